Background: an optimization exercise with open tools, aiming at small area. Do not read the settings as production practice. The RTL was checked by simulation tests, not by an equivalence proof against the original design. Runs are listed by start time; runs that overlapped did not see each other's results, and the first one shown may already differ from the original design. Not every run is shown, and edits may drop behaviour that the tests do not exercise. No activity file was given, so power comes from the tool's default toggle rates.

--- flow/run.sh ---
#!/bin/bash
# synth_recipe.tcl (not shown) runs the flow's synth.tcl, then flattens the netlist and writes it again
# the make line also repeats each setting of config.mk as NAME=value (left out here)
make -C /OpenROAD-flow-scripts/flow DESIGN_CONFIG=/design/flow/config.mk WORK_HOME=/design/flow/orfs CLKGATE_MAP_FILE= SYNTH_SCRIPT=/design/flow/synth_recipe.tcl finish
--- flow/config.mk ---
export PLATFORM = sky130hd
export DESIGN_NAME = fifo
export DESIGN_NICKNAME = fifo
export VERILOG_FILES = /design/flow/design.v
export SDC_FILE = /design/flow/constraint.sdc
export NUM_CORES = 4
export LEC_CHECK = 0
export CAP_MARGIN = 20
export CORE_MARGIN = 2
export CORE_UTILIZATION = 40
export SLEW_MARGIN = 20
--- flow/constraint.sdc ---
create_clock -name core_clock -period 4.0 [get_ports {clk}]
set_input_delay 0.8000 -clock core_clock [delete_from_list [all_inputs] [get_ports {clk}]]
set_output_delay 0.8000 -clock core_clock [all_outputs]
set_load 0.01 [all_outputs]
--- flow/design.v ---
module fifo
        #(parameter WIDTH = 16,
        parameter DEPTH = 16)
        (output logic [WIDTH-1:0] fifo_data_out,
        output logic fifo_full, fifo_empty,
        input logic [WIDTH-1:0] fifo_data_in,
        input logic rst_, clk, fifo_write, fifo_read);
        logic [$clog2(DEPTH)-1:0] wr_ptr, rd_ptr;
        logic [DEPTH-1:0][WIDTH-1:0] fifo_memory;
        logic [$clog2(DEPTH):0] cnt;
	always_ff @(posedge clk, negedge rst_) begin 
	if(!rst_) begin
	    for(bit[4:0] i = 0 ;i <= DEPTH - 1 ; i++)begin fifo_memory[i] <= 0 ; end
	    wr_ptr <= 0;
   	    rd_ptr <= 0;
	    cnt <= 0;
        end
        else begin
            if(fifo_write && !fifo_full) begin
                fifo_memory[wr_ptr] <= fifo_data_in;
                wr_ptr <= wr_ptr + 1 ;
                cnt <= cnt + 1 ;
            end
            else if(fifo_read && !fifo_empty)begin
                fifo_data_out <= fifo_memory[rd_ptr];
                rd_ptr <= rd_ptr + 1;
                cnt <= cnt - 1;
            end
        end
    end
    always_comb begin
        if(cnt == 0) begin 
            fifo_empty = 1;
            fifo_full = 0;
        end
        else if(cnt == DEPTH) begin 
            fifo_empty = 0;
            fifo_full = 1;
        end
        else begin 
            fifo_empty = 0;
            fifo_full = 0;
        end
    end
endmodule
==> summary.md, run 1 <==
| Metric | Value |
|---|---|
| Status | no timing/DRC/antenna violations |
| CP startpoint | cnt[0]$_DFFE_PN0P_ |
| Vias per cell | between 6 and 7 |
| IO Pins | 38 |
| Largest area contributor in the netlist | dfrtp_1 |
| Die Area | 33560 sq um |
| CTS-repair resized insts | 0 |
| Initial core utilization | 0.4070 |
| Num rows | 65 |
| Hold_buf cts | 0 |
| Worst Setup Path Type | reg2out |
| Placed Area | 13780 sq um |
| Nets | 911 |
| Worst r2r src | wr_ptr[0]$_DFFE_PN0P_ |
| Max Slew Vio Count | 0 |
| Synth Area per Inst | roughly 15 sq um |
| Worst EP required | 3.20 ns |
| Dpl ws | 0.6662 ns |
| RR Endpoint | fifo_memory[193]$_DFFE_PN0P_ |
| Crit path capture | fifo_full |
| DRT iter0 DRCs | 606 |
| Worst path slowest cell | nor4_4 |
| Antenna cells | 0 |
| Number of synthesized register bits | between 200 and 300 |
| Max FO, Critical Path | 6 |
| Syn_nets | 887 |
| Register area share after synthesis | 0.5615 |
| TNS Setup | 0 ns |
| Worst R2R Path Depth | 8 |
| Synth top area share | 0.5241 |
| Die height | 183.2 microns |
| Initial antenna violation count | 0 |
| Non-Filler Instances | between 1000 and 1500 |
| Critical path launch point type | flip-flop |
| Ys async rst share | 0.9439 |
| Top post-synthesis cells by area | dfrtp_1 (52%), mux4_2 (11%), a32o_1 (11%), mux2_2 (9.7%), edfxtp_1 (3.7%) |
| Clock buffer depth | 3 |
| Synthesis-to-layout area growth | 15.39% |
| First-pass GRT wire length | 52290 microns |
| Hold Slack | ~0.17 ns |
| Core Util, Final | 0.4697 |
| Total GRT Usage | 0.2025 |
| Tmin final | 3.291 ns |
| Fin crit share | 0.8228 |
| Routed vias | 8143 |
| Critical path depth | 4 |
| Cts bufs inserted | 31 |
| Synth warnings | 1 |
| CP delay by family, top | simple AND/OR/NAND/NOR gates |
| Largest stage delay, worst path | 0.60 ns |
| CTS Root Cell | clkbuf_16 |
| CP Cell Sequence | nor4_4 > nand2_1 > inv_1 > clkdlybuf4s50_1 |
| CP endpoint kind | output pin |
| Postcts setup bufs | 0 |
| CTS clk-pin slew, worst paths | 0.06 ns |
| Synth cell types | 51 |
| # setup viols final | 0 |
| RSZ-0062 raised after global routing | false |
| Worst Path Buf+Inv | 2 |
| Netlist Area Pre-Place | 12840 sq um |
| Synth Instances | 859 |
| Placed Cells | 1252 |
| Finished Cell Area | 14820 sq um |
| Filler cells | roughly 2800 |
| Share of layout cells above drive strength 1 | 0.3172 |
| R2R Setup Slk | 0.90 ns |
| Commonest register cell after synthesis | dfrtp_1 |
| Total Power | 12.83 mW |
| Min-Delay Path Class | in2async |
| CORE AREA | 31560 sq um |
| Static leakage | 6.184 nW |
| Routed Antenna Nets | 0 |
| Post-DP HPWL | 20370 microns |
| Port-buffer cells | 37 |
| Vias in the first global route | 8611 |
| Fmax | 303.8 MHz |
| Drt wl/cell | 24.99 microns |
| Routability Congestion | around 0.76 |
| Slew headroom | 0.3996 |
| CP arrival | between 2 and 2.5 ns |
| Drt pass-1 iters | 5 |
| CTS tree | yes |
| Number of synthesized flops with an enable pin | 16 |
| CTS sink cnt | 285 |
| Final hold vios | 0 |
| Die width | around 180 microns |
| Max_cap viols | 0 |
| GRT Residual Overflow | 0 |
| VDD IR max | 0.3733 mV |
| H-tree depth | 1 |
| Residual DRC | 0 |
| Largest net degree at the start of global routing | 127 |
| Worst-Skew Late Latency | 0.57 ns |
| Setup WS post-layout | 0.7087 ns |
| Worst Skew | 0.02611 ns |
| Post-Route WL | 32740 microns |
| Pwr Density | 865.7 nW/um^2 |
| Worst-Margin Slew | 0.8957 ns |
-- layer usage --
| metal | share of wire | global-route usage | vias to the layer above | wire length [microns] |
|---|---|---|---|---|
| li1 | - | - | 3488 | - |
| met1 | 0.46 | 0.2968 | 4392 | 14950 |
| met2 | 0.48 | 0.3250 | 224 | 15670 |
| met3 | 0.049 | 0.02562 | 39 | 1617 |
| met4 | 0.015 | 0.04416 | 0 | 499 |
| met5 | 0 | 0 | - | 0 |
-- where the power goes --
group	internal, mW	switching (mW)
sequential	4.15	0.806
clock	1.73	1.16
combinational	2.51	2.46
total	8.39	4.44
-- worst min path at each step --
stage                            startpoint                            to  slack, ns  depth (start not counted)
6_report                               rst_   fifo_memory[48]$_DFFE_PN0P_       0.17                          1
5_1_grt                                rst_   fifo_memory[48]$_DFFE_PN0P_       0.21                          1
4_1_cts                                rst_   fifo_memory[48]$_DFFE_PN0P_       0.20                          1
3_5_place_dp    fifo_memory[28]$_DFFE_PN0P_   fifo_memory[28]$_DFFE_PN0P_       0.47                          1
3_3_place_gp   fifo_memory[168]$_DFFE_PN0P_  fifo_memory[168]$_DFFE_PN0P_       0.46                          1
2_1_floorplan   fifo_memory[27]$_DFFE_PN0P_   fifo_memory[27]$_DFFE_PN0P_       0.45                          1
-- cell type report --
type	instances	area [sq um]	area share
sequential	285	7217	0.4870
multi-input combinational	480	5295	0.3573
clock buffer	44	884.6	0.05969
timing repair buffer	79	740.7	0.04998
tap	402	503.0	0.03394
clock inverter	14	155.1	0.01047
inverter	6	25.02	0.001688
-- flip-flops by register name, indices dropped and copies added (netlist names) --
signal,flops
rd_ptr,4
cnt,5
fifo_memory,256
fifo_data_out,16
wr_ptr,4
-- cell usage in the layout, fill, tap and decap left out, types with 3 or more instances in the layout --
cell type / count
clkbuf_8: 6
a22oi_1: 32
ha_1: 7
bufinv_16: 3
nor3_2: 3
nand4_1: 5
mux2_2: 111
nand2b_1: 4
mux4_2: 64
buf_4: 38
dfrtp_1: 267
buf_12: 4
clkbuf_16: 31
and2_1: 4
clkbuf_1: 7
xnor2_1: 9
nor2_1: 6
edfxtp_1: 16
a32o_1: 140
o2bb2ai_1: 5
and3_1: 3
nor2b_1: 8
clkdlybuf4s50_1: 36
nand2_1: 40
clkinv_2: 8
inv_1: 5
-- cell usage after synthesis (all sizes together), types with 4 or more instances --
cell	instances
inv	6
ha	7
nor2	7
buf	21
a22oi	32
nor3	4
mux2	114
nor2b	8
xnor2	9
a32o	140
nand4	5
nand2b	4
mux4	64
and2	4
clkbuf	67
nand2	40
dfrtp	269
edfxtp	16
o2bb2ai	5
-- cell families after synthesis --
kind of cell	after synthesis	share of synthesized area
adders and majority gates	8	0.008378
AOI/OAI and AO/OA	194	0.1427
buffers and inverters	94	0.02962
xor gates and xnor gates	11	0.007502
muxes	179	0.2132
DFF	285	0.5615
and+or+nand+nor	88	0.03702
==> inputs of run 2 (changes only) <==
==> flow/design.v (replaced) <==
module fifo
        #(parameter WIDTH = 16,
        parameter DEPTH = 16)
        (output logic [WIDTH-1:0] fifo_data_out,
        output logic fifo_full, fifo_empty,
        input logic [WIDTH-1:0] fifo_data_in,
        input logic rst_, clk, fifo_write, fifo_read);
    logic [DEPTH-1:0][WIDTH-1:0] mem;
    logic [DEPTH-1:0] head;
    logic empty_r;
    logic push, pop;
    assign fifo_empty = empty_r;
    assign fifo_full  = head[DEPTH-1];
    assign push = fifo_write && !fifo_full;
    assign pop  = fifo_read && !fifo_empty && !push;
    always_ff @(posedge clk, negedge rst_) begin
        if (!rst_) begin
            head <= '0;
            empty_r <= 1'b1;
        end else if (push) begin
            head <= {head[DEPTH-2:0], empty_r};
            empty_r <= 1'b0;
        end else if (pop) begin
            head <= {1'b0, head[DEPTH-1:1]};
            empty_r <= head[0];
        end
    end
    logic [WIDTH-1:0] rdata;
    always_comb begin
        rdata = '0;
        for (int i = 0; i < DEPTH; i++)
            rdata = rdata | (mem[i] & {WIDTH{head[i]}});
    end
    always_ff @(posedge clk) begin
        if (push && rst_)
            mem <= {mem[DEPTH-2:0], fifo_data_in};
        if (pop && rst_)
            fifo_data_out <= rdata;
    end
endmodule
==> summary.md, run 2 <==
| Metric | Value |
|---|---|
| Status | no timing/DRC/antenna violations (unchanged) |
| Synthesis-to-layout area growth | 14.29% (was 15.39%) |
| CP arrival | 2.35 ns (was 2.49 ns) |
| Commonest non-fill, non-tap cell in the layout | edfxtp_1 (was dfrtp_1) |
| Commonest register cell after synthesis | edfxtp_1 (was dfrtp_1) |
| Fmax | 317.7 MHz (was 303.8 MHz) |
| H-tree depth | 1 (unchanged) |
| IO Pins | 38 (unchanged) |
| Placed Cells | 880 (was 1252) |
| Hold_buf cts | 0 (unchanged) |
| Slew headroom | 0.2240 (was 0.3996) |
| Worst-Margin Slew | 1.164 ns (was 0.8957 ns) |
| Die height | 165.5 microns (was 183.2 microns) |
| Initial core utilization | 0.4037 (was 0.4070) |
| Top post-synthesis cells by area | edfxtp_1 (78%), a22o_1 (5.5%), a221oi_1 (5.3%), dfrtp_1 (3.8%), buf_6 (1.5%) (was dfrtp_1 (52%), mux4_2 (11%), a32o_1 (11%), mux2_2 (9.7%), edfxtp_1 (3.7%)) |
| VDD IR max | 0.3228 mV (was 0.3733 mV) |
| Synth top cells by count | edfxtp_1 (272), a22o_1 (65), a221oi_1 (63), nand2_1 (29) (was dfrtp_1 (269), a32o_1 (140), mux2_2 (111), clkbuf_1 (67), mux4_2 (64)) |
| R2R Setup Slk | 1.37 ns (was 0.90 ns) |
| Fin crit share | 0.7869 (was 0.8228) |
| Vias per cell | 5.889 (was 6.216) |
| Worst Setup Path Type | reg2out (unchanged) |
| Synth top area share | 0.7831 (was 0.5241) |
| Clock buffer depth | 3 (unchanged) |
| Vias in the first global route | 5602 (was 8611) |
| CTS-repair resized insts | 0 (unchanged) |
| Worst Skew | 0.009185 ns (was 0.02611 ns) |
| Synth Area per Inst | 19.31 sq um (was 14.95 sq um) |
| Number of synthesized flops with an enable pin | 272 (was 16) |
| Worst path slowest cell | dfrtp_1 (was nor4_4) |
| DRT iter0 DRCs | 713 (was 606) |
| Drt pass-1 iters | 5 (unchanged) |
| Residual DRC | 0 (unchanged) |
| Largest area contributor in the netlist | edfxtp_1 (was dfrtp_1) |
| Top reg by flops | mem (was fifo_memory) |
| Routability Congestion | 0.7665 (was 0.7579) |
| Die Area | 27380 sq um (was 33560 sq um) |
| Routed vias | 5489 (was 8143) |
| Drt wl/cell | 24.79 microns (was 24.99 microns) |
| Largest regs | mem x256, fifo_data_out x16, head x16 (was fifo_memory x256, fifo_data_out x16, cnt x5) |
| Total GRT Usage | 0.1695 (was 0.2025) |
| Largest register FFs | 256 (unchanged) |
| Post-DP HPWL | 11860 microns (was 20370 microns) |
| Most frequent cell after synthesis | edfxtp_1 (was dfrtp_1) |
| CTS clk-pin slew, worst paths | 0.06 ns (about the same) |
| Nets | 596 (was 911) |
| Hold Crit Start | mem[97]$_DFFE_PP_ |
| Synth cell types | 24 (was 51) |
| Syn_nets | 560 (was 887) |
| Footprint of the multi-input gates | 1562 sq um (was 5295 sq um) |
| Initial antenna violation count | 0 (unchanged) |
| Static leakage | 3.818 nW (was 6.184 nW) |
| Max Slew Vio Count | 0 (unchanged) |
| Most frequent cells in the layout | edfxtp_1 (272), a22o_1 (65), a221oi_1 (63), clkdlybuf4s50_1 (37) (was dfrtp_1 (267), a32o_1 (140), mux2_2 (111), mux4_2 (64), nand2_1 (40)) |
| Post-Route WL | 23100 microns (was 32740 microns) |
| RSZ-0062 raised after global routing | false (unchanged) |
| Routed Antenna Nets | 0 (unchanged) |
| Register area share after synthesis | 0.8240 (was 0.5615) |
| Die width | 165.5 microns (was 183.2 microns) |
| Pwr Density | 696.1 nW/um^2 (was 865.7 nW/um^2) |
| Largest stage delay, worst path | 1.10 ns (was 0.60 ns) |
| Total Power | 8.297 mW (was 12.83 mW) |
| Critical path launch point type | flip-flop (unchanged) |
| Hold Path End | mem[113]$_DFFE_PP_ |
| Tmin final | 3.148 ns (was 3.291 ns) |
| Worst EP required | 3.20 ns (about the same) |
| Port-buffer cells | 37 (unchanged) |
| RR Endpoint | mem[208]$_DFFE_PP_ (was fifo_memory[193]$_DFFE_PN0P_) |
| Final hold vios | 0 (unchanged) |
| Num rows | 59 (was 65) |
| GRT Residual Overflow | 0 (unchanged) |
| Hold Slack | 0.4446 ns (was 0.1730 ns) |
| Register area | 8596 sq um (was 7217 sq um) |
| CTS tree | yes (unchanged) |
| CTS sink cnt | 289 (was 285) |
| Number of synthesized register bits | 289 (was 285) |
| Min-Delay Path Class | reg2reg (was in2async) |
| CORE AREA | 25840 sq um (was 31560 sq um) |
| CP delay by family, top | flip-flops (was simple AND/OR/NAND/NOR gates) |
| Non-Filler Instances | 932 (was 1310) |
| CP Cell Sequence | clkdlybuf4s50_1 (was nor4_4 > nand2_1 > inv_1 > clkdlybuf4s50_1) |
| Cts bufs inserted | 29 (was 31) |
| # setup viols final | 0 (unchanged) |
| Synth Instances | 540 (was 859) |
| Max_cap viols | 0 (unchanged) |
| Worst-Skew Late Latency | 0.53 ns (was 0.57 ns) |
| Postcts setup bufs | 0 (unchanged) |
| Hold Crit Depth | 0 |
| Share of layout cells above drive strength 1 | 0.08040 (was 0.3172) |
| Worst r2r src | head[15]$_DFFE_PN0P_ (was wr_ptr[0]$_DFFE_PN0P_) |
| Max FO, Critical Path | 21 (was 6) |
| CTS Root Cell | clkbuf_16 (unchanged) |
| Worst Path Buf+Inv | 1 (was 2) |
| Worst R2R Path Depth | 3 (was 8) |
| First-pass GRT wire length | 34070 microns (was 52290 microns) |
| CP endpoint kind | output pin (unchanged) |
| Synth warnings | 1 (unchanged) |
| TNS Setup | 0 ns (unchanged) |
| Largest net degree at the start of global routing | 117 (was 127) |
| Netlist Area Pre-Place | 10430 sq um (was 12840 sq um) |
| Filler cells | 2167 (was 2782) |
| Ys async rst share | 0.05882 (was 0.9439) |
| Antenna cells | 0 (unchanged) |
[run 2: cell types whose count changed after synthesis, sizes merged, moves of 62 or more]
| cell | delta |
|---|---|
| a32o | -140 |
| clkbuf | -62 |
| mux4 | -64 |
| a221oi | +63 |
| a22o | +65 |
| dfrtp | -253 |
| edfxtp | +256 |
| mux2 | -114 |
[run 2: per-stage QoR]
stage	worst slack (ns)	utilization	instance area (sq um)
final	0.8523	0.4614	11920
after global routing	0.7998	0.4614	11920
after CTS	0.8484	0.4613	11920
after detailed placement	1.045	0.4265	11020
after global placement	1.124	0.4265	11020
after floorplan	-1.201	-	10460
[run 2: worst max-delay path by stage]
stage	to	slack, ns	from	depth (start not counted)
after floorplan	mem[0]$_DFFE_PP_	-1.20	fifo_write	3
after global placement	mem[100]$_DFFE_PP_	1.12	rst_	5
after detailed placement	mem[180]$_DFFE_PP_	1.04	rst_	5
after CTS	fifo_full	0.85	head[15]$_DFFE_PN0P_	1
after global routing	fifo_full	0.80	head[15]$_DFFE_PN0P_	1
final	fifo_full	0.85	head[15]$_DFFE_PN0P_	1
[run 2: kinds of logic after synthesis]
family | Yosys count | share of synthesized area
AND/OR/NAND/NOR | 67 | 0.02927
buffers and inverters | 39 | 0.02819
AO/OA/AOI/OAI | 145 | 0.1185
flip-flops | 289 | 0.8240
[run 2: report_power, final]
part	internal, mW	switching, mW
combinational	0.520	0.465
clock	1.51	1.08
sequential	3.76	0.967
total	5.79	2.51
[run 2: layout make-up]
cell class | count | share of cell area
Inverter | 1 | 0.0003149
Multi-Input combinational cell | 212 | 0.1310
Clock buffer | 33 | 0.06214
Tap cell | 335 | 0.03516
Sequential cell | 289 | 0.7211
Timing Repair Buffer | 43 | 0.03695
Clock inverter | 19 | 0.01333
[run 2: routing by layer]
layer	wire length [microns]	track usage	vias to the layer above
met5	0	0	-
met1	10020	0.2451	2854
met3	1671	0.03122	33
met4	438	0.04232	0
met2	10970	0.2678	245
li1	-	-	2357
==> inputs of run 3 (changes only) <==
==> flow/design.v (replaced) <==
module fifo_aoi3
        (output logic y,
        input logic a0, s0, a1, s1, a2, s2);
    assign y = ~((a0 & s0) | (a1 & s1) | (a2 & s2));
endmodule
module fifo
        #(parameter WIDTH = 16,
        parameter DEPTH = 16)
        (output logic [WIDTH-1:0] fifo_data_out,
        output logic fifo_full, fifo_empty,
        input logic [WIDTH-1:0] fifo_data_in,
        input logic rst_, clk, fifo_write, fifo_read);
    logic [DEPTH-1:0][WIDTH-1:0] mem;
    logic [$clog2(DEPTH):0] cnt;
    logic push, pop;
    assign fifo_empty = (cnt == 0);
    assign fifo_full  = (cnt == DEPTH);
    assign push = fifo_write && !fifo_full;
    assign pop  = fifo_read && !fifo_empty && !push;
    always_ff @(posedge clk, negedge rst_) begin
        if (!rst_)
            cnt <= 0;
        else if (push)
            cnt <= cnt + 1;
        else if (pop)
            cnt <= cnt - 1;
    end
    logic [DEPTH-1:0] sel;
    always_comb
        for (int i = 0; i < DEPTH; i++)
            sel[i] = (cnt[$clog2(DEPTH)-1:0] == 4'(i + 1));
    logic [WIDTH-1:0] rdata;
    logic [4:0][WIDTH-1:0] t;
    for (genvar k = 0; k < 5; k++) begin : g_slice
        for (genvar b = 0; b < WIDTH; b++) begin : g_bit
            fifo_aoi3 u_aoi (.y(t[k][b]),
                .a0(mem[3*k][b]), .s0(sel[3*k]),
                .a1(mem[3*k+1][b]), .s1(sel[3*k+1]),
                .a2(mem[3*k+2][b]), .s2(sel[3*k+2]));
        end
    end
    assign rdata = ~(t[0] & t[1] & t[2] & t[3] & t[4]) | (mem[15] & {WIDTH{sel[15]}});
    always_ff @(posedge clk) begin
        if (push && rst_)
            mem <= {mem[DEPTH-2:0], fifo_data_in};
        if (pop && rst_)
            fifo_data_out <= rdata;
    end
endmodule
--- a/flow/config.mk
+++ b/flow/config.mk
@@ -9,3 +9,4 @@
 export CORE_MARGIN = 2
 export CORE_UTILIZATION = 40
 export SLEW_MARGIN = 20
+export SYNTH_HIERARCHICAL = 1
==> summary.md, run 3 <==
| Metric | Value |
|---|---|
| Synth Area per Inst | 20.71 sq um (was 19.31 sq um) |
| # setup viols final | 0 (unchanged) |
| Routed Antenna Nets | 0 (unchanged) |
| Worst-Skew Late Latency | 0.54 ns (was 0.53 ns) |
| CTS-repair resized insts | 0 (unchanged) |
| Die Area | 25760 sq um (was 27380 sq um) |
| Worst Setup Path Type | reg2out (unchanged) |
| Worst-Margin Slew | 1.142 ns (was 1.164 ns) |
| Vias per cell | 5.954 (was 5.889) |
| Footprint of the multi-input gates | 1562 sq um (unchanged) |
| CP endpoint kind | output pin (unchanged) |
| Top post-synthesis cells by area | edfxtp_1 (83%), a222oi_1 (8.2%), dfrtp_1 (1.3%), and3_1 (1.0%), nand4_1 (1.0%) (was edfxtp_1 (78%), a22o_1 (5.5%), a221oi_1 (5.3%), dfrtp_1 (3.8%), buf_6 (1.5%)) |
| VDD IR max | 0.3286 mV (was 0.3228 mV) |
| Number of synthesized register bits | 277 (was 289) |
| Share of layout cells above drive strength 1 | 0.1320 (was 0.08040) |
| Largest area contributor in the netlist | edfxtp_1 (unchanged) |
| Postcts setup bufs | 0 (unchanged) |
| Pwr Density | 679.9 nW/um^2 (was 696.1 nW/um^2) |
| Worst path slowest cell | or4_4 (was dfrtp_1) |
| Max_cap viols | 0 (unchanged) |
| Largest regs | mem x256, fifo_data_out x16, cnt x5 (was mem x256, fifo_data_out x16, head x16) |
| Finished Cell Area | 11700 sq um (was 11920 sq um) |
| Placed Area | 10780 sq um (was 11020 sq um) |
| Critical path depth | 3 (was 1) |
| Initial antenna violation count | 0 (unchanged) |
| Total Power | 7.957 mW (was 8.297 mW) |
| Total GRT Usage | 0.1588 (was 0.1695) |
| Drt wl/cell | 23.51 microns (was 24.79 microns) |
| Routed vias | 5311 (was 5489) |
| Register area | 8293 sq um (was 8596 sq um) |
| Setup WS post-layout | 0.6943 ns (was 0.8523 ns) |
| Fin crit share | 0.8264 (was 0.7869) |
| Port-buffer cells | 37 (unchanged) |
| Synth top cells by count | edfxtp_1 (272), a222oi_1 (80), nand2_1 (21), and3_1 (16), nand4_1 (16) (was edfxtp_1 (272), a22o_1 (65), a221oi_1 (63), nand2_1 (29)) |
| Most frequent cell after synthesis | edfxtp_1 (unchanged) |
| Static leakage | 3.716 nW (was 3.818 nW) |
| Max Slew Vio Count | 0 (unchanged) |
| TNS Setup | 0 ns (unchanged) |
| Slew headroom | 0.2361 (was 0.2240) |
| Drt pass-1 iters | 6 (was 5) |
| Routability Congestion | 0.8176 (was 0.7665) |
| Final hold vios | 0 (unchanged) |
| CTS sink cnt | 277 (was 289) |
| Synth Instances | 473 (was 540) |
| CP Cell Sequence | or4_4 > nor2_1 > clkdlybuf4s50_1 (was clkdlybuf4s50_1) |
| Tmin final | 3.306 ns (was 3.148 ns) |
| Max FO, Critical Path | 11 (was 21) |
| Netlist Area Pre-Place | 9798 sq um (was 10430 sq um) |
| Commonest register cell after synthesis | edfxtp_1 (unchanged) |
| Largest net degree at the start of global routing | 142 (was 117) |
| Synth warnings | 7 (was 1) |
| Worst EP required | 3.20 ns (about the same) |
| Hold Crit Depth | 0 (unchanged) |
| Pint | 5.767 mW (was 5.786 mW) |
| GRT Residual Overflow | 0 (unchanged) |
| Top reg by flops | mem (unchanged) |
| Worst Path Buf+Inv | 1 (unchanged) |
| Part of the power in the clock network | 0.330 (was 0.312) |
| Sw Pwr | 2.190 mW (was 2.511 mW) |
| First-pass GRT wire length | 31380 microns (was 34070 microns) |
| Worst Skew | 0.01115 ns (was 0.009185 ns) |
| IO Pins | 38 (unchanged) |
| Dpl ws | 0.5983 ns (was 1.045 ns) |
| Cts bufs inserted | 28 (was 29) |
| Ys async rst share | 0.01805 (was 0.05882) |
| Most frequent cells in the layout | edfxtp_1 (272), a222oi_1 (80), clkdlybuf4s50_1 (37), clkbuf_16 (29), nand2_1 (21) (was edfxtp_1 (272), a22o_1 (65), a221oi_1 (63), clkdlybuf4s50_1 (37)) |
| Initial core utilization | 0.4053 (was 0.4037) |
| Post-DP HPWL | 11290 microns (was 11860 microns) |
| Largest register FFs | 256 (unchanged) |
| Register area share after synthesis | 0.8464 (was 0.8240) |
| Vias in the first global route | 5208 (was 5602) |
| Critical path launch point type | flip-flop (unchanged) |
| Largest stage delay, worst path | 0.71 ns (was 1.10 ns) |
| Residual DRC | 0 (unchanged) |
| Synthesis-to-layout area growth | 19.45% (was 14.29%) |
| Number of synthesized flops with an enable pin | 272 (unchanged) |
| CTS tree | yes (unchanged) |
| CORE AREA | 24180 sq um (was 25840 sq um) |
| Switching share of power | 0.2753 (was 0.3026) |
| Syn_nets | 497 (was 560) |
| Die width | 160.5 microns (was 165.5 microns) |
| Commonest non-fill, non-tap cell in the layout | edfxtp_1 (unchanged) |
| CP arrival | 2.51 ns (was 2.35 ns) |
| Status | no timing/DRC/antenna violations (unchanged) |
| Num rows | 57 (was 59) |
| Nets | 571 (was 596) |
| CTS clk-pin slew, worst paths | 0.06 ns (about the same) |
| Filler cells | 1965 (was 2167) |
| Synth top area share | 0.8336 (was 0.7831) |
| CTS Root Cell | clkbuf_16 (unchanged) |
| H-tree depth | 1 (unchanged) |
| Reg power frac | 0.480 (was 0.570) |
| CP delay by family, top | simple AND/OR/NAND/NOR gates (was flip-flops) |
| Fmax | 302.5 MHz (was 317.7 MHz) |
| RSZ-0062 raised after global routing | false (unchanged) |
| DRT iter0 DRCs | 936 (was 713) |
| Die height | 160.5 microns (was 165.5 microns) |
| Post-Route WL | 20980 microns (was 23100 microns) |
| Clock buffer depth | 3 (unchanged) |
| Worst R2R Path Depth | 7 (was 3) |
| Hold_buf cts | 0 (unchanged) |
| Comb power frac | 0.190 (was 0.119) |
| Antenna cells | 0 (unchanged) |
| Min-Delay Path Class | reg2reg (unchanged) |
| Synth cell types | 30 (was 24) |
run 3: path summary, 6_finish.rpt:
| check | from | endpoint | slack [ns] |
|---|---|---|---|
| hold / removal | mem[144]$_DFFE_PP_ | mem[160]$_DFFE_PP_ | 0.45 |
| setup / recovery | cnt[0]$_DFFE_PN0P_ | fifo_full | 0.69 |
| min in group asynchronous | rst_ | cnt[4]$_DFFE_PN0P_ | 0.51 |
| setup reg to reg | cnt[0]$_DFFE_PN0P_ | cnt[4]$_DFFE_PN0P_ | 0.83 |
| max in group asynchronous | rst_ | cnt[2]$_DFFE_PN0P_ | 3.27 |
| hold reg to reg | mem[144]$_DFFE_PP_ | mem[160]$_DFFE_PP_ | 0.45 |
run 3: routing by layer:
layer | wire [microns] | global-route usage | part of all wire | up-vias
met5 | 0 | 0 | 0 | -
met4 | 537 | 0.05160 | 0.026 | 0
met3 | 2011 | 0.03254 | 0.096 | 46
met2 | 9792 | 0.2469 | 0.47 | 270
met1 | 8633 | 0.2268 | 0.41 | 2718
li1 | - | - | - | 2277
run 3: area by class of cell:
cell class	instances	area share
clock buffers	33	0.06329
clock inverters	18	0.01604
inverters	4	0.001283
multi-input cells	185	0.1334
repair buffers	51	0.04276
flip-flops and latches	277	0.7086
well taps	324	0.03464
run 3: kinds of logic (layout without fill, tap and decap cells):
logic type | after synthesis | in the layout | share of synthesized area
DFF | 277 | 277 | 0.8464
AOI/OAI and AO/OA | 97 | 97 | 0.09539
and+or+nand+nor | 81 | 81 | 0.04367
buffers and inverters | 11 | 106 | 0.006001
adders and majority gates | 4 | 4 | 0.005875
xor gates and xnor gates | 3 | 3 | 0.002682
run 3: power groups by stage:
stage,registers (mW),logic [mW],clock network [mW]
final,3.82,1.52,2.63
after detailed placement,3.87,1.51,0
after global placement,3.85,1.48,0
after CTS,3.82,1.52,2.69
after global routing,3.85,1.62,2.79
after floorplan,3.78,0.940,0
run 3: through the flow:
step                        util  cells  hold WS (ns)
after floorplan                -    473        0.4260
after global placement    0.4457    841        0.4298
after detailed placement  0.4457    841        0.4348
after CTS                 0.4841    892        0.4483
after global routing      0.4841    892        0.4565
final                     0.4841    892        0.4453
run 3: per-module statistics from Yosys (local to each module, per instance):
module,flip-flops and latches,cells inside,times used,cell area (sq um)
fifo,277,393,1,8997
fifo_aoi3,0,1,80,10.01
==> inputs of run 4 (changes only) <==
--- a/flow/design.v
+++ b/flow/design.v
@@ -11,24 +11,24 @@
         input logic [WIDTH-1:0] fifo_data_in,
         input logic rst_, clk, fifo_write, fifo_read);
     logic [DEPTH-1:0][WIDTH-1:0] mem;
-    logic [$clog2(DEPTH):0] cnt;
+    logic [$clog2(DEPTH):0] last;
     logic push, pop;
-    assign fifo_empty = (cnt == 0);
-    assign fifo_full  = (cnt == DEPTH);
+    assign fifo_empty = last[$clog2(DEPTH)];
+    assign fifo_full  = !last[$clog2(DEPTH)] && (&last[$clog2(DEPTH)-1:0]);
     assign push = fifo_write && !fifo_full;
     assign pop  = fifo_read && !fifo_empty && !push;
     always_ff @(posedge clk, negedge rst_) begin
         if (!rst_)
-            cnt <= 0;
+            last <= '1;
         else if (push)
-            cnt <= cnt + 1;
+            last <= last + 1'b1;
         else if (pop)
-            cnt <= cnt - 1;
+            last <= last - 1'b1;
     end
     logic [DEPTH-1:0] sel;
     always_comb
         for (int i = 0; i < DEPTH; i++)
-            sel[i] = (cnt[$clog2(DEPTH)-1:0] == 4'(i + 1));
+            sel[i] = (last[$clog2(DEPTH)-1:0] == 4'(i));
     logic [WIDTH-1:0] rdata;
     logic [4:0][WIDTH-1:0] t;
     for (genvar k = 0; k < 5; k++) begin : g_slice
==> flow/flow/run.sh (new file) <==
#!/bin/bash
# The standard layout with two changes:
#  - clock tree: clkbuf_8 leaf buffers on clusters of up to 20 registers, and
#    no dummy loads (the clock tree is not balanced with extra buffers);
#  - port buffers: buf_1 instead of the default choice.
# The make output of every step goes to standard.log in the work folder; ORFS
# keeps each tool's own log under orfs/logs/.
set -euo pipefail
export CTS_ARGS="-sink_clustering_enable -repair_clock_nets -dont_use_dummy_load -buf_list sky130_fd_sc_hd__clkbuf_8 -sink_clustering_size 20 -sink_clustering_max_diameter 60"
export BUFFER_PORTS_ARGS="-buffer_cell sky130_fd_sc_hd__buf_1"
bash standard.sh > standard.log 2>&1
==> flow/standard.sh (new file) <==
#!/bin/bash
# synth_recipe.tcl (not shown) runs the flow's synth.tcl, then flattens the netlist and writes it again
# the make line also repeats each setting of config.mk as NAME=value (left out here)
make -C /OpenROAD-flow-scripts/flow DESIGN_CONFIG=/design/flow/config.mk WORK_HOME=/design/flow/orfs CLKGATE_MAP_FILE= SYNTH_SCRIPT=/design/flow/synth_recipe.tcl "${@:-finish}"
--- a/flow/config.mk
+++ b/flow/config.mk
@@ -7,6 +7,6 @@
 export LEC_CHECK = 0
 export CAP_MARGIN = 20
 export CORE_MARGIN = 2
-export CORE_UTILIZATION = 40
+export CORE_UTILIZATION = 65
 export SLEW_MARGIN = 20
 export SYNTH_HIERARCHICAL = 1
removed: flow/run.sh
==> summary.md, run 4 <==
| Metric | Value |
|---|---|
| Adder-cell area share of the yosys netlist | 0.007160 (was 0.005874) |
| Initial antenna violation count | 0 (unchanged) |
| Largest regs | mem x256, fifo_data_out x16, last x5 (was mem x256, fifo_data_out x16, cnt x5) |
| Top post-synthesis cells by area | edfxtp_1 (83%), a222oi_1 (8.2%), dfstp_2 (1.3%), and3_1 (1.1%), nand4_1 (1.0%) (was edfxtp_1 (83%), a222oi_1 (8.2%), dfrtp_1 (1.3%), and3_1 (1.0%), nand4_1 (1.0%)) |
| Worst Skew | 0.06169 ns (was 0.01115 ns) |
| Routed vias | 5133 (was 5311) |
| Placed Area | 10280 sq um (was 10780 sq um) |
| Max FO, Critical Path | 16 (was 11) |
| Synth Instances | 465 (was 473) |
| Static leakage | 3.257 nW (was 3.716 nW) |
| Slew headroom | 0.2605 (was 0.2361) |
| Syn_nets | 490 (was 497) |
| CTS tree | yes (unchanged) |
| Port-buffer cells | 37 (unchanged) |
| CP delay by family, top | simple AND/OR/NAND/NOR gates (unchanged) |
| Total GRT Usage | 0.2447 (was 0.1588) |
| Die width | 126.7 microns (was 160.5 microns) |
| CTS clk-pin slew, worst paths | 0.12 ns (was 0.06 ns) |
| Die height | 126.7 microns (was 160.5 microns) |
| Vias per cell | 7.271 (was 5.954) |
| Die Area | 16050 sq um (was 25760 sq um) |
| CP arrival | 3.10 ns (was 2.51 ns) |
| TNS Setup | 0 ns (unchanged) |
| Fmax | 370.8 MHz (was 302.5 MHz) |
| CP Cell Sequence | or2b_1 > nor2_2 > a222oi_1 > and3_1 > nand4_1 (was or4_4 > nor2_1 > clkdlybuf4s50_1) |
| H-tree depth | 1 (unchanged) |
| CP endpoint kind | flip-flop (was output pin) |
| Max_cap viols | 0 (unchanged) |
| Synth Area per Inst | 21.04 sq um (was 20.71 sq um) |
| Core Util, Final | 0.7191 (was 0.4841) |
| Met1 usage | 0.3528 (was 0.2268) |
| Top reg by flops | mem (unchanged) |
| CORE AREA | 14640 sq um (was 24180 sq um) |
| Critical path launch point type | flip-flop (unchanged) |
| Filler cells | 897 (was 1965) |
| Vias in the first global route | 5076 (was 5208) |
| Mux cell area share after synthesis | 0.001534 (was 0) |
| Nets | 549 (was 571) |
| Netlist Area Pre-Place | 9786 sq um (was 9798 sq um) |
| Synth warnings | 7 (unchanged) |
| VDD IR max | 0.4181 mV (was 0.3286 mV) |
| Max Slew Vio Count | 0 (unchanged) |
| Finished Cell Area | 10530 sq um (was 11700 sq um) |
| CTS sink cnt | 277 (unchanged) |
| Worst EP required | 4.41 ns (was 3.20 ns) |
| Worst Setup Path Type | reg2reg (was reg2out) |
| Switching share of power | 0.2901 (was 0.2753) |
| Synth cell types | 31 (was 30) |
| Sw Pwr | 1.806 mW (was 2.190 mW) |
| Pint | 4.419 mW (was 5.767 mW) |
| Postcts setup bufs | 0 (unchanged) |
| Share of layout cells above drive strength 1 | 0.09770 (was 0.1320) |
| Commonest register cell after synthesis | edfxtp_1 (unchanged) |
| GRT Residual Overflow | 0 (unchanged) |
| Grt met2 use | 0.3914 (was 0.2469) |
| Clock buffer depth | 3 (unchanged) |
| Min-Delay Path Class | in2reg (was reg2reg) |
| Largest net degree at the start of global routing | 105 (was 142) |
| Dpl ws | 1.306 ns (was 0.5983 ns) |
| Number of synthesized flops with an enable pin | 272 (unchanged) |
| Hold_buf cts | 0 (unchanged) |
| Final hold vios | 0 (unchanged) |
| Tmin final | 2.697 ns (was 3.306 ns) |
| Post-DP HPWL | 10750 microns (was 11290 microns) |
| Number of synthesized register bits | 277 (unchanged) |
| Largest area contributor in the netlist | edfxtp_1 (unchanged) |
| First-pass GRT wire length | 29420 microns (was 31380 microns) |
| Part of the power in the clock network | 0.195 (was 0.330) |
| Register area share after synthesis | 0.8481 (was 0.8464) |
| Cts bufs inserted | 18 (was 28) |
| Residual DRC | 0 (unchanged) |
| Initial core utilization | 0.6682 (was 0.4053) |
| Antenna cells | 0 (unchanged) |
| Status | no timing/DRC/antenna violations (unchanged) |
| Comb power frac | 0.205 (was 0.190) |
| Post-Route WL | 19630 microns (was 20980 microns) |
| Routed Antenna Nets | 0 (unchanged) |
| Gr busiest metal | met2 (unchanged) |
| Synth top area share | 0.8347 (was 0.8336) |
| M3 GR Usage | 0.04808 (was 0.03254) |
| Synthesis-to-layout area growth | 7.608% (was 19.45%) |
| CTS-repair resized insts | 0 (unchanged) |
| Synth Area in Simple Gates | 0.04437 (was 0.04367) |
| XOR/XNOR Fraction of Synth Area | 0.002685 (was 0.002682) |
| Worst-Skew Late Latency | 0.54 ns (about the same) |
| Commonest non-fill, non-tap cell in the layout | edfxtp_1 (unchanged) |
| Largest register FFs | 256 (unchanged) |
| Reg power frac | 0.600 (was 0.480) |
| Largest stage delay, worst path | 0.87 ns (was 0.71 ns) |
| Post-synthesis compound-gate area fraction | 0.08925 (was 0.09539) |
| Most frequent cells in the layout | edfxtp_1 (272), a222oi_1 (80), buf_1 (37), nand2_1 (21), clkbuf_8 (18) (was edfxtp_1 (272), a222oi_1 (80), clkdlybuf4s50_1 (37), clkbuf_16 (29), nand2_1 (21)) |
| Synth top cells by count | edfxtp_1 (272), a222oi_1 (80), nand2_1 (21), and3_1 (17), nand4_1 (16) (was edfxtp_1 (272), a222oi_1 (80), nand2_1 (21), and3_1 (16), nand4_1 (16)) |
| DRT iter0 DRCs | 1017 (was 936) |
| Main combinational cell family by area after synthesis | compound AO/OA/AOI/OAI gates (unchanged) |
| Drt pass-1 iters | 9 (was 6) |
| Worst path slowest cell | nor2_2 (was or4_4) |
| Pwr Density | 591.1 nW/um^2 (was 679.9 nW/um^2) |
| Drt wl/cell | 27.81 microns (was 23.51 microns) |
| Worst-Margin Slew | 1.108 ns (was 1.142 ns) |
| IO Pins | 38 (unchanged) |
| Ys async rst share | 0.01805 (unchanged) |
| RSZ-0062 raised after global routing | false (unchanged) |
| Worst Path Buf+Inv | 0 (was 1) |
| Most frequent cell after synthesis | edfxtp_1 (unchanged) |
| CTS Root Cell | clkbuf_8 (was clkbuf_16) |
| Fin crit share | 0.6742 (was 0.8264) |
| Setup WS post-layout | 1.303 ns (was 0.6943 ns) |
| # setup viols final | 0 (unchanged) |
| Num rows | 44 (was 57) |
| Routability Congestion | 0.7754 (was 0.8176) |
run 4: cell count changes in the layout (fill, tap and decap cells not counted), sizes merged, moves of 4 or more:
cell           previous run  this run
buf                      14        44
bufinv                    4         0
clkinv                   12         0
dfstp                     0         5
a211oi                    4         0
clkbuf                   33        18
dfrtp                     5         0
clkdlybuf4s50            37         0
run 4: cell type report:
cell class	instances	area [sq um]	share of cell area
multi-input cells	179	1509	0.1433
well taps	184	230.2	0.02186
clock buffers	18	247.7	0.02353
flip-flops and latches	277	8299	0.7881
repair buffers	44	229.0	0.02174
inverters	4	15.01	0.001426
run 4: power by group through the flow:
stage               Sequential, mW  Clock (mW)  Combinational (mW)
floorplan                     3.69           0               0.893
detailed placement            3.79           0                1.26
finish                        3.74        1.21                1.28
global route                  3.76        1.31                1.38
global placement              3.78           0                1.22
CTS                           3.73        1.25                1.27
run 4: cell families after synthesis:
logic type | Yosys count
adders and majority gates | 5
buffers and inverters | 9
muxes | 1
AOI/OAI and AO/OA | 89
xor gates and xnor gates | 3
and+or+nand+nor | 81
DFF | 277
run 4: layer usage:
metal  up-vias  routed length, microns
li1       2186                       -
met1      2604                    7668
met2       303                    9544
met3        40                    1964
met4         0                     456
met5         -                       0
run 4: worst reg2reg max path, cell delays in order, from the launching register on:
cell      delay [ns]
dfstp_2         0.74
or2b_1          0.37
nor2_2          0.87
a222oi_1        0.30
and3_1          0.26
nand4_1         0.10
run 4: Yosys stat by module, one instance, submodules excluded:
module	cells	times used
fifo	385	1
fifo_aoi3	1	80
run 4: path summary, 6_finish.rpt:
| path | from | end | slack [ns] | cells after the start |
|---|---|---|---|---|
| max in group asynchronous | rst_ | last[2]$_DFFE_PN1P_ | 3.50 | 1 |
| max | last[2]$_DFFE_PN1P_ | fifo_data_out[11]$_DFFE_PP_ | 1.30 | 5 |
| min reg2reg | mem[97]$_DFFE_PP_ | mem[113]$_DFFE_PP_ | 0.44 | 0 |
| max reg2reg | last[2]$_DFFE_PN1P_ | fifo_data_out[11]$_DFFE_PP_ | 1.30 | 5 |
| min in group asynchronous | rst_ | last[1]$_DFFE_PN1P_ | 0.46 | 1 |
| min | fifo_data_in[6] | mem[6]$_DFFE_PP_ | 0.42 | 1 |
run 4: per-stage QoR:
| step | power (mW) | hold WS [ns] | cells |
|---|---|---|---|
| after floorplan | 4.580 | 0.4260 | 465 |
| after global placement | 4.995 | 0.4301 | 688 |
| after detailed placement | 5.059 | 0.4335 | 688 |
| after CTS | 6.252 | 0.4044 | 706 |
| after global routing | 6.457 | 0.4037 | 706 |
| final | 6.224 | 0.4177 | 706 |
==> inputs of run 5 (changes only) <==
--- a/flow/design.v
+++ b/flow/design.v
@@ -11,24 +11,24 @@
         input logic [WIDTH-1:0] fifo_data_in,
         input logic rst_, clk, fifo_write, fifo_read);
     logic [DEPTH-1:0][WIDTH-1:0] mem;
-    logic [$clog2(DEPTH):0] last;
+    logic [$clog2(DEPTH):0] nlast;
     logic push, pop;
-    assign fifo_empty = last[$clog2(DEPTH)];
-    assign fifo_full  = !last[$clog2(DEPTH)] && (&last[$clog2(DEPTH)-1:0]);
+    assign fifo_empty = !nlast[$clog2(DEPTH)];
+    assign fifo_full  = nlast[$clog2(DEPTH)] && !(|nlast[$clog2(DEPTH)-1:0]);
     assign push = fifo_write && !fifo_full;
     assign pop  = fifo_read && !fifo_empty && !push;
     always_ff @(posedge clk, negedge rst_) begin
         if (!rst_)
-            last <= '1;
+            nlast <= '0;
         else if (push)
-            last <= last + 1'b1;
+            nlast <= nlast - 1'b1;
         else if (pop)
-            last <= last - 1'b1;
+            nlast <= nlast + 1'b1;
     end
     logic [DEPTH-1:0] sel;
     always_comb
         for (int i = 0; i < DEPTH; i++)
-            sel[i] = (last[$clog2(DEPTH)-1:0] == 4'(i));
+            sel[i] = (nlast[$clog2(DEPTH)-1:0] == 4'(DEPTH - 1 - i));
     logic [WIDTH-1:0] rdata;
     logic [4:0][WIDTH-1:0] t;
     for (genvar k = 0; k < 5; k++) begin : g_slice
==> flow/flow/run.sh (replaced) <==
#!/bin/bash
# The standard layout with three changes:
#  - clock tree: clkbuf_8 leaf buffers on clusters of up to 20 registers, and
#    no dummy loads (the clock tree is not balanced with extra buffers);
#  - port buffers: buf_1 instead of the default choice;
#  - after global routing, gates off the critical paths are downsized
#    (RECOVER_POWER 100).
# The make output of every step goes to standard.log in the work folder; ORFS
# keeps each tool's own log under orfs/logs/.
set -euo pipefail
export CTS_ARGS="-sink_clustering_enable -repair_clock_nets -dont_use_dummy_load -buf_list sky130_fd_sc_hd__clkbuf_8 -sink_clustering_size 20 -sink_clustering_max_diameter 60"
export BUFFER_PORTS_ARGS="-buffer_cell sky130_fd_sc_hd__buf_1"
export RECOVER_POWER=100
bash standard.sh > standard.log 2>&1
==> summary.md, run 5 <==
| Metric | Value |
|---|---|
| CP delay by family, top | buffers and inverters (was simple AND/OR/NAND/NOR gates) |
| Hold_buf cts | 0 (unchanged) |
| GRT Residual Overflow | 0 (unchanged) |
| Share of layout cells above drive strength 1 | 0.08779 (was 0.09770) |
| CTS clk-pin slew, worst paths | 0.12 ns (about the same) |
| Synth Area per Inst | 21.08 sq um (was 21.04 sq um) |
| Max_cap viols | 3 (was 0) |
| Core Util, Final | 0.7174 (was 0.7191) |
| Ys async rst share | 0.01805 (unchanged) |
| Port-buffer cells | 37 (unchanged) |
| Routability Congestion | 0.8006 (was 0.7754) |
| Static leakage | 3.243 nW (was 3.257 nW) |
| DRT iter0 DRCs | 896 (was 1017) |
| Largest regs | mem x256, fifo_data_out x16, nlast x5 (was mem x256, fifo_data_out x16, last x5) |
| Largest area contributor in the netlist | edfxtp_1 (unchanged) |
| Post-Route WL | 18880 microns (was 19630 microns) |
| Status | complete, but fails checks (was no timing/DRC/antenna violations) |
| Worst Skew | 0.04111 ns (was 0.06169 ns) |
| Worst path slowest cell | clkbuf_1 (was nor2_2) |
| Netlist Area Pre-Place | 9739 sq um (was 9786 sq um) |
| Die width | 126.4 microns (was 126.7 microns) |
| CP endpoint kind | flip-flop (unchanged) |
| Synthesis-to-layout area growth | 7.464% (was 7.608%) |
| Routed Antenna Nets | 0 (unchanged) |
| Synth warnings | 7 (unchanged) |
| Initial core utilization | 0.6676 (was 0.6682) |
| CTS-repair resized insts | 0 (unchanged) |
| Clock buffer depth | 3 (unchanged) |
| Worst-Skew Late Latency | 0.53 ns (was 0.54 ns) |
| Failed Checks | capacitance limit, slew limit |
| CTS tree | yes (unchanged) |
| Fmax | 307.6 MHz (was 370.8 MHz) |
| Initial antenna violation count | 0 (unchanged) |
| Largest stage delay, worst path | 1.00 ns (was 0.87 ns) |
| Largest register FFs | 256 (unchanged) |
| Min-Delay Path Class | in2async (was in2reg) |
| Largest net degree at the start of global routing | 112 (was 105) |
| Max FO, Critical Path | 20 (was 16) |
| Number of synthesized flops with an enable pin | 272 (unchanged) |
| Synth Instances | 462 (was 465) |
| Die Area | 15980 sq um (was 16050 sq um) |
| Critical path launch point type | flip-flop (unchanged) |
| Max Slew Vio Count | 164 (was 0) |
| Synth cell types | 30 (was 31) |
| Pwr Density | 593.2 nW/um^2 (was 591.1 nW/um^2) |
| CTS sink cnt | 277 (unchanged) |
| Tmin final | 3.251 ns (was 2.697 ns) |
| Finished Cell Area | 10470 sq um (was 10530 sq um) |
| Antenna cells | 0 (unchanged) |
| Top post-synthesis cells by area | edfxtp_1 (84%), a222oi_1 (8.2%), dfrtp_1 (1.3%), and3_1 (1.0%), nand4_1 (1.0%) (was edfxtp_1 (83%), a222oi_1 (8.2%), dfstp_2 (1.3%), and3_1 (1.1%), nand4_1 (1.0%)) |
| Critical path depth | 6 (was 5) |
| CTS Root Cell | clkbuf_8 (unchanged) |
| Worst EP required | 4.10 ns (was 4.41 ns) |
| Routed vias | 5023 (was 5133) |
| Placed Area | 10280 sq um (unchanged) |
| Worst R2R Path Depth | 6 (was 5) |
| Total GRT Usage | 0.2389 (was 0.2447) |
| Number of synthesized register bits | 277 (unchanged) |
| Worst Setup Path Type | reg2reg (unchanged) |
| Post-DP HPWL | 10530 microns (was 10750 microns) |
| CP Cell Sequence | nor4_4 > buf_4 > a21o_1 > inv_1 > nor3_2 > clkbuf_1 (was or2b_1 > nor2_2 > a222oi_1 > and3_1 > nand4_1) |
| Most frequent cell after synthesis | edfxtp_1 (unchanged) |
| Vias per cell | 7.095 (was 7.271) |
| Postcts setup bufs | 0 (unchanged) |
| Die height | 126.4 microns (was 126.7 microns) |
| Synth top cells by count | edfxtp_1 (272), a222oi_1 (80), nand2_1 (21), and3_1 (16), nand4_1 (16) (was edfxtp_1 (272), a222oi_1 (80), nand2_1 (21), and3_1 (17), nand4_1 (16)) |
| Top reg by flops | mem (unchanged) |
| Nets | 550 (was 549) |
| IO Pins | 38 (unchanged) |
| Worst-Margin Slew | 1.746 ns (was 1.108 ns) |
| Drt wl/cell | 26.67 microns (was 27.81 microns) |
| RSZ-0062 raised after global routing | false (unchanged) |
| Synth top area share | 0.8386 (was 0.8347) |
| Drt pass-1 iters | 8 (was 9) |
| Commonest non-fill, non-tap cell in the layout | edfxtp_1 (unchanged) |
| Vias in the first global route | 4920 (was 5076) |
| Num rows | 44 (unchanged) |
| Slew headroom | -0.1638 (was 0.2605) |
| Final hold vios | 0 (unchanged) |
| # setup viols final | 0 (unchanged) |
| VDD IR max | 0.3652 mV (was 0.4181 mV) |
| CORE AREA | 14590 sq um (was 14640 sq um) |
| Most frequent cells in the layout | edfxtp_1 (272), a222oi_1 (80), buf_1 (36), nand2_1 (21), clkbuf_8 (18) (was edfxtp_1 (272), a222oi_1 (80), buf_1 (37), nand2_1 (21), clkbuf_8 (18)) |
| Syn_nets | 486 (was 490) |
| Register area share after synthesis | 0.8515 (was 0.8481) |
| CP arrival | 3.35 ns (was 3.10 ns) |
| Cts bufs inserted | 18 (unchanged) |
| H-tree depth | 1 (unchanged) |
| Worst Path Buf+Inv | 3 (was 0) |
| TNS Setup | 0 ns (unchanged) |
| First-pass GRT wire length | 28840 microns (was 29420 microns) |
| Residual DRC | 0 (unchanged) |
| Fin crit share | 0.8126 (was 0.6742) |
| Commonest register cell after synthesis | edfxtp_1 (unchanged) |
[run 5: changes by cell type after synthesis, sizes merged, moves of 2 or more]
cell and delta:
buf -2, inv +3, dfrtp +5, xnor2 +2, dfstp -5, nor2 -2, xor2 -2
[run 5: final cells by class]
class / instances / area (sq um)
Timing Repair Buffer: 47 / 205.2
Fill cell: 887 / 4123
Clock buffer: 18 / 247.7
Multi-Input combinational cell: 175 / 1456
Tap cell: 184 / 230.2
Sequential cell: 277 / 8293
Inverter: 7 / 33.78
[run 5: stage by stage]
stage / worst slack [ns] / hold WS [ns] / instances / power, mW
3_3_place_gp: 1.450 / 0.4309 / 690 / 5.048
3_5_place_dp: 1.325 / 0.4341 / 690 / 5.100
2_1_floorplan: -1.234 / 0.4260 / 462 / 4.593
6_report: 0.7495 / 0.1526 / 708 / 6.209
4_1_cts: 1.134 / 0.1323 / 708 / 6.280
5_1_grt: 0.5252 / 0.1389 / 708 / 6.474
[run 5: worst reg2reg max path: stages (launching register included)]
cell and delay (ns):
dfrtp_1 0.53, nor4_4 0.31, buf_4 0.33, a21o_1 0.32, inv_1 0.16, nor3_2 0.19
clkbuf_1 1.00
[run 5: kinds of logic (layout without fill, tap and decap cells)]
group           count (synthesis)  in the layout  share of synthesized area
compound gates                 88             88                    0.08813
xor+xnor                        3              3                   0.002698
fa+ha+maj                       4              4                   0.005910
buf+inv                        10             72                   0.005138
flops                         277            277                     0.8515
mux                             3              3                   0.004111
simple gates                   77             77                    0.04253
[run 5: per-module statistics from Yosys (local to each module, per instance)]
module,copies in the design,cells
fifo_aoi3,80,1
fifo,1,382
[run 5: report_power, final]
part           leakage [nW]  internal [mW]  switching (mW)
logic                 0.509          0.482           0.816
registers              2.60           3.54           0.176
clock network         0.129          0.410           0.785
[run 5: path summary, 6_finish.rpt]
kind | from | slack (ns) | end
setup / recovery | nlast[0]$_DFFE_PN0P_ | 0.75 | fifo_data_out[13]$_DFFE_PP_
hold / removal | rst_ | 0.15 | nlast[0]$_DFFE_PN0P_
setup reg to reg | nlast[0]$_DFFE_PN0P_ | 0.75 | fifo_data_out[13]$_DFFE_PP_
hold reg to reg | mem[143]$_DFFE_PP_ | 0.42 | mem[159]$_DFFE_PP_
max in group asynchronous | rst_ | 3.55 | nlast[2]$_DFFE_PN0P_
min in group core_clock | mem[143]$_DFFE_PP_ | 0.42 | mem[159]$_DFFE_PP_
[run 5: routing by layer]
layer | up-vias | GRT usage | share of wire
li1 | 2176 | - | -
met1 | 2570 | 0.3531 | 0.39
met2 | 248 | 0.3863 | 0.50
met3 | 29 | 0.04007 | 0.091
met4 | 0 | 0.05495 | 0.016
met5 | - | 0 | 0
==> inputs of run 6 (changes only) <==
==> flow/flow/run.sh (replaced) <==
#!/bin/bash
# The standard layout with two changes:
#  - clock tree: clkbuf_8 leaf buffers on clusters of up to 20 registers, and
#    no dummy loads (the clock tree is not balanced with extra buffers);
#  - port buffers: buf_1 instead of the default choice.
# The make output of every step goes to standard.log in the work folder; ORFS
# keeps each tool's own log under orfs/logs/.
set -euo pipefail
export CTS_ARGS="-sink_clustering_enable -repair_clock_nets -dont_use_dummy_load -buf_list sky130_fd_sc_hd__clkbuf_8 -sink_clustering_size 20 -sink_clustering_max_diameter 60"
export BUFFER_PORTS_ARGS="-buffer_cell sky130_fd_sc_hd__buf_1"
bash standard.sh > standard.log 2>&1
==> summary.md, run 6 <==
| Metric | Value |
|---|---|
| Status | no timing/DRC/antenna violations (was complete, but fails checks) |
| Ys async rst share | 0.01805 (unchanged) |
| Worst Path Buf+Inv | 2 (was 3) |
| Synth cell types | 30 (unchanged) |
| Worst Skew | 0.04166 ns (was 0.04111 ns) |
| CP delay by family, top | flip-flops (was buffers and inverters) |
| Worst Setup Path Type | reg2out (was reg2reg) |
| Slew headroom | 0.2907 (was -0.1638) |
| Vias in the first global route | 4920 (unchanged) |
| Largest register FFs | 256 (unchanged) |
| Initial antenna violation count | 0 (unchanged) |
| Max_cap viols | 0 (was 3) |
| Syn_nets | 486 (unchanged) |
| Largest area contributor in the netlist | edfxtp_1 (unchanged) |
| Number of synthesized register bits | 277 (unchanged) |
| Most frequent cells in the layout | edfxtp_1 (272), a222oi_1 (80), buf_1 (37), nand2_1 (21), clkbuf_8 (18) (was edfxtp_1 (272), a222oi_1 (80), buf_1 (36), nand2_1 (21), clkbuf_8 (18)) |
| Share of layout cells above drive strength 1 | 0.09924 (was 0.08779) |
| CTS sink cnt | 277 (unchanged) |
| Synthesis-to-layout area growth | 8.119% (was 7.464%) |
| Hold_buf cts | 0 (unchanged) |
| Pwr Density | 592.6 nW/um^2 (was 593.2 nW/um^2) |
| Setup WS post-layout | 1.193 ns (was 0.7495 ns) |
| CTS-repair resized insts | 0 (unchanged) |
| Synth top area share | 0.8386 (unchanged) |
| DRT iter0 DRCs | 1009 (was 896) |
| Critical path launch point type | flip-flop (unchanged) |
| Post-DP HPWL | 10530 microns (unchanged) |
| Cts bufs inserted | 18 (unchanged) |
| CTS clk-pin slew, worst paths | 0.12 ns (about the same) |
| Synth Area per Inst | 21.08 sq um (unchanged) |
| Fin crit share | 0.7017 (was 0.8126) |
| Postcts setup bufs | 0 (unchanged) |
| Number of synthesized flops with an enable pin | 272 (unchanged) |
| Clock buffer depth | 3 (unchanged) |
| Total GRT Usage | 0.2389 (unchanged) |
| CP arrival | 2.01 ns (was 3.35 ns) |
| Max Slew Vio Count | 0 (was 164) |
| H-tree depth | 1 (unchanged) |
| Top post-synthesis cells by area | edfxtp_1 (84%), a222oi_1 (8.2%), dfrtp_1 (1.3%), and3_1 (1.0%), nand4_1 (1.0%) (unchanged) |
| CTS tree | yes (unchanged) |
| Antenna cells | 0 (unchanged) |
| Worst EP required | 3.20 ns (was 4.10 ns) |
| Placed Cells | 690 (unchanged) |
| Die Area | 15980 sq um (unchanged) |
| Tmin final | 2.807 ns (was 3.251 ns) |
| Register area share after synthesis | 0.8515 (unchanged) |
| Die height | 126.4 microns (unchanged) |
| Commonest register cell after synthesis | edfxtp_1 (unchanged) |
| Static leakage | 3.267 nW (was 3.243 nW) |
| Min-Delay Path Class | in2async (unchanged) |
| CTS Root Cell | clkbuf_8 (unchanged) |
| VDD IR max | 0.3653 mV (was 0.3652 mV) |
| Most frequent cell after synthesis | edfxtp_1 (unchanged) |
| Post-Route WL | 18970 microns (was 18880 microns) |
| Largest net degree at the start of global routing | 112 (unchanged) |
| CP endpoint kind | output pin (was flip-flop) |
| Routability Congestion | 0.8006 (unchanged) |
| Worst-Skew Late Latency | 0.53 ns (about the same) |
| Non-Filler Instances | 708 (unchanged) |
| Vias per cell | 7.121 (was 7.095) |
| # setup viols final | 0 (unchanged) |
| Synth top cells by count | edfxtp_1 (272), a222oi_1 (80), nand2_1 (21), and3_1 (16), nand4_1 (16) (unchanged) |
| Routed Antenna Nets | 0 (unchanged) |
| Drt pass-1 iters | 8 (unchanged) |
| Max FO, Critical Path | 20 (unchanged) |
| Nets | 550 (unchanged) |
| Netlist Area Pre-Place | 9739 sq um (unchanged) |
| CORE AREA | 14590 sq um (unchanged) |
| Die width | 126.4 microns (unchanged) |
| GRT Residual Overflow | 0 (unchanged) |
| Fmax | 356.3 MHz (was 307.6 MHz) |
| Initial core utilization | 0.6676 (unchanged) |
| CP Cell Sequence | nor4_4 > buf_4 > and2_1 > buf_1 (was nor4_4 > buf_4 > a21o_1 > inv_1 > nor3_2 > clkbuf_1) |
| First-pass GRT wire length | 28840 microns (unchanged) |
| Synth warnings | 7 (unchanged) |
| Final hold vios | 0 (unchanged) |
| Port-buffer cells | 37 (unchanged) |
| Synth Instances | 462 (unchanged) |
| Routed vias | 5042 (was 5023) |
| Largest stage delay, worst path | 0.53 ns (was 1.00 ns) |
| Num rows | 44 (unchanged) |
| Largest regs | mem x256, fifo_data_out x16, nlast x5 (unchanged) |
| RSZ-0062 raised after global routing | false (unchanged) |
| Drt wl/cell | 26.79 microns (was 26.67 microns) |
| Commonest non-fill, non-tap cell in the layout | edfxtp_1 (unchanged) |
| Residual DRC | 0 (unchanged) |
| Worst-Margin Slew | 1.063 ns (was 1.746 ns) |
| IO Pins | 38 (unchanged) |
| Top reg by flops | mem (unchanged) |
| Worst path slowest cell | dfrtp_1 (was clkbuf_1) |
| Hold Slack | 0.1485 ns (was 0.1526 ns) |
| Dpl ws | 1.325 ns (unchanged) |
==> run 6: changes by cell type in the layout (fill, tap and decap cells not counted), sizes merged <==
cell	before	now
buf	42	47
clkbuf	23	18
==> run 6: Yosys stat by module (local to each module, per instance) <==
| module | copies in the design | flip-flops and latches | area [sq um] | cells inside |
|---|---|---|---|---|
| fifo_aoi3 | 80 | 0 | 10.01 | 1 |
| fifo | 1 | 277 | 8939 | 382 |
==> run 6: logic make-up after synthesis <==
kind of cell             share of synthesized area
XOR/XNOR                                  0.002698
AO/OA/AOI/OAI                              0.08813
AND/OR/NAND/NOR                            0.04253
buffers and inverters                     0.005138
multiplexers                              0.004111
adder cells (fa/ha/maj)                   0.005910
flip-flops                                  0.8515
==> run 6: where the power goes <==
group	switching [mW]	leakage, nW	total (mW)	internal, mW
Sequential	0.178	2.60	3.71	3.53
Clock	0.786	0.129	1.20	0.410
Combinational	0.825	0.533	1.34	0.511
Total	1.79	3.27	6.24	4.45
==> run 6: stage by stage <==
step                total power, mW  instance area (sq um)  setup TNS (ns)    util
floorplan                     4.593                   9754         -315.78       -
global placement              5.048                  10280               0  0.7048
detailed placement            5.100                  10280               0  0.7048
CTS                           6.280                  10530               0  0.7218
global route                  6.499                  10530               0  0.7218
finish                        6.240                  10530               0  0.7218
==> run 6: area by class of cell <==
cell class / instances / area, sq um
sequential: 277 / 8293
multi-input combinational: 175 / 1474
fill: 880 / 4059
tap: 184 / 230.2
inverter: 7 / 33.78
clock buffer: 18 / 247.7
timing repair buffer: 47 / 251.5
==> run 6: final timing paths <==
check | from | endpoint | slack (ns) | cells past startpoint
min in group core_clock | mem[143]$_DFFE_PP_ | mem[159]$_DFFE_PP_ | 0.42 | 0
max in group asynchronous | rst_ | nlast[2]$_DFFE_PN0P_ | 3.55 | 1
worst max-delay path | nlast[0]$_DFFE_PN0P_ | fifo_full | 1.19 | 4
worst min register to register | mem[143]$_DFFE_PP_ | mem[159]$_DFFE_PP_ | 0.42 | 0
worst min-delay path | rst_ | nlast[0]$_DFFE_PN0P_ | 0.15 | 1
worst max register to register | nlast[0]$_DFFE_PN0P_ | nlast[4]$_DFFE_PN0P_ | 1.29 | 9
==> run 6: metal layers <==
metal	GRT usage	part of all wire	wire length [microns]	vias up
met5	0	0	0	-
met4	0.05495	0.015	276	0
met3	0.04007	0.091	1722	25
met2	0.3863	0.50	9447	268
met1	0.3531	0.40	7519	2570
li1	-	-	-	2179
==> inputs of run 7 (changes only) <==
==> flow/flow/run.sh (replaced) <==
#!/bin/bash
# The standard layout with two changes:
#  - clock tree: clkbuf_8 leaf buffers on clusters of up to 16 registers, and
#    no dummy loads (the clock tree is not balanced with extra buffers);
#  - port buffers: buf_1 instead of the default choice.
# The make output of every step goes to standard.log in the work folder; ORFS
# keeps each tool's own log under orfs/logs/.
set -euo pipefail
export CTS_ARGS="-sink_clustering_enable -repair_clock_nets -dont_use_dummy_load -buf_list sky130_fd_sc_hd__clkbuf_8 -sink_clustering_size 16 -sink_clustering_max_diameter 50"
export BUFFER_PORTS_ARGS="-buffer_cell sky130_fd_sc_hd__buf_1"
bash standard.sh > standard.log 2>&1
==> summary.md, run 7 <==
| Metric | Value |
|---|---|
| Post-Route WL | 19030 microns (was 18970 microns) |
| Synthesis-to-layout area growth | 8.826% (was 8.119%) |
| Routed vias | 4982 (was 5042) |
| Largest area contributor in the netlist | edfxtp_1 (unchanged) |
| Initial core utilization | 0.6676 (unchanged) |
| Number of synthesized register bits | 277 (unchanged) |
| CP arrival | 2.02 ns (was 2.01 ns) |
| Post-DP HPWL | 10530 microns (unchanged) |
| RSZ-0062 raised after global routing | false (unchanged) |
| Vias per cell | 6.987 (was 7.121) |
| Total GRT Usage | 0.2398 (was 0.2389) |
| Residual DRC | 0 (unchanged) |
| Antenna cells | 0 (unchanged) |
| Fin crit share | 0.7041 (was 0.7017) |
| H-tree depth | 1 (unchanged) |
| Largest regs | mem x256, fifo_data_out x16, nlast x5 (unchanged) |
| Static leakage | 3.303 nW (was 3.267 nW) |
| Slew headroom | 0.2982 (was 0.2907) |
| Routability Congestion | 0.8006 (unchanged) |
| CTS Root Cell | clkbuf_8 (unchanged) |
| VDD IR max | 0.3703 mV (was 0.3653 mV) |
| Filler cells | 876 (was 880) |
| CP startpoint | nlast[1]$_DFFE_PN0P_ (was nlast[0]$_DFFE_PN0P_) |
| Die width | 126.4 microns (unchanged) |
| Most frequent cell after synthesis | edfxtp_1 (unchanged) |
| Critical path depth | 4 (unchanged) |
| GRT Residual Overflow | 0 (unchanged) |
| Hold Slack | 0.1310 ns (was 0.1485 ns) |
| Worst R2R Path Depth | 9 (unchanged) |
| Top post-synthesis cells by area | edfxtp_1 (84%), a222oi_1 (8.2%), dfrtp_1 (1.3%), and3_1 (1.0%), nand4_1 (1.0%) (unchanged) |
| Worst Path Buf+Inv | 2 (unchanged) |
| Tmin final | 2.817 ns (was 2.807 ns) |
| Worst r2r src | nlast[1]$_DFFE_PN0P_ (was nlast[0]$_DFFE_PN0P_) |
| Number of synthesized flops with an enable pin | 272 (unchanged) |
| Initial antenna violation count | 0 (unchanged) |
| Crit path capture | fifo_full (unchanged) |
| Max FO, Critical Path | 20 (unchanged) |
| CP endpoint kind | output pin (unchanged) |
| Commonest register cell after synthesis | edfxtp_1 (unchanged) |
| Routed Antenna Nets | 0 (unchanged) |
| CTS tree | yes (unchanged) |
| Port-buffer cells | 37 (unchanged) |
| Worst EP required | 3.20 ns (about the same) |
| Footprint of the multi-input gates | 1474 sq um (unchanged) |
| Largest register FFs | 256 (unchanged) |
| Worst Setup Path Type | reg2out (unchanged) |
| CP delay by family, top | flip-flops (unchanged) |
| Worst-Margin Slew | 1.052 ns (was 1.063 ns) |
| Commonest non-fill, non-tap cell in the layout | edfxtp_1 (unchanged) |
| Top reg by flops | mem (unchanged) |
| Die height | 126.4 microns (unchanged) |
| CTS-repair resized insts | 0 (unchanged) |
| Fmax | 355.0 MHz (was 356.3 MHz) |
| TNS Setup | 0 ns (unchanged) |
| Register area | 8293 sq um (unchanged) |
| Num rows | 44 (unchanged) |
| Drt wl/cell | 26.69 microns (was 26.79 microns) |
| Synth Area per Inst | 21.08 sq um (unchanged) |
| DRT iter0 DRCs | 930 (was 1009) |
| Share of layout cells above drive strength 1 | 0.1078 (was 0.09924) |
| Status | no timing/DRC/antenna violations (unchanged) |
| Core Util, Final | 0.7265 (was 0.7218) |
| Max Slew Vio Count | 0 (unchanged) |
| CP Cell Sequence | nor4_4 > buf_4 > and2_1 > buf_1 (unchanged) |
| CTS sink cnt | 277 (unchanged) |
| Synth warnings | 7 (unchanged) |
| Synth top area share | 0.8386 (unchanged) |
| Worst path slowest cell | dfrtp_1 (unchanged) |
| Most frequent cells in the layout | edfxtp_1 (272), a222oi_1 (80), buf_1 (37), clkbuf_8 (23), nand2_1 (21) (was edfxtp_1 (272), a222oi_1 (80), buf_1 (37), nand2_1 (21), clkbuf_8 (18)) |
| CTS clk-pin slew, worst paths | 0.11 ns (was 0.12 ns) |
| Largest stage delay, worst path | 0.53 ns (about the same) |
| Netlist Area Pre-Place | 9739 sq um (unchanged) |
| Clock buffer depth | 3 (unchanged) |
| Nets | 555 (was 550) |
| First-pass GRT wire length | 28980 microns (was 28840 microns) |
| R2R Setup Slk | 1.29 ns (about the same) |
| IO Pins | 38 (unchanged) |
| Min-Delay Path Class | in2async (unchanged) |
| Largest net degree at the start of global routing | 112 (unchanged) |
| Critical path launch point type | flip-flop (unchanged) |
| Worst-Skew Late Latency | 0.53 ns (about the same) |
| Postcts setup bufs | 0 (unchanged) |
| # setup viols final | 0 (unchanged) |
| Worst Skew | 0.03800 ns (was 0.04166 ns) |
| Die Area | 15980 sq um (unchanged) |
| Synth Instances | 462 (unchanged) |
| Max_cap viols | 0 (unchanged) |
| Cts bufs inserted | 23 (was 18) |
| Syn_nets | 486 (unchanged) |
| Final hold vios | 0 (unchanged) |
| Synth top cells by count | edfxtp_1 (272), a222oi_1 (80), nand2_1 (21), and3_1 (16), nand4_1 (16) (unchanged) |
| CORE AREA | 14590 sq um (unchanged) |
| Synth cell types | 30 (unchanged) |
| Ys async rst share | 0.01805 (unchanged) |
| Vias in the first global route | 5024 (was 4920) |
| RR Endpoint | nlast[4]$_DFFE_PN0P_ (unchanged) |
| Pwr Density | 601.9 nW/um^2 (was 592.6 nW/um^2) |
| Register area share after synthesis | 0.8515 (unchanged) |
| Drt pass-1 iters | 7 (was 8) |
| Hold_buf cts | 0 (unchanged) |
run 7: cell counts after synthesis:
No cell type changed its count.
run 7: area by class of cell:
cell class / instances / share of cell area
clock buffer: 23 / 0.02987
sequential: 277 / 0.7824
multi-input combinational: 175 / 0.1391
inverter: 7 / 0.003187
tap: 184 / 0.02172
timing repair buffer: 47 / 0.02373
run 7: cells by family (layout without fill, tap and decap cells):
| family | Yosys count | after routing | synth area share |
|---|---|---|---|
| adders and majority gates | 4 | 4 | 0.005910 |
| AOI/OAI and AO/OA | 88 | 88 | 0.08813 |
| xor gates and xnor gates | 3 | 3 | 0.002698 |
| muxes | 3 | 3 | 0.004111 |
| DFF | 277 | 277 | 0.8515 |
| and+or+nand+nor | 77 | 77 | 0.04253 |
| buffers and inverters | 10 | 77 | 0.005138 |
run 7: worst min path at each step:
stage / from / endpoint / slack, ns
floorplan: mem[96]$_DFFE_PP_ / mem[112]$_DFFE_PP_ / 0.43
detailed placement: mem[0]$_DFFE_PP_ / mem[16]$_DFFE_PP_ / 0.43
global placement: mem[39]$_DFFE_PP_ / mem[55]$_DFFE_PP_ / 0.43
finish: rst_ / nlast[1]$_DFFE_PN0P_ / 0.13
CTS: rst_ / nlast[1]$_DFFE_PN0P_ / 0.12
global route: rst_ / nlast[1]$_DFFE_PN0P_ / 0.13
run 7: power by group:
part	switching, mW	leakage, nW	internal (mW)	total [mW]
logic	0.822	0.533	0.511	1.33
clock network	0.821	0.165	0.515	1.34
registers	0.179	2.60	3.53	3.71
run 7: through the flow:
stage	area [sq um]	power, mW	setup WS [ns]	cells
2_1_floorplan	9754	4.593	-1.234	462
3_3_place_gp	10280	5.048	1.450	690
3_5_place_dp	10280	5.100	1.325	690
4_1_cts	10600	6.412	1.140	713
5_1_grt	10600	6.639	1.005	713
6_report	10600	6.379	1.183	713
run 7: per-module statistics from Yosys, one instance, submodules excluded:
module     copies in the design  cells inside  flops+latches
fifo                          1           382            277
fifo_aoi3                    80             1              0
run 7: routing by layer:
| metal | track usage | wire length [microns] | vias to the layer above |
|---|---|---|---|
| li1 | - | - | 2186 |
| met1 | 0.3462 | 7679 | 2534 |
| met2 | 0.3916 | 9510 | 234 |
| met3 | 0.04344 | 1586 | 28 |
| met4 | 0.05947 | 257 | 0 |
| met5 | 0 | 0 | - |

[re-timing with driven ports]
How much do the figures lean on ideal ports? The routed layouts below were timed once more, with nothing changed but the port constraints.
Step 1 assumes that a clkbuf_16 drives the clock port and a buf_2 every other input.
Step 2 times the ports against the registers' clock, not the clock port: input delays grow and output delays shrink by t, the midpoint of the rising clock arrivals with the driver on.
Slacks: no drivers / after step 1 / after step 2; pairs: no drivers / after step 1.
run | t (ns) | setup slack, ns | pins driven straight from the clock port
run 1 | 0.606 | 0.709 / 0.663 / 0.629 | 1
run 2 | 0.573 | 0.852 / 0.810 / 0.999 | 1
run 3 | 0.575 | 0.694 / 0.652 / 0.587 | 1
run 4 | 0.546 | 1.303 / 1.303 / 1.303 | 1
run 5 | 0.543 | 0.749 / 0.749 / 0.736 | 1
run 6 | 0.543 | 1.193 / 1.154 / 1.290 | 1
run 7 | 0.556 | 1.183 / 1.143 / 1.294 | 1
For run 3, which loses most, drivers alone change the setup slack by -0.042 ns; drivers and shift together by -0.107 ns.
